From an optimization exercise on the open Yosys and OpenROAD flow, aimed at small area; shortcuts taken in it are not production practice. At most, simulation tests tie the RTL to the original design; equivalence was not proved. The runs stand in the order in which they began. Some may have run side by side, so a run need not build on the results above it, and the first need not be the original design. The series may have gaps, and a smaller design here may also do less where the tests do not look. Only the layout flow was run in runs 1 to 6; the RTL was not checked for function there. The clock input has no modelled driver; a real chip could not lean on it and would need a root buffer or a full tree.

===== run.sh =====
#!/bin/bash
# synth_recipe.tcl (not shown) runs the flow's synth.tcl, then flattens the netlist and writes it again
# the make line also repeats each setting of config.mk as NAME=value (left out here)
make -C /OpenROAD-flow-scripts/flow DESIGN_CONFIG=/design/flow/config.mk WORK_HOME=/design/flow/orfs CLKGATE_MAP_FILE= SYNTH_SCRIPT=/design/flow/synth_recipe.tcl finish

===== config.mk =====
export PLATFORM = sky130hd
export DESIGN_NAME = hockey
export DESIGN_NICKNAME = hockey
export VERILOG_FILES = /design/flow/design.v
export SDC_FILE = /design/flow/constraint.sdc
export NUM_CORES = 4
export LEC_CHECK = 0
export CAP_MARGIN = 20
export CORE_MARGIN = 2
export CORE_UTILIZATION = 40
export PLACE_DENSITY = 0.6
export SLEW_MARGIN = 20

===== constraint.sdc =====
create_clock -name core_clock -period 5.0 [get_ports {clk}]
set_input_delay 1.0000 -clock core_clock [delete_from_list [all_inputs] [get_ports {clk}]]
set_output_delay 1.0000 -clock core_clock [all_outputs]
set_load 0.01 [all_outputs]

===== design.v =====
module hockey(
    input clk,
    input rst,
    input BTN_A,
    input BTN_B,
    input [1:0] DIR_A,
    input [1:0] DIR_B,
    input [2:0] Y_in_A,
    input [2:0] Y_in_B,
    output reg [6:0] SSD5,
    output reg [6:0] SSD4, 
    output reg [6:0] SSD2,
    output reg [6:0] SSD1,
    output reg [6:0] SSD0, 
	output reg [2:0] X_COORD,
	output reg [2:0] Y_COORD,
    output reg LD0,
    output reg LD5,
    output reg LD6,
    output reg LD7,
    output reg LD8,
    output reg LD9,
    output reg LD15
    );
    parameter [3:0] IDLE = 0;
    parameter [3:0] DISP = 1;
    parameter [3:0] HIT_A = 2;
    parameter [3:0] HIT_B = 3;
    parameter [3:0] SEND_A = 4;
    parameter [3:0] SEND_B = 5; 
    parameter [3:0] RESP_A = 6;
    parameter [3:0] RESP_B = 7;
    parameter [3:0] GOAL_A = 8;
    parameter [3:0] GOAL_B = 9;
    parameter [3:0] END_state = 10;
    reg Turn;
    reg [1:0] Timer;
    reg [1:0] direction_Y;
    reg [1:0] Score_A;
    reg [1:0] Score_B;
    reg [3:0] State; 
    always @(posedge clk or posedge rst)  
    begin
        if(rst) begin
            State <= IDLE;
            Timer <= 0;
            Score_A <= 0;
            Score_B <= 0;
            X_COORD <= 0;
            Y_COORD <= 0;
            SSD2 <= 7'b0000000;  
            SSD0 <= 7'b0000000;
            SSD5 <= 7'b0000000;
            SSD4 <= 7'b0000000;
            SSD1 <= 7'b0000000;
            Turn <= 0;
            direction_Y <= 0;
            LD0 <=0;
            LD5 <=0;
            LD6 <=0;
            LD7 <=0;
            LD8 <=0;
            LD9 <=0;
            LD15 <=0;
        end
        else begin
        case(State)
        IDLE:
        begin
        if(BTN_A  == 1)
        begin
            Turn<= 0;
            State <= DISP; 
        end
        else if(BTN_B == 1)begin
            Turn<= 1;  
            State <= DISP; 
        end
        else begin
            State <=IDLE ;
        end
        end
        DISP: 
        begin
            SSD2<=Score_A; 
            SSD1 <= 7'b1111110;
            SSD0<=Score_B;
            if(Timer < 2) begin
                Timer <= Timer + 1;
                State <= DISP;
            end
            else begin
                Timer <= 0 ;
                if(Turn == 1)begin
                    State <= HIT_B; 
                end
                else begin
                    State <= HIT_A; 
                end
            end
        end
        HIT_B: begin
            LD9<=0;
            LD8<=0;
            LD7<=0;
            LD6<=0;
            LD5<=0;
            LD0<=1; 
            SSD2 <= 7'b0000000;  
            SSD0 <= 7'b0000000;
            SSD1 <= 7'b0000000;
        if(BTN_B == 1 && (Y_in_B <5)) begin
            X_COORD <= 4;
            Y_COORD <= Y_in_B;
            direction_Y <= DIR_B;
            State <= SEND_A; 
        end
        else begin
            State <= HIT_B; 
        end
        end
        HIT_A: begin
            LD9 <= 0;
            LD8 <= 0;
            LD7 <= 0;
            LD6 <= 0;
            LD5 <= 0;
            LD15 <=1;  
            SSD2 <= 7'b0000000;  
            SSD0 <= 7'b0000000;
            SSD1 <= 7'b0000000;
        if(BTN_A == 1 && (Y_in_A < 5)) begin
            X_COORD <= 0;
            Y_COORD <= Y_in_A;
            direction_Y <= DIR_A;
            State <= SEND_B; 
        end
        else begin
            State <= HIT_A; 
        end
        end
        SEND_A:  begin
            LD0<=0;
            if(X_COORD==4)begin LD9<=1;SSD4<=4; end
            else if(X_COORD==3)begin LD9<=0; LD8<=1;SSD4<=3; end
            else if(X_COORD==2)begin LD8<=0; LD7<=1;SSD4<=2; end
            else if(X_COORD==1)begin LD7<=0; LD6<=1;SSD4<=1; end
            else if(X_COORD==0)begin LD6<=0; LD5<=1;SSD4<=0; end
            SSD5<=Y_COORD;
            if(Timer < 2)begin
                Timer <= Timer + 1;
                State<=SEND_A;
            end
            else begin
               Timer <= 0;
               if(direction_Y == 0) begin  
                if(X_COORD > 1)begin
                    X_COORD <= X_COORD -1;
                    SSD4<=SSD4-1;
                    State <= SEND_A;
                end
                else begin
                    X_COORD <= 0;
                    SSD4<=SSD4-1;
                    State <= RESP_A; 
                end
               end
               if(direction_Y == 2'b01)begin  
                 if(Y_COORD == 4)begin
                    direction_Y <= 2'b10;
                    Y_COORD <= Y_COORD - 1;  
                    SSD5<=SSD5-1;  
                    if(X_COORD > 1)begin
                        X_COORD <= X_COORD -1;
                        SSD4<=SSD4-1;
                        State <= SEND_A;  
                    end
                    else begin
                        X_COORD <= 0;
                        SSD4<=SSD4-1;
                        State <= RESP_A; 
                    end
                end
                else begin
                    Y_COORD <= Y_COORD + 1;
                    SSD5<=SSD5+1;
                    if(X_COORD > 1)begin
                        X_COORD <= X_COORD -1;
                        SSD4<=SSD4-1;
                        State <= SEND_A  ;    
                    end
                    else begin
                        X_COORD <= 0;
                        SSD4<=SSD4-1;
                        State <= RESP_A; 
                    end
                end
               end
               if(direction_Y == 2'b10)begin  
                   if(Y_COORD == 0)begin
                    direction_Y <= 2'b01;
                    Y_COORD <= Y_COORD + 1;
                    SSD5<=SSD5+1; 
                    if(X_COORD > 1)begin
                        X_COORD <= X_COORD -1;
                        SSD4<=SSD4-1;
                        State <= SEND_A   ;   
                    end
                    else begin
                        X_COORD <= 0;
                        SSD4<=SSD4-1;
                        State <= RESP_A; 
                    end
                   end
                   else begin
                    Y_COORD <= Y_COORD - 1;
                    SSD5<=SSD5-1; 
                    if(X_COORD > 1)begin
                        X_COORD <= X_COORD -1;
                        SSD4<=SSD4-1;
                        State <= SEND_A  ;    
                    end
                    else begin
                        X_COORD <= 0;
                        SSD4<=SSD4-1;
                        State <= RESP_A; 
                    end
                   end
                end
            end
        end
        SEND_B: begin
            LD15<=0;
            if(X_COORD==0)begin LD5<=1;SSD4<=0; end
            else if(X_COORD==1)begin LD5<=0; LD6<=1;SSD4<=1; end
            else if(X_COORD==2)begin LD6<=0; LD7<=1;SSD4<=2; end
            else if(X_COORD==3)begin LD7<=0; LD8<=1;SSD4<=3; end
            else if(X_COORD==4)begin LD8<=0; LD9<=1;SSD4<=4; end
            if(Y_COORD==5)begin SSD5<=5; end
            else if(Y_COORD==4)begin  SSD5<=4; end
            else if(Y_COORD==3)begin  SSD5<=3; end
            else if(Y_COORD==2)begin  SSD5<=2; end
            else if(Y_COORD==1)begin  SSD5<=1; end
            if(Timer < 2) begin
                Timer <= Timer + 1;
                State <= SEND_B;
            end
            else begin
                Timer <= 0;
                if(direction_Y == 2'b00) begin  
                    if(X_COORD < 3)begin
                        X_COORD <= X_COORD + 1;
                        SSD4 <= SSD4 +1;
                        State <= SEND_B;
                    end
                    else begin
                        X_COORD <= 4;
                        SSD4<=SSD4+1;
                        State <= RESP_B;
                    end
                end
                else if(direction_Y == 2'b01)begin 
                    if(Y_COORD == 4)begin
                        direction_Y <= 2'b10;
                        Y_COORD <= Y_COORD - 1;
                        SSD5<=SSD5-1;
                        if(X_COORD < 3)begin
                            X_COORD <= X_COORD + 1;
                            SSD4<= SSD4+1;
                            State <= SEND_B;
                        end
                        else begin
                            X_COORD <= 4;
                            SSD4<=SSD4+1;
                            State <= RESP_B;
                        end
                    end
                    else begin
                        Y_COORD <= Y_COORD + 1;
                        SSD5<=SSD5+1;
                        if(X_COORD < 3)begin
                            X_COORD <= X_COORD + 1;
                            SSD4<=SSD4+1;
                            State <= SEND_B;
                        end
                        else begin
                            X_COORD <= 4;
                            SSD4<=SSD4+1;
                            State <= RESP_B;
                        end
                    end
                end
                else if(direction_Y == 2'b10) begin 
                        if(Y_COORD == 0)begin
                            direction_Y <= 2'b01;
                            Y_COORD <= Y_COORD + 1;
                            SSD5<=SSD5+1;
                            if(X_COORD < 3)begin
                                X_COORD <= X_COORD + 1;
                                SSD4<=SSD4+1;
                                State <= SEND_B;
                            end
                            else begin
                                X_COORD <= 4;
                                SSD4<=SSD4+1;
                                State <= RESP_B;
                            end
                        end
                        else begin
                            Y_COORD <= Y_COORD - 1;
                            SSD5<=SSD5-1;
                            if(X_COORD < 3)begin
                                X_COORD <= X_COORD + 1;
                                SSD4<=SSD4+1;
                                State <= SEND_B;
                            end
                            else begin
                                X_COORD <= 4;
                                SSD4<=SSD4+1;
                                State <= RESP_B;
                            end
                         end
                end
            end
        end
    RESP_A: begin
     LD5<=0;
     if(Timer < 2)begin
        if(BTN_A == 1 && (Y_COORD == Y_in_A))begin
          X_COORD <= 1;
          Timer <= 0;
          if(DIR_A == 2'b00) begin
            direction_Y <= DIR_A;
            State <= SEND_B;
            end
          else if(DIR_A == 2'b01) begin
            if(Y_COORD == 4)begin
                direction_Y <= 2'b10;
                Y_COORD <= Y_COORD -1;
                State <= SEND_B;
            end
            else begin
                direction_Y <= DIR_A;
                Y_COORD <= Y_COORD +1;
                State <= SEND_B;
            end
          end
          else if(DIR_A == 2'b10)begin
            if(Y_COORD == 0)begin
                direction_Y <= 2'b01;
                Y_COORD <= Y_COORD + 1;
                State <= SEND_B;
            end
            else begin
                direction_Y <= DIR_A;
                Y_COORD <= Y_COORD - 1;
                State <= SEND_B;
            end
          end
        end
        else begin
            Timer <=Timer + 1;
            State <= RESP_A;
         end
     end
     else begin
        Timer <= 0;
        Score_B <= Score_B + 1;
        State <= GOAL_B;
     end
    end
    RESP_B: begin
    LD9<=0;
    if(Timer < 2)begin
       if(BTN_B== 1 && (Y_COORD == Y_in_B))begin
        X_COORD <= 3;
        Timer <= 0;
        if(DIR_B == 2'b00)begin
            direction_Y <= DIR_B;
            State <= SEND_A;
        end
        else if(DIR_B == 2'b01) begin
            if(Y_COORD == 4)begin
                direction_Y <= 2'b10;
                Y_COORD <= Y_COORD -1;
                State <= SEND_A;
            end
            else begin
                direction_Y <= DIR_B   ;
                Y_COORD <= Y_COORD + 1;
                State <= SEND_A;
            end
        end
        else if(DIR_B == 2'b10) begin
            if(Y_COORD == 0)begin
                direction_Y <= 2'b01;
                Y_COORD <= Y_COORD +1;
                State <= SEND_A;
            end
            else begin
                direction_Y <= DIR_B;
                Y_COORD <= Y_COORD -1;
                State <= SEND_A;
            end
        end
       end
       else begin
        Timer <= Timer + 1;
        State <= RESP_B;
       end
    end
    else begin
        Timer <= 0;
        Score_A <= Score_A + 1;
        State <= GOAL_A; 
    end
    end
    GOAL_B: begin
        LD9<=1;
        LD8<=1;
        LD7<=1;
        LD6<=1;
        LD5<=1;
        SSD0<=Score_B;
        SSD2<=Score_A;
        if(Timer < 2) begin
            Timer <= Timer + 1;
            State <= GOAL_B; 
        end
        else begin
            Timer <= 0;
            if(Score_B == 3) begin
                Turn <= 1; 
                State <= END_state; 
            end
            else begin
                State <= HIT_A; 
            end
        end
    end
    GOAL_A: begin
        LD9<=1;
        LD8<=1;
        LD7<=1;
        LD6<=1;
        LD5<=1;
        SSD2<=Score_A;
        SSD0<=Score_B;
        if(Timer < 2)begin
            Timer <= Timer + 1;
            State <= GOAL_A; 
        end
        else begin
            Timer <= 0;
            if(Score_A == 3)begin
                Turn <= 0;
                State <= END_state; 
            end
            else begin
                State <= HIT_B; 
            end
        end
    end
    END_state: begin
        SSD0<=Score_B;
        SSD2<=Score_A;
        if(Score_A==2'b10)begin SSD5<= 7'b1100000; end
        else if(Score_B==2'b10)begin SSD5<= 7'b0001000; end
        if (Timer % 4 == 0) begin
            LD9 <= ~LD9;  
            LD8 <= ~LD8;  
            LD7 <= ~LD7;  
            LD6 <= ~LD6;  
            LD5 <= ~LD5;  
        end
        Timer <= Timer + 1;    
        State <= END_state; 
    end
endcase
end
end
endmodule

==> results of run 1 <==
## critical path, stage by stage
cell and delay (ps):
clkdlybuf4s50_1 470, o21ai_0 370, a32oi_1 210, a2111oi_4 480, nand2_1 110, nor3_2 340
mux2_2 380
## per-layer routing
metal	wire length (µm)	global-route usage
met1	6820	0.305
met2	7330	0.381
met3	904	0.0379
met4	233	0.0786
met5	0	0
## path summary, 6_finish.rpt
path / startpoint / endpoint / slack (ps) / depth (start not counted)
setup / recovery: Y_in_A[1] / Y_COORD[0]$_DFFE_PP0P_ / 1830 / 7
hold / removal: SSD4[6]$_DFFE_PP0N_ / SSD4[6]$_DFFE_PP0N_ / 480 / 1
setup reg to reg: Y_COORD[0]$_DFFE_PP0P_ / SSD5[6]$_DFFE_PP0P_ / 1880 / 8
hold reg to reg: SSD4[6]$_DFFE_PP0N_ / SSD4[6]$_DFFE_PP0N_ / 480 / 1
max in group asynchronous: rst / Score_A[0]$_DFFE_PP0P_ / 3310 / 2
min in group asynchronous: rst / SSD5[1]$_DFFE_PP0P_ / 1170 / 2
## final cells by class
cell class	count	area, µm²
multi-input cells	530	3490
fillers	1216	6530
repair buffers	55	538
well taps	168	210
clock buffers	8	136
inverters	35	133
flip-flops and latches	45	1130
## synth_stat cells (all sizes together), types with 12 or more instances
cell    count  area, µm²
nor2       52        195
a32oi      14        123
nand2      51        191
a21oi      58        290
o21ai      77        389
dfrtp      45       1130
o22ai      15       93.8
ha         31        388
clkbuf     31        118
inv        33        124
nand3      17       85.1
nand2b     12       75.1
buf        36        216
## through the flow
| step | cell area, µm² | utilization |
|---|---|---|
| final | 5630 | 0.463 |
| after global routing | 5630 | 0.463 |
| after CTS | 5630 | 0.463 |
| after detailed placement | 5500 | 0.452 |
| after global placement | 5500 | 0.452 |
| after floorplan | 5070 | - |
## registers in the layout, indices dropped and copies added (netlist names), 2 cells and up
register,flops
Timer,2
SSD0,2
Y_COORD,3
SSD5,7
SSD2,2
Score_A,2
Score_B,2
State,4
X_COORD,3
direction_Y,2
SSD4,7
## logic make-up (layout without fill, tap and decap cells)
logic type      count (synthesis)  count (layout)  share of synthesized area
compound gates                254             254                      0.331
xor+xnor                       16              16                     0.0278
fa+ha+maj                      31              31                     0.0770
buf+inv                       102              98                     0.0924
flops                          45              45                      0.224
mux                            20              20                     0.0442
other cells                     1              11                   0.000744
simple gates                  198             198                      0.204
==> qor.yml, run 1 <==
global_route:
  grt_use_total: 0.230
  first_global_vias: 4917
  antenna_found_initial: 0
  grt_max_degree: 51
  grt_pass1_wl_um: 24900
  grt-ovfl-total: 0
yosys:
  syn_inst: 667
  syn_area_per_cell_um2: 7.55
  synth-async-reset-ratio: 1.00
  synth_seq_cells: 45
  synth_cell_type_count: 83
  ys_warn_count: 1
  synth_edf_count: 0
  ys.flop_type: "dfrtp_1"
  netlist_area_mm2: 0.00504
  seq_area_frac_synth: 0.224
clock_tree:
  cts_hold_buf: 0
  cts_buffers: 5
  cts_root_buffer: "clkbuf_16"
  cts.htree.levels: 2
  clk_latency_ps: 300
  cts_resized: 0
  numClockSinks: 45
  cts_tree: "yes"
  cts_setup_buffers: 0
  path_clk_slew_ps: 70
  cts_max_path_buffers: 2
sta:
  rsz0062_at_grt: "false"
  tns_ps: 0
  hold_viol: 0
  fin_skew_ps: 8.18
  setup_viol: 0
  min_period_ps: 3170
  fmax_ghz: 0.315
  hold_slack_ps: 485
  drv_slew: 0
  finalCritPeriodShare: 0.635
  worst_slack_ps: 1830
  tightestPinTransition_ps: 1050
  relSlewSlack: 0.291
routing:
  route.vias.total: 5210
  drt_pass1_iterations: 6
  wl_per_cell_um: 18.2
  routed_wl_um: 15300
  route.antenna.remaining_nets: 0
  drc: 0
  avgViaCountPerCell: 6.20
  drtIter0Drc: 567
floorplan:
  ios: 62
  start_util: 0.414
  fp.dieW_um: 116
  core.rowCount: 40
  dieArea_mm2: 0.0135
  core-area_mm2: 0.0122
  die_h_um: 116
worst_setup_path:
  worstSetupPathType: "input pin to flip-flop"
  cp-end-kind: "flip-flop"
  crit_path_start_kind: "input pin"
  cp_max_fo: 4
  cp_data_arrival_time_ps: 3360
  required_ps: 5190
placed_design:
  dp.cells: 833
  place_ws_ps: 1560
  hpwlAfterDp_um: 10900
  io_buffers: 50
  gp_congestion: 0.910
finish:
  num_antenna_cells: 0
  final_nets: 717
  mostFrequentLayoutCell: "o21ai_0"
  drive_above_1_share: 0.0639
  fin_cells: 841
  final_cell_mix: "o21ai_0 (74), a21oi_1 (58), nor2_1 (52)"
  area_growth_pct: 11.8
run:
  max_cap_viol_count: 0
min_path:
  hold_class: "flip-flop to flip-flop"
outcome:
  status: "finished clean"
Power of run 1 is not shown: the default activity estimate is doubtful for this run.
==> run 2, diff against run 1 <==
==> design.v (replaced) <==
module hockey(
    input clk,
    input rst,
    input BTN_A,
    input BTN_B,
    input [1:0] DIR_A,
    input [1:0] DIR_B,
    input [2:0] Y_in_A,
    input [2:0] Y_in_B,
    output [6:0] SSD5,
    output [6:0] SSD4,
    output [6:0] SSD2,
    output [6:0] SSD1,
    output [6:0] SSD0,
    output reg [2:0] X_COORD,
    output reg [2:0] Y_COORD,
    output LD0,
    output LD5,
    output LD6,
    output LD7,
    output LD8,
    output LD9,
    output LD15
    );
    localparam [2:0] IDLE = 3'd0,
                     DISP = 3'd1,
                     HIT  = 3'd2,
                     SEND = 3'd3,
                     RESP = 3'd4,
                     GOAL = 3'd5,
                     END0 = 3'd6,
                     ENDS = 3'd7;
    reg [2:0] p;
    reg s;
    reg [1:0] T;
    reg [1:0] d;
    reg [1:0] SA, SB;
    reg f;           
    reg s1;          
    reg m;           
    reg [2:0] v;     
    reg [4:0] led;   
    reg l0, l15;
    wire btn = s ? BTN_B : BTN_A;
    wire [1:0] dir = s ? DIR_B : DIR_A;
    wire [2:0] yin = s ? Y_in_B : Y_in_A;
    wire tend = (T == 2'd2);
    wire [1:0] dd = (p == SEND) ? d : dir;
    wire up = (dd == 2'd1);
    wire [2:0] yst = up ? ((Y_COORD == 3'd4) ? 3'd3 : Y_COORD + 3'd1)
                        : ((Y_COORD == 3'd0) ? 3'd1 : Y_COORD - 3'd1);
    wire [1:0] dst = up ? ((Y_COORD == 3'd4) ? 2'd2 : 2'd1)
                        : ((Y_COORD == 3'd0) ? 2'd1 : 2'd2);
    wire ymove = (d == 2'd1) || (d == 2'd2);
    wire [2:0] ynext = (tend && ymove) ? yst : Y_COORD;
    wire [4:0] xoh = 5'b1 << X_COORD;
    wire [1:0] conc = s ? SA : SB;    
    wire hit = btn && (Y_COORD == yin);
    always @(posedge clk or posedge rst) begin
        if (rst) begin
            p <= IDLE; s <= 0; T <= 0; d <= 0; SA <= 0; SB <= 0;
            f <= 0; s1 <= 0; m <= 0; v <= 0; led <= 0; l0 <= 0; l15 <= 0;
            X_COORD <= 0; Y_COORD <= 0;
        end else begin
            case (p)
            IDLE: begin
                if (BTN_A) p <= DISP;
                else if (BTN_B) begin p <= DISP; s <= 1; end
            end
            DISP: begin
                f <= 1; s1 <= 1;
                if (tend) begin T <= 0; p <= HIT; end
                else T <= T + 1;
            end
            HIT: begin
                led <= 0; f <= 0; s1 <= 0;
                if (s) l0 <= 1; else l15 <= 1;
                if (btn && yin < 5) begin
                    X_COORD <= {s, 2'b00}; Y_COORD <= yin; d <= dir; p <= SEND; s <= ~s;
                    m <= s & (X_COORD[2:1] == 2'b00);
                end
            end
            SEND: begin
                if (s) l15 <= 0; else l0 <= 0;
                led <= xoh; m <= 0;
                v <= (~s || Y_COORD != 0) ? ynext : v + {2'b0, tend && ymove};
                if (tend) begin
                    T <= 0;
                    if (d != 2'd3) begin
                        X_COORD <= s ? X_COORD + 1 : X_COORD - 1;
                        if (X_COORD == {1'b0, s, 1'b1}) p <= RESP;
                        if (ymove) begin d <= dst; Y_COORD <= yst; end
                    end
                end else T <= T + 1;
            end
            RESP: begin
                if (tend) begin
                    T <= 0; p <= GOAL;
                    if (s) SA <= SA + 1; else SB <= SB + 1;
                end else if (hit) begin
                    X_COORD <= {1'b0, s, 1'b1}; T <= 0; m <= 1;
                    if (dir != 2'd3) begin p <= SEND; s <= ~s; end
                    if (dir == 2'd0) d <= 0;
                    else if (dir != 2'd3) begin d <= dst; Y_COORD <= yst; end
                end else T <= T + 1;
            end
            GOAL: begin
                led <= 5'b11111; f <= 1;
                if (tend) begin
                    T <= 0;
                    p <= ((s ? SA : SB) == 2'd3) ? END0 : HIT;
                end else T <= T + 1;
            end
            default: begin  
                p <= ENDS;
                T <= T + 1;
                if (T == 2'd0) led <= ~led;
                if (SA == 2'd2 || SB == 2'd2) v <= 0;
            end
            endcase
        end
    end
    wire pa = (p == ENDS) && (SA == 2'd2);
    wire pb = (p == ENDS) && (SB == 2'd2);
    assign SSD5 = {pa, pa, 1'b0, pb, v};
    assign SSD4 = {4'b0, m ? X_COORD[1] : X_COORD[2], X_COORD[1] & ~m, X_COORD[0] & ~m};
    assign SSD2 = {5'b0, SA & {2{f}}};
    assign SSD0 = {5'b0, SB & {2{f}}};
    assign SSD1 = {{6{s1}}, 1'b0};
    assign {LD9, LD8, LD7, LD6, LD5} = led;
    assign LD0 = l0;
    assign LD15 = l15;
endmodule
--- a/config.mk
+++ b/config.mk
@@ -6,4 +6,5 @@
 export NUM_CORES = 4
 export LEC_CHECK = 0
+export ABC_AREA = 1
 export CAP_MARGIN = 20
 export CORE_MARGIN = 2
==> run 2 against run 1 <==
Compared with the run above: critical endpoint is now SSD5[6]; first-iteration DRC count fell by 74%; sequential share of layout area rose by 4.1 points; still clean on timing, DRC and antenna; worst setup slack better by 340 ps; global-route usage fell by 4.9 points; utilization rose by 1.9 points.
==> qor.yml, run 2 <==
outcome:
  status: "finished clean"
finish:
  final_nets: 450
  fin_cells: 503
  regArea_um2: 776
  mostFrequentLayoutCell: "nand2_1"
  area_growth_pct: 18.1
  largest_register: "led"
  largest_reg_flops: 5
  drive_above_1_share: 0.109
  multi_input_area_mm2: 0.00156
  final_cell_mix: "nand2_1 (102), inv_1 (48), clkdlybuf4s50_1 (45)"
  num_antenna_cells: 0
  fillers: 723
worst_setup_path:
  cp_data_arrival_time_ps: 1830
  crit_cells: 5
  crit_slowest_cell: "dfrtp_1"
  r2r-start: "s$_DFFE_PP0P_"
  required_ps: 4000
  cp-end-kind: "output pin"
  slowest_delay_ps: 560
  critPathLaunch: "p[2]$_DFFE_PP0P_"
  reg2reg_depth: 9
  cp_max_fo: 7
  cp_top_family: "buffers and inverters"
  worstSetupPathType: "flip-flop to output pin"
  crit_top_cell: "nand2_1"
  path_cells: "nand2_1 > inv_1 > nand2_1 > nor2_1 > clkdlybuf4s50_1"
  crit_path_start_kind: "flip-flop"
  worstPathBufferInverterCount: 2
routing:
  avgViaCountPerCell: 4.79
  drc: 0
  wl_per_cell_um: 12.7
  route.antenna.remaining_nets: 0
  drtIter0Drc: 145
  routed_wl_um: 6370
  drt_pass1_iterations: 5
  route.vias.total: 2408
clock_tree:
  cts.htree.levels: 2
  clk_latency_ps: 280
  cts_resized: 0
  path_clk_slew_ps: 70
  cts_tree: "yes"
  numClockSinks: 31
  cts_buffers: 5
  cts_root_buffer: "clkbuf_8"
  cts_setup_buffers: 0
  cts_hold_buf: 0
  cts_max_path_buffers: 2
yosys:
  syn_inst: 385
  synth.top_cell.area_share: 0.285
  syn_area_per_cell_um2: 7.08
  netlist_area_mm2: 0.00273
  synthMuxAreaShare: 0
  seq_area_frac_synth: 0.285
  ys_warn_count: 1
  synth_edf_count: 0
  synth_top_area_cell: "dfrtp_1"
  synthTopCellsByArea: "dfrtp_1 (28%), nand2_1 (14%), buf_4 (7.7%)"
  ys.flop_type: "dfrtp_1"
  synth_top_family_by_area: "simple AND/OR/NAND/NOR gates"
  yosysMostFrequentCell: "nand2_1"
  yosys-top-cells-count: "nand2_1 (102), inv_1 (48), nand3_1 (37)"
  synth_fa_ha_area_frac: 0.0670
  synth-async-reset-ratio: 1.00
  synth_xor_area_frac: 0.0225
  synth-compound-area-share: 0.0973
  synth-simple-area-share: 0.363
  synth_cell_type_count: 32
  synth_seq_cells: 31
min_path:
  min_path_cells: 2
  min_from: "l15$_DFFE_PP0P_"
  hold_class: "flip-flop to flip-flop"
global_route:
  antenna_found_initial: 0
  grt-ovfl-total: 0
  grt_use_total: 0.182
  first_global_vias: 2254
  grt_max_degree: 32
  grt_pass1_wl_um: 10700
floorplan:
  ios: 62
  core-area_mm2: 0.00668
  fp.dieW_um: 86.6
  dieArea_mm2: 0.00749
  core.rowCount: 30
  start_util: 0.408
  die_h_um: 86.6
sta:
  tns_ps: 0
  min_period_ps: 2830
  fmax_ghz: 0.353
  relSlewSlack: 0.399
  rsz0062_at_grt: "false"
  fin_skew_ps: 3.61
  setup_viol: 0
  tightestPinTransition_ps: 890
  finalCritPeriodShare: 0.567
  hold_viol: 0
  drv_slew: 0
placed_design:
  io_buffers: 45
  dp.cells: 495
  gp_congestion: 0.899
  hpwlAfterDp_um: 4870
run:
  max_cap_viol_count: 0
==> run 2: worst paths after layout <==
path                       slack (ps)                  to
min                               510     l15$_DFFE_PP0P_
min in group asynchronous        1090    v[1]$_DFFE_PP0P_
max reg2reg                      2790    p[1]$_DFFE_PP0P_
min reg2reg                       510     l15$_DFFE_PP0P_
max                              2170             SSD5[6]
max in group asynchronous        3600  led[3]$_DFFE_PP0P_
==> run 2: layout make-up <==
class,instances,share of cell area
sequential,31,0.241
multi-input combinational,283,0.484
clock buffer,6,0.0256
clock inverter,2,0.0109
inverter,55,0.0657
tap,80,0.0311
timing repair buffer,46,0.142
==> run 2: stage by stage <==
stage          hold slack, ps  utilization  setup slack, ps  instance area (µm²)
3_3_place_gp              497        0.464             2460                 3100
2_1_floorplan             467            -             3070                 2780
3_5_place_dp              498        0.464             2390                 3100
6_report                  513        0.482             2170                 3220
4_1_cts                   519        0.482             2160                 3220
5_1_grt                   557        0.482             2040                 3220
==> run 2: per-layer routing <==
layer	wire length [µm]	track usage	share of wire
met1	3150	0.251	0.49
met3	269	0.0324	0.042
met5	0	0	0
met4	87	0.0540	0.014
met2	2870	0.291	0.45
==> run 2: cell families after synthesis <==
| kind of cell | count (synthesis) |
|---|---|
| DFF | 31 |
| buffers and inverters | 86 |
| other | 1 |
| AOI/OAI and AO/OA | 48 |
| and+or+nand+nor | 198 |
| adders and majority gates | 14 |
| xor gates and xnor gates | 7 |
==> run 2: tightest hold or removal path, cell delays in order (launching register included) <==
cell	delay, ps
dfrtp_1	370
nand2_1	60
nand2_1	50
Power of run 2 is not shown: the default activity estimate is doubtful for this run.
==> run 3, diff against run 2 <==
==> flow/run.sh (new file) <==
#!/bin/bash
# The standard layout (standard.sh), with two changes to how the layout is made:
#  - synthesis maps the logic with an area-oriented ABC script (flow/abc_area2.script) and
#    leaves adders as plain gates for ABC (ADDER_MAP_FILE empty); registers are unchanged;
#  - port buffers are the smallest buffer, buf_1.
set -euo pipefail
HERE=$(pwd)
rm -rf "$HERE/scripts_mod"
cp -r "$FLOW_HOME/scripts" "$HERE/scripts_mod"
sed -i "s|set abc_script \$::env(SCRIPTS_DIR)/abc_area.script|set abc_script $HERE/flow/abc_area2.script|" "$HERE/scripts_mod/synth_preamble.tcl"
grep -q "abc_area2.script" "$HERE/scripts_mod/synth_preamble.tcl"
export BUFFER_PORTS_ARGS="-buffer_cell sky130_fd_sc_hd__buf_1"
bash standard.sh SCRIPTS_DIR="$HERE/scripts_mod" ADDER_MAP_FILE= finish > standard.log 2>&1
==> flow/abc_area2.script (new file) <==
strash
&get -n
&deepsyn -T 30
&put
dch
map -a
topo
==> standard.sh (new file) <==
#!/bin/bash
# synth_recipe.tcl (not shown) runs the flow's synth.tcl, then flattens the netlist and writes it again
# the make line also repeats each setting of config.mk as NAME=value (left out here)
make -C /OpenROAD-flow-scripts/flow DESIGN_CONFIG=/design/flow/config.mk WORK_HOME=/design/flow/orfs CLKGATE_MAP_FILE= SYNTH_SCRIPT=/design/flow/synth_recipe.tcl "${@:-finish}"
removed: run.sh
==> run 3 against run 2 <==
Compared with the run above: maximum frequency decreased by 10%; global-route usage increased by 0.71 points; synthesized area is 25% lower; routed wire length shrank 22%; first-iteration DRC count grew 17%; still clean on timing, DRC and antenna; count of clock-buffer cells in the layout unchanged; synthesized cell count shrank 25%; flip-flop and latch count stayed put; die area fell by 24%.
==> qor.yml, run 3 <==
outcome:
  status: "finished clean"
finish:
  area_growth_pct: 12.5
  regArea_um2: 776
  largest_register: "led"
  final_cell_mix: "nand2_1 (55), clkinv_1 (45), buf_1 (45)"
  mostFrequentLayoutCell: "nand2_1"
  final_nets: 345
  num_antenna_cells: 0
  largest_reg_flops: 5
  post-route-util: 0.475
  drive_above_1_share: 0.0361
  multi_input_area_um2: 960
  fillers: 493
placed_design:
  gp_congestion: 0.883
  place_ws_ps: 1880
  io_buffers: 45
  hpwlAfterDp_um: 3800
yosys:
  syn_area_per_cell_um2: 7.09
  synth-compound-area-share: 0.210
  synth_top_family_by_area: "compound AO/OA/AOI/OAI gates"
  synthMuxAreaShare: 0
  ys.flop_type: "dfrtp_1"
  synth_cell_type_count: 25
  synth_edf_count: 0
  yosys-top-cells-count: "nand2_1 (55), clkinv_1 (45), nor2_1 (41)"
  seq_area_frac_synth: 0.381
  synth.top_cell.area_share: 0.381
  ys_warn_count: 1
  netlist_area_mm2: 0.00204
  yosysMostFrequentCell: "nand2_1"
  synth_xor_area_frac: 0.0215
  syn_inst: 287
  synth_seq_cells: 31
  synth_fa_ha_area_frac: 0
  synthTopCellsByArea: "dfrtp_1 (38%), nand2_1 (10%), buf_4 (9.2%)"
  synth-async-reset-ratio: 1.00
  synth_top_area_cell: "dfrtp_1"
  synth-simple-area-share: 0.210
worst_setup_path:
  worstPathBufferInverterCount: 4
  required_ps: 5200
  crit_path_start_kind: "flip-flop"
  crit_slowest_cell: "dfrtp_1"
  cp-end-kind: "flip-flop"
  cp_max_fo: 15
  cp_data_arrival_time_ps: 3360
  worstSetupPathType: "flip-flop to flip-flop"
  cp_top_family: "compound AO/OA/AOI/OAI gates"
  path_cells: "clkinv_1 > nand2_1 > nand2_1 > clkinv_1 > o22ai_1 > a21oi_1 > o2111ai_1 > o21ai_0 > nand2_1 > o21ai_0 > nand2_1 > clkinv_1 > o21ai_0 > clkinv_1 > o21ai_0 > a22oi_1"
  slowest_delay_ps: 630
run:
  max_cap_viol_count: 0
routing:
  drc: 0
  routed_wl_um: 4950
  route.vias.total: 1970
  wl_per_cell_um: 12.4
  route.antenna.remaining_nets: 0
  drt_pass1_iterations: 4
  drtIter0Drc: 170
  avgViaCountPerCell: 4.94
clock_tree:
  cts.htree.levels: 2
  cts_root_buffer: "clkbuf_8"
  numClockSinks: 31
  cts_setup_buffers: 0
  cts_max_path_buffers: 2
  cts_hold_buf: 0
  clk_latency_ps: 280
  path_clk_slew_ps: 70
  cts_tree: "yes"
  cts_resized: 0
  cts_buffers: 5
floorplan:
  core.rowCount: 25
  start_util: 0.423
  ios: 62
  core-area_mm2: 0.00482
  dieArea_mm2: 0.00568
  fp.dieW_um: 75.3
  die_h_um: 75.3
sta:
  fin_skew_ps: 4.37
  tns_ps: 0
  worst_slack_ps: 1840
  relSlewSlack: 0.618
  drv_slew: 0
  tightestPinTransition_ps: 567
  setup_viol: 0
  rsz0062_at_grt: "false"
  fmax_ghz: 0.317
  hold_slack_ps: 479
  finalCritPeriodShare: 0.631
  min_period_ps: 3160
  hold_viol: 0
global_route:
  grt_max_degree: 32
  grt_use_total: 0.189
  antenna_found_initial: 0
  grt-ovfl-total: 0
  grt_pass1_wl_um: 7980
  first_global_vias: 1689
min_path:
  hold_class: "flip-flop to flip-flop"
==> run 3: final cells by class <==
| class | count | share of cell area |
|---|---|---|
| clock inverter | 2 | 0.0153 |
| timing repair buffer | 47 | 0.0803 |
| tap | 67 | 0.0366 |
| multi-input combinational | 201 | 0.419 |
| clock buffer | 6 | 0.0361 |
| inverter | 45 | 0.0738 |
| sequential | 31 | 0.339 |
==> run 3: cells by family (layout without fill, tap and decap cells) <==
| group | count (synthesis) | in the layout |
|---|---|---|
| AOI/OAI and AO/OA | 71 | 71 |
| and+or+nand+nor | 109 | 109 |
| buffers and inverters | 70 | 100 |
| xor gates and xnor gates | 5 | 5 |
| other | 1 | 16 |
| DFF | 31 | 31 |
==> run 3: path summary, 6_finish.rpt <==
| kind | startpoint | slack (ps) | cells past startpoint | endpoint |
|---|---|---|---|---|
| setup / recovery | s$_DFFE_PP0P_ | 1840 | 16 | Y_COORD[2]$_DFFE_PP0P_ |
| hold / removal | SB[1]$_DFFE_PP0P_ | 480 | 1 | SB[1]$_DFFE_PP0P_ |
| setup reg to reg | s$_DFFE_PP0P_ | 1840 | 16 | Y_COORD[2]$_DFFE_PP0P_ |
| hold reg to reg | SB[1]$_DFFE_PP0P_ | 480 | 1 | SB[1]$_DFFE_PP0P_ |
| max in group asynchronous | rst | 3940 | 3 | l0$_DFFE_PP0P_ |
| min in group asynchronous | rst | 760 | 3 | v[0]$_DFFE_PP0P_ |
==> run 3: per-layer routing <==
metal	vias up	track usage	wire length, µm
met2	78	0.270	2100
met5	-	0	0
met4	0	0.0663	70
li1	1004	-	-
met3	6	0.0476	334
met1	882	0.277	2440
==> run 3: per-stage QoR <==
stage               cells  cell area, µm²
floorplan             302            2090
global placement      391            2170
global route          399            2290
finish                399            2290
detailed placement    391            2170
CTS                   399            2290
Power of run 3 is not shown: the default activity estimate is doubtful for this run.
==> run 4, diff against run 3 <==
--- a/config.mk
+++ b/config.mk
@@ -10,4 +10,5 @@
 export CORE_MARGIN = 2
 export CORE_UTILIZATION = 40
+export CTS_BUF_LIST = sky130_fd_sc_hd__clkbuf_2 sky130_fd_sc_hd__clkbuf_4
 export PLACE_DENSITY = 0.6
 export SLEW_MARGIN = 20
==> run 4 against run 3 <==
Compared with the run above: via count grew 0.71%; flip-flop and latch count unchanged; largest cell class unchanged; clock skew up 8.6 ps; critical endpoint unchanged.
==> qor.yml, run 4 <==
finish:
  final_cell_mix: "nand2_1 (55), clkinv_1 (46), buf_1 (45)"
  area_growth_pct: 10.4
  mostFrequentLayoutCell: "nand2_1"
  num_antenna_cells: 0
  final_nets: 345
  post-route-util: 0.467
  largest_register: "led"
  largest_reg_flops: 5
  drive_above_1_share: 0.0331
  fillers: 504
worst_setup_path:
  cp-end-kind: "flip-flop"
  crit_path_start_kind: "flip-flop"
  cp_data_arrival_time_ps: 3430
  critPathLaunch: "s$_DFFE_PP0P_"
  r2r-start: "s$_DFFE_PP0P_"
  cp_max_fo: 15
  worstSetupPathType: "flip-flop to flip-flop"
  required_ps: 5260
placed_design:
  gp_congestion: 0.883
  io_buffers: 45
  hpwlAfterDp_um: 3800
sta:
  rsz0062_at_grt: "false"
  min_period_ps: 3170
  setup_viol: 0
  relSlewSlack: 0.618
  fmax_ghz: 0.316
  tns_ps: 0
  tightestPinTransition_ps: 567
  fin_skew_ps: 13.0
  drv_slew: 0
  hold_viol: 0
  finalCritPeriodShare: 0.634
routing:
  avgViaCountPerCell: 4.97
  drc: 0
  routed_wl_um: 4970
  route.antenna.remaining_nets: 0
  drtIter0Drc: 172
  wl_per_cell_um: 12.4
  drt_pass1_iterations: 4
  route.vias.total: 1984
yosys:
  synth_fa_ha_area_frac: 0
  netlist_area_mm2: 0.00204
  syn_area_per_cell_um2: 7.09
  synth_xor_area_frac: 0.0215
  synth_edf_count: 0
  syn_inst: 287
  yosys-top-cells-count: "nand2_1 (55), clkinv_1 (45), nor2_1 (41)"
  synthTopCellsByArea: "dfrtp_1 (38%), nand2_1 (10%), buf_4 (9.2%)"
  seq_area_frac_synth: 0.381
  synth-async-reset-ratio: 1.00
  synth_seq_cells: 31
  synth-compound-area-share: 0.210
  synth_top_family_by_area: "compound AO/OA/AOI/OAI gates"
  synth_cell_type_count: 25
  synth_top_area_cell: "dfrtp_1"
  yosysMostFrequentCell: "nand2_1"
  ys.flop_type: "dfrtp_1"
  synth.top_cell.area_share: 0.381
  synthMuxAreaShare: 0
  synth-simple-area-share: 0.210
  ys_warn_count: 1
min_path:
  min_from: "SB[1]$_DFFE_PP0P_"
  hold_class: "flip-flop to flip-flop"
floorplan:
  die_h_um: 75.3
  start_util: 0.423
  fp.dieW_um: 75.3
  dieArea_mm2: 0.00568
  core.rowCount: 25
  ios: 62
  core-area_mm2: 0.00482
global_route:
  grt_use_total: 0.188
  grt-ovfl-total: 0
  first_global_vias: 1691
  grt_pass1_wl_um: 7980
  antenna_found_initial: 0
  grt_max_degree: 32
clock_tree:
  cts_tree: "yes"
  cts_buffers: 5
  cts_resized: 0
  path_clk_slew_ps: 100
  clk_latency_ps: 350
  cts_setup_buffers: 0
  cts_max_path_buffers: 2
  cts.htree.levels: 2
  cts_root_buffer: "clkbuf_4"
  numClockSinks: 31
  cts_hold_buf: 0
run:
  max_cap_viol_count: 0
outcome:
  status: "finished clean"
==> run 4: kinds of logic after synthesis <==
kind of cell,after synthesis
buf+inv,70
flops,31
other cells,1
xor+xnor,5
simple gates,109
compound gates,71
==> run 4: layout make-up <==
| type | instances | area [µm²] | area share |
|---|---|---|---|
| clock inverter | 3 | 38.8 | 0.0173 |
| inverter | 45 | 169 | 0.0751 |
| multi-input combinational | 201 | 960 | 0.427 |
| clock buffer | 5 | 37.5 | 0.0167 |
| sequential | 31 | 776 | 0.345 |
| tap | 67 | 83.8 | 0.0373 |
| timing repair buffer | 47 | 184 | 0.0818 |
==> run 4: path summary, 6_finish.rpt <==
check	slack [ps]	cells after the start	end
min in group asynchronous	690	3	s1$_DFFE_PP0P_
worst min register to register	480	1	SB[1]$_DFFE_PP0P_
worst min-delay path	480	1	SB[1]$_DFFE_PP0P_
max in group asynchronous	4000	3	m$_DFFE_PP0P_
worst max-delay path	1830	16	Y_COORD[2]$_DFFE_PP0P_
worst max register to register	1830	16	Y_COORD[2]$_DFFE_PP0P_
==> run 4: worst max-delay path: stages (launching register included) <==
cell and delay, ps:
dfrtp_1 640, clkinv_1 450, nand2_1 160, nand2_1 110, clkinv_1 60, o22ai_1 50, a21oi_1 120, o2111ai_1 110
o21ai_0 310, nand2_1 130, o21ai_0 210, nand2_1 140, clkinv_1 110, o21ai_0 140, clkinv_1 120, o21ai_0 90
a22oi_1 140
==> run 4: layer usage <==
metal  wire, µm  global-route usage  up-vias
met5          0                   0        -
met4         86              0.0643        0
met3        282              0.0503        9
met1       2490               0.274      894
li1           -                   -     1005
met2       2110               0.270       76
==> run 4: through the flow <==
step                      hold slack [ps]  cells  setup slack (ps)  cell area [µm²]
after floorplan                       449    302              2340             2090
after global placement                465    391              1960             2170
after detailed placement              472    391              1880             2170
after CTS                             489    399              1850             2250
after global routing                  503    399              1370             2250
final                                 485    399              1830             2250
Power of run 4 is not shown: the default activity estimate is doubtful for this run.
==> run 5, diff against run 4 <==
--- a/design.v
+++ b/design.v
@@ -37,8 +37,7 @@
     reg [1:0] SA, SB;
     reg f;           
-    reg s1;          
     reg m;           
     reg [2:0] v;     
-    reg [4:0] led;   
+    reg [2:0] L;     
     reg l0, l15;
     wire btn = s ? BTN_B : BTN_A;
@@ -54,5 +53,4 @@
     wire ymove = (d == 2'd1) || (d == 2'd2);
     wire [2:0] ynext = (tend && ymove) ? yst : Y_COORD;
-    wire [4:0] xoh = 5'b1 << X_COORD;
     wire [1:0] conc = s ? SA : SB;    
     wire hit = btn && (Y_COORD == yin);
@@ -60,5 +58,5 @@
         if (rst) begin
             p <= IDLE; s <= 0; T <= 0; d <= 0; SA <= 0; SB <= 0;
-            f <= 0; s1 <= 0; m <= 0; v <= 0; led <= 0; l0 <= 0; l15 <= 0;
+            f <= 0; m <= 0; v <= 0; L <= 0; l0 <= 0; l15 <= 0;
             X_COORD <= 0; Y_COORD <= 0;
         end else begin
@@ -69,10 +67,10 @@
             end
             DISP: begin
-                f <= 1; s1 <= 1;
+                f <= 1;
                 if (tend) begin T <= 0; p <= HIT; end
                 else T <= T + 1;
             end
             HIT: begin
-                led <= 0; f <= 0; s1 <= 0;
+                L <= 0; f <= 0;
                 if (s) l0 <= 1; else l15 <= 1;
                 if (btn && yin < 5) begin
@@ -83,5 +81,5 @@
             SEND: begin
                 if (s) l15 <= 0; else l0 <= 0;
-                led <= xoh; m <= 0;
+                L <= X_COORD ^ 3'b101; m <= 0;
                 v <= (~s || Y_COORD != 0) ? ynext : v + {2'b0, tend && ymove};
                 if (tend) begin
@@ -106,5 +104,5 @@
             end
             GOAL: begin
-                led <= 5'b11111; f <= 1;
+                L <= 3'b010; f <= 1;
                 if (tend) begin
                     T <= 0;
@@ -115,5 +113,5 @@
                 p <= ENDS;
                 T <= T + 1;
-                if (T == 2'd0) led <= ~led;
+                if (T == 2'd0) L[1] <= ~L[1];
                 if (SA == 2'd2 || SB == 2'd2) v <= 0;
             end
@@ -127,6 +125,11 @@
     assign SSD2 = {5'b0, SA & {2{f}}};
     assign SSD0 = {5'b0, SB & {2{f}}};
-    assign SSD1 = {{6{s1}}, 1'b0};
-    assign {LD9, LD8, LD7, LD6, LD5} = led;
+    assign SSD1 = {{6{f & ~|{SA, SB}}}, 1'b0};
+    wire lon = (L == 3'b010);
+    assign LD5 = lon | (L == 3'd5);
+    assign LD6 = lon | (L == 3'd4);
+    assign LD7 = lon | (L == 3'd7);
+    assign LD8 = lon | (L == 3'd6);
+    assign LD9 = lon | (L == 3'd1);
     assign LD0 = l0;
     assign LD15 = l15;
--- a/flow/run.sh
+++ b/flow/run.sh
@@ -3,5 +3,6 @@
 #  - synthesis maps the logic with an area-oriented ABC script (flow/abc_area2.script) and
 #    leaves adders as plain gates for ABC (ADDER_MAP_FILE empty); registers are unchanged;
-#  - port buffers are the smallest buffer, buf_1.
+#  - port buffers are the smallest buffer, buf_1;
+#  - clock tree: one level of clkbuf_8, no dummy loads.
 set -euo pipefail
 HERE=$(pwd)
@@ -11,3 +12,4 @@
 grep -q "abc_area2.script" "$HERE/scripts_mod/synth_preamble.tcl"
 export BUFFER_PORTS_ARGS="-buffer_cell sky130_fd_sc_hd__buf_1"
+export CTS_ARGS="${MY_CTS_ARGS:--sink_clustering_enable -repair_clock_nets -dont_use_dummy_load -buf_list sky130_fd_sc_hd__clkbuf_8 -sink_clustering_size 40 -sink_clustering_max_diameter 400}"
 bash standard.sh SCRIPTS_DIR="$HERE/scripts_mod" ADDER_MAP_FILE= finish > standard.log 2>&1
--- a/config.mk
+++ b/config.mk
@@ -10,5 +10,4 @@
 export CORE_MARGIN = 2
 export CORE_UTILIZATION = 40
-export CTS_BUF_LIST = sky130_fd_sc_hd__clkbuf_2 sky130_fd_sc_hd__clkbuf_4
 export PLACE_DENSITY = 0.6
 export SLEW_MARGIN = 20
==> run 5 against run 4 <==
Compared with the run above: cell area fell by 9.3%; clock skew fell by 5.6 ps; worst setup slack got worse by 810 ps; maximum frequency fell by 20%; utilization fell by 0.79 points.
==> qor.yml, run 5 <==
sta:
  tns_ps: 0
  rsz0062_at_grt: "false"
  fmax_ghz: 0.252
  relSlewSlack: 0.601
  min_period_ps: 3970
  finalCritPeriodShare: 0.795
  setup_viol: 0
  tightestPinTransition_ps: 598
  hold_viol: 0
  fin_skew_ps: 7.43
  drv_slew: 0
routing:
  drtIter0Drc: 110
  routed_wl_um: 4730
  wl_per_cell_um: 13.2
  drt_pass1_iterations: 4
  route.antenna.remaining_nets: 0
  avgViaCountPerCell: 5.17
  route.vias.total: 1845
  drc: 0
global_route:
  first_global_vias: 1662
  grt_max_degree: 29
  grt_use_total: 0.190
  grt_pass1_wl_um: 7900
  antenna_found_initial: 0
  grt-ovfl-total: 0
floorplan:
  fp.dieW_um: 72.7
  core-area_mm2: 0.00444
  dieArea_mm2: 0.00529
  start_util: 0.425
  ios: 62
  core.rowCount: 24
  die_h_um: 72.7
clock_tree:
  clk_latency_ps: 270
  path_clk_slew_ps: 100
  cts_tree: "yes"
  numClockSinks: 28
  cts_hold_buf: 0
  cts_root_buffer: "clkbuf_8"
  cts_setup_buffers: 0
  cts_buffers: 3
  cts_resized: 0
  cts_max_path_buffers: 2
  cts.htree.levels: 1
worst_setup_path:
  cp_data_arrival_time_ps: 4130
  crit_slowest_cell: "dfrtp_1"
  cp-end-kind: "flip-flop"
  path_cells: "clkinv_1 > nand2_1 > nand2_1 > a22oi_1 > o21ai_0 > o41ai_1 > nand3_1 > nor2_1 > clkinv_1 > nand2_1 > nand2_1 > nor2_1 > nand2_1 > a32oi_1 > a21oi_1"
  slowest_delay_ps: 720
  required_ps: 5150
  worstSetupPathType: "flip-flop to flip-flop"
  cp_top_family: "simple AND/OR/NAND/NOR gates"
  cp_max_fo: 18
  crit_top_cell: "nand2_1"
  crit_path_start_kind: "flip-flop"
  worstPathBufferInverterCount: 2
yosys:
  synth.top_cell.area_share: 0.371
  synth-async-reset-ratio: 1.00
  netlist_area_mm2: 0.00189
  yosys-top-cells-count: "nand2_1 (51), nor2_1 (38), clkinv_1 (34)"
  ys_warn_count: 1
  ys.flop_type: "dfrtp_1"
  synthTopCellsByArea: "dfrtp_1 (37%), nand2_1 (10%), buf_4 (9.5%)"
  syn_area_per_cell_um2: 7.10
  synth_seq_cells: 28
  synth_cell_type_count: 24
  synth_edf_count: 0
  seq_area_frac_synth: 0.371
  syn_inst: 266
  synth_top_area_cell: "dfrtp_1"
  yosysMostFrequentCell: "nand2_1"
run:
  max_cap_viol_count: 0
placed_design:
  gp_congestion: 0.874
  hpwlAfterDp_um: 3750
  io_buffers: 45
finish:
  final_cell_mix: "nand2_1 (51), buf_1 (45), nor2_1 (38)"
  area_growth_pct: 8.02
  drive_above_1_share: 0.0164
  mostFrequentLayoutCell: "nand2_1"
  final_nets: 321
  num_antenna_cells: 0
min_path:
  hold_class: "flip-flop to flip-flop"
outcome:
  status: "finished clean"
run 5: cell count changes after synthesis, moves of 3 or more:
| cell | change |
|---|---|
| nor3_1 | +6 |
| a21oi_1 | +6 |
| dfrtp_1 | -3 |
| o22ai_1 | +3 |
| nand2_1 | -4 |
| o21ai_0 | -10 |
| nor2_1 | -3 |
| clkinv_1 | -11 |
| xnor2_1 | +3 |
run 5: path summary, 6_finish.rpt:
path                                   start                end  slack (ps)  depth (start not counted)
hold / removal             SA[0]$_DFFE_PP0P_  SA[0]$_DFFE_PP0P_         510                          1
hold reg to reg            SA[0]$_DFFE_PP0P_  SA[0]$_DFFE_PP0P_         510                          1
setup reg to reg               s$_DFFE_PP0P_   d[0]$_DFFE_PP0P_        1030                         15
setup / recovery               s$_DFFE_PP0P_   d[0]$_DFFE_PP0P_        1030                         15
min in group asynchronous                rst   L[1]$_DFFE_PP0P_         760                          2
max in group asynchronous                rst   v[1]$_DFFE_PP0P_        3840                          2
run 5: area by class of cell:
| class | count | area, µm² |
|---|---|---|
| Clock buffer | 3 | 41.3 |
| Fill cell | 473 | 2400 |
| Inverter | 34 | 128 |
| Multi-Input combinational cell | 195 | 936 |
| Sequential cell | 28 | 701 |
| Tap cell | 52 | 65.1 |
| Timing Repair Buffer | 45 | 169 |
run 5: logic make-up after synthesis:
family                    after synthesis  synth area share
AOI/OAI and AO/OA                      63             0.197
and+or+nand+nor                       107             0.225
xor gates and xnor gates                9            0.0418
DFF                                    28             0.371
other                                   1           0.00199
buffers and inverters                  58             0.163
run 5: metal layers:
layer	wire length, µm	track usage
met5	0	0
met1	2190	0.281
met2	2210	0.303
met3	293	0.0207
met4	31	0.0370
run 5: through the flow:
| step | worst slack (ps) | util | hold WS [ps] | instance area (µm²) | cells |
|---|---|---|---|---|---|
| floorplan | 1820 | - | 470 | 1940 | 281 |
| global placement | 1320 | 0.450 | 495 | 2000 | 354 |
| detailed placement | 1100 | 0.450 | 493 | 2000 | 354 |
| CTS | 1070 | 0.459 | 509 | 2040 | 357 |
| global route | 562 | 0.459 | 527 | 2040 | 357 |
| finish | 1030 | 0.459 | 508 | 2040 | 357 |
Power of run 5 is not shown: the default activity estimate is doubtful for this run.
==> run 6, diff against run 5 <==
--- a/flow/run.sh
+++ b/flow/run.sh
@@ -13,3 +13,3 @@
 export BUFFER_PORTS_ARGS="-buffer_cell sky130_fd_sc_hd__buf_1"
 export CTS_ARGS="${MY_CTS_ARGS:--sink_clustering_enable -repair_clock_nets -dont_use_dummy_load -buf_list sky130_fd_sc_hd__clkbuf_8 -sink_clustering_size 40 -sink_clustering_max_diameter 400}"
-bash standard.sh SCRIPTS_DIR="$HERE/scripts_mod" ADDER_MAP_FILE= finish > standard.log 2>&1
+bash standard.sh SCRIPTS_DIR="$HERE/scripts_mod" ADDER_MAP_FILE= SKIP_REPAIR_TIE_FANOUT=1 finish > standard.log 2>&1
==> run 6 against run 5 <==
Compared with the run above: still clean on timing, DRC and antenna; routed wire length rose by 2.3%; cell area fell by 2.8%; clock skew rose by 4.0 ps; maximum frequency fell by 1.8%; register-to-register slack got worse by 70 ps; global-route usage rose by 0.40 points; count of clock-buffer cells in the layout did not move; critical path depth did not move; final cell count fell by 4.2%; sequential share of layout area rose by 0.98 points.
==> qor.yml, run 6 <==
clock_tree:
  cts_tree: "yes"
  cts_resized: 0
  cts_buffers: 3
  cts.htree.levels: 1
  clk_latency_ps: 280
  cts_hold_buf: 0
  numClockSinks: 28
  cts_setup_buffers: 0
  cts_root_buffer: "clkbuf_8"
  cts_max_path_buffers: 2
  path_clk_slew_ps: 90
sta:
  drv_slew: 0
  fmax_ghz: 0.247
  relSlewSlack: 0.594
  hold_viol: 0
  rsz0062_at_grt: "false"
  tns_ps: 0
  fin_skew_ps: 11.5
  finalCritPeriodShare: 0.809
  setup_viol: 0
  min_period_ps: 4050
  tightestPinTransition_ps: 607
floorplan:
  ios: 62
  die_h_um: 72.7
  dieArea_mm2: 0.00529
  core-area_mm2: 0.00444
  start_util: 0.425
  fp.dieW_um: 72.7
  core.rowCount: 24
routing:
  drt_pass1_iterations: 4
  route.vias.total: 1823
  wl_per_cell_um: 14.1
  route.antenna.remaining_nets: 0
  avgViaCountPerCell: 5.33
  routed_wl_um: 4840
  drtIter0Drc: 73
  drc: 0
min_path:
  hold_class: "flip-flop to flip-flop"
  min_path_cells: 1
yosys:
  synth-async-reset-ratio: 1.00
  synth_cell_type_count: 24
  ys_warn_count: 1
  syn_inst: 266
  syn_area_per_cell_um2: 7.10
  yosys-top-cells-count: "nand2_1 (51), nor2_1 (38), clkinv_1 (34)"
  yosysMostFrequentCell: "nand2_1"
  seq_area_frac_synth: 0.371
  synth_seq_cells: 28
  ys.flop_type: "dfrtp_1"
  synth.top_cell.area_share: 0.371
  synthTopCellsByArea: "dfrtp_1 (37%), nand2_1 (10%), buf_4 (9.5%)"
  synth_edf_count: 0
  synth_top_area_cell: "dfrtp_1"
  netlist_area_mm2: 0.00189
finish:
  design_area_mm2: 0.00198
  final_cell_mix: "nand2_1 (51), buf_1 (45), nor2_1 (38)"
  final_nets: 306
  fillers: 470
  num_antenna_cells: 0
  mostFrequentLayoutCell: "nand2_1"
  drive_above_1_share: 0.0172
  area_growth_pct: 5.04
  post-route-util: 0.446
global_route:
  antenna_found_initial: 0
  first_global_vias: 1740
  grt_max_degree: 29
  grt-ovfl-total: 0
  grt_pass1_wl_um: 8070
  grt_use_total: 0.194
outcome:
  status: "finished clean"
worst_setup_path:
  crit_slowest_cell: "dfrtp_1"
  reg2reg_depth: 15
  cp_max_fo: 18
  r2r-start: "s$_DFFE_PP0P_"
  cp_data_arrival_time_ps: 4190
  required_ps: 5140
  path_cells: "clkinv_1 > nand2_1 > nand2_1 > a22oi_1 > o21ai_0 > o41ai_1 > nand3_1 > nor2_1 > clkinv_1 > nand2_1 > nand2_1 > nor2_1 > nand2_1 > a32oi_1 > a21oi_1"
  critPathLaunch: "s$_DFFE_PP0P_"
  worstSetupPathType: "flip-flop to flip-flop"
  slowest_delay_ps: 740
  cp-end-kind: "flip-flop"
  ff2ff_setup_slack_ps: 950
  crit_path_start_kind: "flip-flop"
  crit_top_cell: "nand2_1"
  endpoint: "d[0]$_DFFE_PP0P_"
  r2r-end: "d[0]$_DFFE_PP0P_"
placed_design:
  gp_congestion: 0.883
  placed_cell_area_mm2: 0.00194
  io_buffers: 45
  hpwlAfterDp_um: 3750
run:
  max_cap_viol_count: 0
-- run 6: logic make-up (layout without fill, tap and decap cells) --
| family | Yosys count | count (layout) | synth area share |
|---|---|---|---|
| flip-flops | 28 | 28 | 0.371 |
| AO/OA/AOI/OAI | 63 | 63 | 0.197 |
| AND/OR/NAND/NOR | 107 | 107 | 0.225 |
| buffers and inverters | 58 | 82 | 0.163 |
| other | 1 | 1 | 0.00199 |
| XOR/XNOR | 9 | 9 | 0.0418 |
-- run 6: metrics by stage --
stage / std cells / setup slack (ps) / hold WS [ps]
floorplan: 266 / 1820 / 470
global placement: 339 / 1320 / 501
detailed placement: 339 / 1050 / 495
CTS: 342 / 1030 / 510
global route: 342 / 397 / 535
finish: 342 / 954 / 509
-- run 6: layer usage --
metal	GRT usage	routed length [µm]	share of wire	vias up
met3	0.0262	266	0.055	6
met4	0.0535	45	0.0093	0
met2	0.309	2170	0.45	62
met1	0.277	2360	0.49	830
met5	0	0	0	-
li1	-	-	-	925
-- run 6: critical path: cells and delay by family, from the launching register on --
kind	cells	cell delay, ps
simple gates	8	1490
flops	1	740
buf+inv	2	750
compound gates	5	930
-- run 6: layout make-up --
class                   instances  area (µm²)  area share
clock buffers                   3        41.3      0.0208
well taps                      52        65.1      0.0328
multi-input cells             180         880       0.444
repair buffers                 45         169      0.0852
inverters                      34         128      0.0644
flip-flops and latches         28         701       0.353
-- run 6: worst min-delay path by stage --
stage | startpoint | end | slack, ps
detailed placement | SA[0]$_DFFE_PP0P_ | SA[0]$_DFFE_PP0P_ | 490
floorplan | SA[0]$_DFFE_PP0P_ | SA[0]$_DFFE_PP0P_ | 470
CTS | SA[0]$_DFFE_PP0P_ | SA[0]$_DFFE_PP0P_ | 510
global placement | SA[0]$_DFFE_PP0P_ | SA[0]$_DFFE_PP0P_ | 500
finish | SA[0]$_DFFE_PP0P_ | SA[0]$_DFFE_PP0P_ | 510
global route | SA[0]$_DFFE_PP0P_ | SA[0]$_DFFE_PP0P_ | 530
Power of run 6 is not shown: the default activity estimate is doubtful for this run.
==> run 7, diff against run 6 <==
==> design.v (replaced) <==
module hockey(
    input clk,
    input rst,
    input BTN_A,
    input BTN_B,
    input [1:0] DIR_A,
    input [1:0] DIR_B,
    input [2:0] Y_in_A,
    input [2:0] Y_in_B,
    output [6:0] SSD5,
    output [6:0] SSD4,
    output [6:0] SSD2,
    output [6:0] SSD1,
    output [6:0] SSD0,
    output reg [2:0] X_COORD,
    output reg [2:0] Y_COORD,
    output LD0,
    output LD5,
    output LD6,
    output LD7,
    output LD8,
    output LD9,
    output LD15
    );
    localparam [2:0] IDLE = 3'b000,
                     DISP = 3'b100,
                     HIT  = 3'b001,
                     SEND = 3'b011,
                     RESP = 3'b010,
                     GOAL = 3'b101,
                     END0 = 3'b110,
                     ENDS = 3'b111;
    reg [2:0] p;
    reg s;
    reg [1:0] T;       
    reg [1:0] d;       
    reg [1:0] SA, SB;
    reg f;             
    reg m;             
    reg [2:0] v;       
    reg [2:0] L;       
    reg l0, l15;
    wire [2:0] X = X_COORD;
    wire [2:0] Y = Y_COORD;
    wire pIDLE = (p == IDLE);
    wire pDISP = (p == DISP);
    wire pHIT  = (p == HIT);
    wire pSEND = (p == SEND);
    wire pRESP = (p == RESP);
    wire pGOAL = (p == GOAL);
    wire pEND  = (p[2:1] == 2'b11);
    wire pENDS = (p == ENDS);
    wire btn = s ? BTN_B : BTN_A;
    wire [1:0] dir = s ? DIR_B : DIR_A;
    wire [2:0] yin = s ? Y_in_B : Y_in_A;
    wire tend = T[1];                        
    wire serve = pHIT & btn & (~yin[2] | ~(yin[1] | yin[0]));
    wire hit = pRESP & ~tend & btn & (Y == yin);    
    wire ret = hit & ~(dir[1] & dir[0]);             
    wire step = pSEND & tend & ~(d[1] & d[0]);       
    wire ystep = pSEND ? (tend & (d[1] ^ d[0])) : (hit & (dir[1] ^ dir[0]));
    wire up = pSEND ? d[0] : dir[0];         
    wire y0 = ~(Y[2] | Y[1] | Y[0]);
    wire [2:0] ys = {up & Y[1] & Y[0], Y[2] | (up ? (Y[1] ^ Y[0]) : (Y[1] & Y[0])), ~Y[0]};
    wire upn = up ? ~Y[2] : y0;              
    wire [2:0] yn = serve ? yin : (ystep ? ys : Y);
    wire edge_ = X[0] & ~(X[1] ^ s);         
    wire [2:0] xs = {s & X[1] & X[0], s ? (X[1] ^ X[0]) : (X[2] | (X[1] & X[0])), ~X[0]};
    wire cnt = ~(pIDLE | pHIT | hit);
    wire [1:0] Tn = (cnt & ~(tend & ~pEND)) ? {T[0], ~T[1]} : 2'b00;
    wire [1:0] scorer = s ? SA : SB;
    wire loser2 = SA[1] & SB[1];             
    always @(posedge clk or posedge rst) begin
        if (rst) begin
            p <= IDLE; s <= 0; T <= 0; d <= 0; SA <= 0; SB <= 0;
            f <= 0; m <= 0; v <= 0; L <= 0; l0 <= 0; l15 <= 0;
            X_COORD <= 0; Y_COORD <= 0;
        end else begin
            T <= Tn;
            Y_COORD <= yn;
            if (pIDLE) begin
                s <= BTN_B & ~BTN_A;
                if (BTN_A | BTN_B) p <= DISP;
            end
            if (pDISP & tend) p <= HIT;
            if (pDISP | pGOAL | pEND) f <= 1;
            if (pHIT) begin
                L <= 0; f <= 0;
                if (s) l0 <= 1; else l15 <= 1;
            end
            if (serve) begin
                X_COORD <= {s, 2'b00}; d <= dir; p <= SEND; s <= ~s;
                m <= ~(X[2] | X[1]);
            end
            if (pSEND) begin
                if (s) l15 <= 0; else l0 <= 0;
                L <= X ^ 3'b101; m <= 0;
                if (~(s & y0)) v <= yn;
                else if (ystep) v <= {v[2] | (v[1] & v[0]), v[1] ^ v[0], ~v[0]};
                if (step) begin
                    X_COORD <= xs;
                    if (edge_) p <= RESP;
                end
            end
            if (ystep) d <= {~upn, upn};
            if (pRESP & tend) begin
                p <= GOAL;
                if (s) SA <= {SA[1] ^ SA[0], ~SA[0]}; else SB <= {SB[1] ^ SB[0], ~SB[0]};
            end
            if (hit) begin
                X_COORD <= {1'b0, s, 1'b1}; m <= 1;
                if (ret) begin p <= SEND; s <= ~s; end
                if (dir == 2'b00) d <= 2'b00;
            end
            if (pGOAL) begin
                L <= 3'b010;
                if (tend) p <= (scorer == 2'd3) ? END0 : HIT;
            end
            if (pEND) begin
                p <= ENDS;
                if (T == 2'b00) L[1] <= ~L[1];
                if (loser2) v <= 0;
            end
        end
    end
    wire pa = pENDS & loser2 & ~SA[0];
    wire pb = pENDS & loser2 & ~SB[0];
    assign SSD5 = {pa, pa, 1'b0, pb, v};
    assign SSD4 = {4'b0, m ? X[1] : X[2], X[1] & ~m, X[0] & ~m};
    assign SSD2 = {5'b0, SA & {2{f}}};
    assign SSD0 = {5'b0, SB & {2{f}}};
    assign SSD1 = {{6{f & ~(SA[1] | SA[0] | SB[1] | SB[0])}}, 1'b0};
    wire lon = (L == 3'b010);
    assign LD5 = lon | (L == 3'b101);
    assign LD6 = lon | (L == 3'b100);
    assign LD7 = lon | (L == 3'b111);
    assign LD8 = lon | (L == 3'b110);
    assign LD9 = lon | (L == 3'b001);
    assign LD0 = l0;
    assign LD15 = l15;
endmodule
--- a/flow/run.sh
+++ b/flow/run.sh
@@ -1,8 +1,9 @@
 #!/bin/bash
-# The standard layout (standard.sh), with two changes to how the layout is made:
+# The standard layout (standard.sh), with these changes to how the layout is made:
 #  - synthesis maps the logic with an area-oriented ABC script (flow/abc_area2.script) and
 #    leaves adders as plain gates for ABC (ADDER_MAP_FILE empty); registers are unchanged;
 #  - port buffers are the smallest buffer, buf_1;
-#  - clock tree: one level of clkbuf_8, no dummy loads.
+#  - clock tree: one level of clkbuf_8, no dummy loads;
+#  - constant outputs share the one tie cell that synthesis makes (no repair_tie_fanout).
 set -euo pipefail
 HERE=$(pwd)
==> flow/abc_area2.script (replaced) <==
strash
&get -n
&deepsyn -T 30
&put
dch -f
amap
topo
==> run 7 against run 6 <==
Compared with the run above: sequential share of layout area increased by 2.2 points; largest cell class unchanged; still clean; utilization decreased by 1.1 points; critical path type is now input pin to flip-flop; via count decreased by 9.4%; synthesized cell count decreased by 13%.
==> qor.yml, run 7 <==
outcome:
  status: "finished clean"
worst_setup_path:
  crit_path_start_kind: "input pin"
  path_cells: "buf_1 > o22ai_1 > or4_1 > nor4_1 > buf_4 > o21ai_0 > o21ai_0 > nor2_1 > a222oi_1 > nor2b_1 > nor2_1 > a21oi_1 > nor2_1"
  cp-end-kind: "flip-flop"
  worstSetupPathType: "input pin to flip-flop"
  crit_slowest_cell: "o21ai_0"
  slowest_delay_ps: 450
  cp_max_fo: 7
  crit_top_cell: "nor2_1"
  cp_data_arrival_time_ps: 3660
  required_ps: 5140
routing:
  route.antenna.remaining_nets: 0
  avgViaCountPerCell: 5.33
  drt_pass1_iterations: 4
  drtIter0Drc: 81
  wl_per_cell_um: 13.5
  routed_wl_um: 4180
  drc: 0
  route.vias.total: 1652
placed_design:
  dp.cells: 307
  io_buffers: 45
  hpwlAfterDp_um: 3220
  gp_congestion: 0.848
  place_ws_ps: 1220
floorplan:
  core.rowCount: 24
  ios: 62
  start_util: 0.409
  dieArea_mm2: 0.00494
  die_h_um: 70.3
  fp.dieW_um: 70.3
  core-area_mm2: 0.00429
yosys:
  netlist_area_mm2: 0.00176
  ys.flop_type: "dfrtp_1"
  synth_top_area_cell: "dfrtp_1"
  yosys-top-cells-count: "nor2_1 (46), clkinv_1 (36), dfrtp_1 (28)"
  synth.top_cell.area_share: 0.399
  synth_cell_type_count: 28
  synth_edf_count: 0
  ys_warn_count: 1
  syn_area_per_cell_um2: 7.57
  synthTopCellsByArea: "dfrtp_1 (40%), buf_4 (10%), nor2_1 (9.8%)"
  synth-async-reset-ratio: 1.00
  seq_area_frac_synth: 0.399
  yosysMostFrequentCell: "nor2_1"
  syn_inst: 232
  synth_seq_cells: 28
sta:
  min_period_ps: 3520
  fmax_ghz: 0.284
  fin_skew_ps: 14.0
  worst_slack_ps: 1480
  setup_viol: 0
  hold_viol: 0
  tns_ps: 0
  finalCritPeriodShare: 0.704
  rsz0062_at_grt: "false"
  tightestPinTransition_ps: 731
  drv_slew: 0
  relSlewSlack: 0.508
clock_tree:
  cts.htree.levels: 1
  cts_resized: 0
  cts_hold_buf: 0
  cts_root_buffer: "clkbuf_8"
  path_clk_slew_ps: 100
  clk_latency_ps: 280
  cts_buffers: 3
  cts_setup_buffers: 0
  cts_max_path_buffers: 2
  numClockSinks: 28
  cts_tree: "yes"
global_route:
  grt_use_total: 0.180
  grt_max_degree: 29
  grt_pass1_wl_um: 7070
  first_global_vias: 1512
  grt-ovfl-total: 0
  antenna_found_initial: 0
run:
  max_cap_viol_count: 0
finish:
  fin_cells: 310
  num_antenna_cells: 0
  drive_above_1_share: 0.0233
  mostFrequentLayoutCell: "nor2_1"
  area_growth_pct: 6.27
  final_cell_mix: "nor2_1 (46), buf_1 (45), clkinv_1 (35)"
  final_nets: 274
min_path:
  hold_class: "flip-flop to flip-flop"
## run 7: critical path: cells and delay by family
kind	cells	cell delay [ps]
AOI/OAI and AO/OA	5	1120
buffers and inverters	2	310
and+or+nand+nor	6	1210
## run 7: final timing paths
kind	slack, ps	depth (start not counted)	end	from
max in group asynchronous	3850	2	d[0]$_DFF_PP0_	rst
min in group asynchronous	750	2	p[2]$_DFF_PP0_	rst
hold reg to reg	500	1	SA[1]$_DFFE_PP0P_	SA[1]$_DFFE_PP0P_
setup / recovery	1480	13	v[0]$_DFF_PP0_	BTN_A
hold / removal	500	1	SA[1]$_DFFE_PP0P_	SA[1]$_DFFE_PP0P_
setup reg to reg	1570	13	v[0]$_DFF_PP0_	s$_DFF_PP0_
## run 7: cell type report
| cell class | count | area [µm²] |
|---|---|---|
| sequential | 28 | 701 |
| inverter | 36 | 135 |
| multi-input combinational | 144 | 741 |
| clock buffer | 3 | 41.3 |
| tap | 52 | 65.1 |
| fill | 463 | 2430 |
| timing repair buffer | 47 | 184 |
## run 7: metal layers
metal	part of all wire	GRT usage	up-vias
met4	0.011	0.0449	0
li1	-	-	826
met2	0.48	0.301	55
met3	0.067	0.0346	6
met1	0.44	0.239	765
met5	0	0	-
## run 7: stage by stage
step	area, µm²	hold slack [ps]	util
final	1870	499	0.435
after global routing	1870	534	0.435
after CTS	1870	503	0.435
after detailed placement	1830	489	0.425
after global placement	1830	486	0.425
after floorplan	1760	454	-
## run 7: cell families after synthesis
family	share of synthesized area
AND/OR/NAND/NOR	0.197
AO/OA/AOI/OAI	0.223
buffers and inverters	0.179
flip-flops	0.399
other	0.00213
Power of run 7 is not shown: the default activity estimate is doubtful for this run.
==> run 8, diff against run 7 <==
--- a/design.v
+++ b/design.v
@@ -36,9 +36,7 @@
     reg [1:0] d;       
     reg [1:0] SA, SB;
-    reg f;             
-    reg m;             
+    reg e;             
     reg [2:0] v;       
     reg [2:0] L;       
-    reg l0, l15;
     wire [2:0] X = X_COORD;
     wire [2:0] Y = Y_COORD;
@@ -58,6 +56,6 @@
     wire hit = pRESP & ~tend & btn & (Y == yin);    
     wire ret = hit & ~(dir[1] & dir[0]);             
-    wire step = pSEND & tend & ~(d[1] & d[0]);       
-    wire ystep = pSEND ? (tend & (d[1] ^ d[0])) : (hit & (dir[1] ^ dir[0]));
+    wire step = pSEND & tend & ~(~d[1] & d[0]);       
+    wire ystep = pSEND ? (tend & d[1]) : (hit & (dir[1] ^ dir[0]));
     wire up = pSEND ? d[0] : dir[0];         
     wire y0 = ~(Y[2] | Y[1] | Y[0]);
@@ -74,8 +72,9 @@
         if (rst) begin
             p <= IDLE; s <= 0; T <= 0; d <= 0; SA <= 0; SB <= 0;
-            f <= 0; m <= 0; v <= 0; L <= 0; l0 <= 0; l15 <= 0;
+            e <= 0; v <= 0; L <= 0;
             X_COORD <= 0; Y_COORD <= 0;
         end else begin
             T <= Tn;
+            e <= serve | ret | ((pDISP | pGOAL) & tend);
             Y_COORD <= yn;
             if (pIDLE) begin
@@ -84,16 +83,12 @@
             end
             if (pDISP & tend) p <= HIT;
-            if (pDISP | pGOAL | pEND) f <= 1;
             if (pHIT) begin
-                L <= 0; f <= 0;
-                if (s) l0 <= 1; else l15 <= 1;
+                L <= 0;
             end
             if (serve) begin
-                X_COORD <= {s, 2'b00}; d <= dir; p <= SEND; s <= ~s;
-                m <= ~(X[2] | X[1]);
+                X_COORD <= {s, 2'b00}; p <= SEND; s <= ~s;
             end
             if (pSEND) begin
-                if (s) l15 <= 0; else l0 <= 0;
-                L <= X ^ 3'b101; m <= 0;
+                L <= X ^ 3'b101;
                 if (~(s & y0)) v <= yn;
                 else if (ystep) v <= {v[2] | (v[1] & v[0]), v[1] ^ v[0], ~v[0]};
@@ -103,5 +98,8 @@
                 end
             end
-            if (ystep) d <= {~upn, upn};
+            if (pSEND) begin
+                if (ystep) d[0] <= upn;
+            end else if (pRESP) d <= {dir[1] ^ dir[0], (dir[1] | dir[0]) & upn};
+            else d <= {dir[1] ^ dir[0], dir[0]};
             if (pRESP & tend) begin
                 p <= GOAL;
@@ -109,7 +107,6 @@
             end
             if (hit) begin
-                X_COORD <= {1'b0, s, 1'b1}; m <= 1;
+                X_COORD <= {1'b0, s, 1'b1};
                 if (ret) begin p <= SEND; s <= ~s; end
-                if (dir == 2'b00) d <= 2'b00;
             end
             if (pGOAL) begin
@@ -124,4 +121,7 @@
         end
     end
+    wire noscore = ~(SA[1] | SA[0] | SB[1] | SB[0]);
+    wire f = ((pDISP | pGOAL) & T[0]) | pEND | (pHIT & e);     
+    wire m = pSEND ? (e & (X[0] | noscore)) : X[0];
     wire pa = pENDS & loser2 & ~SA[0];
     wire pb = pENDS & loser2 & ~SB[0];
@@ -130,5 +130,5 @@
     assign SSD2 = {5'b0, SA & {2{f}}};
     assign SSD0 = {5'b0, SB & {2{f}}};
-    assign SSD1 = {{6{f & ~(SA[1] | SA[0] | SB[1] | SB[0])}}, 1'b0};
+    assign SSD1 = {{6{f & noscore}}, 1'b0};
     wire lon = (L == 3'b010);
     assign LD5 = lon | (L == 3'b101);
@@ -137,5 +137,5 @@
     assign LD8 = lon | (L == 3'b110);
     assign LD9 = lon | (L == 3'b001);
-    assign LD0 = l0;
-    assign LD15 = l15;
+    assign LD0  = s ? (pHIT & ~e) : (pSEND & e & ~X[0]);
+    assign LD15 = s ? (pSEND & e & ~X[0]) : (pHIT & ~e);
 endmodule
==> run 8 against run 7 <==
Compared with the run above: still clean; count of clock-buffer cells in the layout unchanged; utilization grew 0.35 points; non-clock buffer count down 2; first-iteration DRC count grew 26%; worst setup slack got worse by 510 ps; via count is 2.3% lower; die area shrank 5.8%; critical path type is now flip-flop to output pin; critical endpoint is now SSD4[2]; largest cell class unchanged.
==> qor.yml, run 8 <==
sta:
  drv_slew: 0
  finalCritPeriodShare: 0.805
  tightestPinTransition_ps: 976
  hold_viol: 0
  fmax_ghz: 0.249
  min_period_ps: 4020
  fin_skew_ps: 14.5
  setup_viol: 0
  relSlewSlack: 0.344
  rsz0062_at_grt: "false"
  tns_ps: 0
worst_setup_path:
  required_ps: 4000
  worstSetupPathType: "flip-flop to output pin"
  cp_data_arrival_time_ps: 3020
  cp_top_family: "simple AND/OR/NAND/NOR gates"
  crit_slowest_cell: "nor3_1"
  crit_top_cell: "nor2_1"
  crit_path_start_kind: "flip-flop"
  worstPathBufferInverterCount: 3
  cp-end-kind: "output pin"
  cp_max_fo: 10
  slowest_delay_ps: 810
  path_cells: "clkinv_1 > nor3_1 > clkinv_1 > nor2_1 > nor2_1 > a21oi_1 > nor2_1 > a21oi_1 > buf_1"
floorplan:
  core.rowCount: 23
  fp.dieW_um: 68.2
  dieArea_mm2: 0.00465
  die_h_um: 68.2
  core-area_mm2: 0.00397
  start_util: 0.415
  ios: 62
min_path:
  hold_class: "flip-flop to flip-flop"
clock_tree:
  cts_setup_buffers: 0
  cts_hold_buf: 0
  cts_max_path_buffers: 2
  numClockSinks: 25
  cts.htree.levels: 1
  clk_latency_ps: 280
  cts_resized: 0
  cts_buffers: 3
  cts_root_buffer: "clkbuf_8"
  cts_tree: "yes"
  path_clk_slew_ps: 90
yosys:
  ys_warn_count: 1
  ys.flop_type: "dfrtp_1"
  synth-async-reset-ratio: 1.00
  synthTopCellsByArea: "dfrtp_1 (38%), buf_4 (11%), nor2_1 (11%)"
  seq_area_frac_synth: 0.380
  synth_edf_count: 0
  syn_inst: 221
  netlist_area_mm2: 0.00165
  synth_top_area_cell: "dfrtp_1"
  yosys-top-cells-count: "nor2_1 (47), clkinv_1 (31), dfrtp_1 (25)"
  synth.top_cell.area_share: 0.380
  syn_area_per_cell_um2: 7.46
  synth_seq_cells: 25
  yosysMostFrequentCell: "nor2_1"
  synth_cell_type_count: 25
routing:
  route.vias.total: 1614
  drc: 0
  drtIter0Drc: 102
  routed_wl_um: 4080
  wl_per_cell_um: 13.8
  avgViaCountPerCell: 5.47
  drt_pass1_iterations: 4
  route.antenna.remaining_nets: 0
global_route:
  grt-ovfl-total: 0
  grt_use_total: 0.189
  grt_max_degree: 26
  first_global_vias: 1408
  grt_pass1_wl_um: 6510
  antenna_found_initial: 0
placed_design:
  gp_congestion: 0.881
  hpwlAfterDp_um: 3140
  io_buffers: 45
finish:
  mostFrequentLayoutCell: "nor2_1"
  final_nets: 261
  area_growth_pct: 5.62
  drive_above_1_share: 0.0122
  num_antenna_cells: 0
  final_cell_mix: "nor2_1 (47), buf_1 (45), clkinv_1 (31)"
run:
  max_cap_viol_count: 0
outcome:
  status: "finished clean"
-- run 8: final timing paths --
kind | startpoint | end | slack [ps] | cells after the start
worst max-delay path | p[0]$_DFF_PP0_ | SSD4[2] | 980 | 9
worst min-delay path | SA[1]$_DFFE_PP0P_ | SA[1]$_DFFE_PP0P_ | 520 | 1
worst max register to register | s$_DFF_PP0_ | v[0]$_DFF_PP0_ | 1440 | 11
worst min register to register | SA[1]$_DFFE_PP0P_ | SA[1]$_DFFE_PP0P_ | 520 | 1
max in group asynchronous | rst | T[1]$_DFF_PP0_ | 3800 | 2
min in group asynchronous | rst | v[2]$_DFF_PP0_ | 770 | 2
-- run 8: cell families after synthesis --
| family | synth area share |
|---|---|
| and+or+nand+nor | 0.204 |
| AOI/OAI and AO/OA | 0.235 |
| buffers and inverters | 0.180 |
| DFF | 0.380 |
| other | 0.00228 |
-- run 8: through the flow --
step / setup slack [ps] / hold slack (ps) / utilization / cell area (µm²) / instances
after floorplan: 2040 / 465 / - / 1650 / 221
after global placement: 1330 / 496 / 0.428 / 1700 / 292
final: 977 / 516 / 0.438 / 1740 / 295
after global routing: 713 / 563 / 0.438 / 1740 / 295
after detailed placement: 1310 / 503 / 0.428 / 1700 / 292
after CTS: 980 / 516 / 0.438 / 1740 / 295
-- run 8: area by class of cell --
class / count / area [µm²]
tap: 50 / 62.6
sequential: 25 / 626
multi-input combinational: 141 / 726
timing repair buffer: 45 / 169
clock buffer: 3 / 41.3
fill: 412 / 2230
inverter: 31 / 116
-- run 8: metal layers --
| layer | track usage | share of wire | vias to the layer above |
|---|---|---|---|
| met3 | 0.0148 | 0.056 | 5 |
| met4 | 0.0675 | 0.013 | 0 |
| li1 | - | - | 792 |
| met2 | 0.314 | 0.46 | 75 |
| met5 | 0 | 0 | - |
| met1 | 0.258 | 0.47 | 742 |
Power of run 8 is not shown: the default activity estimate is doubtful for this run.
==> run 9, diff against run 8 <==
--- a/flow/run.sh
+++ b/flow/run.sh
@@ -4,5 +4,5 @@
 #    leaves adders as plain gates for ABC (ADDER_MAP_FILE empty); registers are unchanged;
 #  - port buffers are the smallest buffer, buf_1;
-#  - clock tree: one level of clkbuf_8, no dummy loads;
+#  - clock tree: a single clkbuf_16 drives every register (flow/cts_collapse.tcl), no dummy loads;
 #  - constant outputs share the one tie cell that synthesis makes (no repair_tie_fanout).
 set -euo pipefail
@@ -13,4 +13,5 @@
 grep -q "abc_area2.script" "$HERE/scripts_mod/synth_preamble.tcl"
 export BUFFER_PORTS_ARGS="-buffer_cell sky130_fd_sc_hd__buf_1"
+export POST_CTS_TCL="$HERE/flow/cts_collapse.tcl"
 export CTS_ARGS="${MY_CTS_ARGS:--sink_clustering_enable -repair_clock_nets -dont_use_dummy_load -buf_list sky130_fd_sc_hd__clkbuf_8 -sink_clustering_size 40 -sink_clustering_max_diameter 400}"
 bash standard.sh SCRIPTS_DIR="$HERE/scripts_mod" ADDER_MAP_FILE= SKIP_REPAIR_TIE_FANOUT=1 finish > standard.log 2>&1
==> flow/cts_collapse.tcl (new file) <==
# POST_CTS hook: the design is small enough for one clock buffer. Move every sink of the
# leaf clock buffers onto the root buffer's net and remove the leaf buffers, so all
# registers are clocked through the same single buffer, a clkbuf_16.
set block [ord::get_db_block]
set root [$block findInst clkbuf_0_clk]
if { $root ne "NULL" } {
  set rnet [[$root findITerm X] getNet]
  set rname [$rnet getName]
  set leaves {}
  foreach inst [$block getInsts] {
    set name [$inst getName]
    if { $name eq "clkbuf_0_clk" } { continue }
    if { ![string match "sky130_fd_sc_hd__clkbuf_*" [[$inst getMaster] getName]] } { continue }
    set anet [[$inst findITerm A] getNet]
    if { $anet eq "NULL" || [$anet getName] ne $rname } { continue }
    lappend leaves $inst
  }
  foreach inst $leaves {
    set name [$inst getName]
    set xit [$inst findITerm X]
    set onet [$xit getNet]
    foreach it [$onet getITerms] {
      if { [[$it getInst] getName] ne $name } {
        $it disconnect
        $it connect $rnet
      }
    }
    [$inst findITerm A] disconnect
    $xit disconnect
    odb::dbInst_destroy $inst
    odb::dbNet_destroy $onet
    puts "cts_collapse: removed $name"
  }
  # one buffer for all registers: the strongest clock buffer keeps the clock-pin slew low
  set big [[ord::get_db] findMaster sky130_fd_sc_hd__clkbuf_16]
  $root swapMaster $big
  puts "cts_collapse: [llength [$rnet getITerms]] pins on $rname, root is [[$root getMaster] getName]"
}
==> run 9 against run 8 <==
Compared with the run above: still clean on timing, DRC and antenna; first-iteration DRC count grew 34%; synthesized area is the same; synthesized cell count did not move; maximum frequency up 1.6%; cell area down 0.93%; final cell count shrank 0.68%; critical endpoint unchanged; highest routed layer is now met3.
==> qor.yml, run 9 <==
outcome:
  status: "finished clean"
worst_setup_path:
  cp_data_arrival_time_ps: 2960
  slowest_delay_ps: 810
  cp_max_fo: 10
  required_ps: 4000
  crit_slowest_cell: "nor3_1"
  crit_top_cell: "nor2_1"
  cp_top_family: "simple AND/OR/NAND/NOR gates"
  path_cells: "clkinv_1 > nor3_1 > clkinv_1 > nor2_1 > nor2_1 > a21oi_1 > nor2_1 > a21oi_1 > buf_1"
  worstPathBufferInverterCount: 3
  crit_path_start_kind: "flip-flop"
  cp-end-kind: "output pin"
  worstSetupPathType: "flip-flop to output pin"
finish:
  regArea_um2: 626
  num_antenna_cells: 0
  final_nets: 259
  post-route-util: 0.434
  final_cell_mix: "nor2_1 (47), buf_1 (45), clkinv_1 (31)"
  multi_input_area_um2: 726
  fin_cells: 293
  mostFrequentLayoutCell: "nor2_1"
  drive_above_1_share: 0.00412
  area_growth_pct: 4.63
  fillers: 415
yosys:
  ys_warn_count: 1
  netlist_area_mm2: 0.00165
  synth-async-reset-ratio: 1.00
  yosysMostFrequentCell: "nor2_1"
  synth_seq_cells: 25
  synth.top_cell.area_share: 0.380
  synthTopCellsByArea: "dfrtp_1 (38%), buf_4 (11%), nor2_1 (11%)"
  seq_area_frac_synth: 0.380
  yosys-top-cells-count: "nor2_1 (47), clkinv_1 (31), dfrtp_1 (25)"
  synth_cell_type_count: 25
  ys.flop_type: "dfrtp_1"
  syn_area_per_cell_um2: 7.46
  syn_inst: 221
  synth_top_area_cell: "dfrtp_1"
  synth_edf_count: 0
floorplan:
  fp.dieW_um: 68.2
  start_util: 0.415
  core.rowCount: 23
  die_h_um: 68.2
  ios: 62
  dieArea_mm2: 0.00465
  core-area_mm2: 0.00397
routing:
  drc: 0
  drtIter0Drc: 137
  avgViaCountPerCell: 5.55
  routed_wl_um: 4110
  route.vias.total: 1626
  drt_pass1_iterations: 7
  route.antenna.remaining_nets: 0
  wl_per_cell_um: 14.0
sta:
  tns_ps: 0
  tightestPinTransition_ps: 981
  worst_slack_ps: 1040
  setup_viol: 0
  fin_skew_ps: 2.42
  fmax_ghz: 0.253
  relSlewSlack: 0.341
  rsz0062_at_grt: "false"
  finalCritPeriodShare: 0.792
  drv_slew: 0
  min_period_ps: 3960
  hold_viol: 0
placed_design:
  hpwlAfterDp_um: 3140
  gp_congestion: 0.881
  dp.cells: 292
  place_ws_ps: 1310
  io_buffers: 45
global_route:
  grt_pass1_wl_um: 6480
  grt-ovfl-total: 0
  grt_max_degree: 26
  grt_use_total: 0.208
  first_global_vias: 1386
  antenna_found_initial: 0
clock_tree:
  numClockSinks: 25
  clk_latency_ps: 160
  path_clk_slew_ps: 100
min_path:
  hold_class: "flip-flop to flip-flop"
run:
  max_cap_viol_count: 0
## run 9: cell counts after synthesis
No cell type changed its count.
## run 9: cells by family (layout without fill, tap and decap cells)
group | count (synthesis) | after routing | share of synthesized area
compound gates | 59 | 59 | 0.235
buf+inv | 55 | 77 | 0.180
flops | 25 | 25 | 0.380
other cells | 1 | 1 | 0.00228
simple gates | 81 | 81 | 0.204
## run 9: per-layer routing
layer | global-route usage | wire [µm] | vias to the layer above
met1 | 0.299 | 1820 | 739
li1 | - | - | 792
met4 | 0.0350 | 0 | 0
met2 | 0.350 | 1900 | 95
met3 | 0.0148 | 392 | 0
met5 | 0 | 0 | -
## run 9: path summary, 6_finish.rpt
check | start | endpoint | slack, ps | cells after the start
max in group asynchronous | rst | p[1]$_DFF_PP0_ | 3700 | 2
min in group asynchronous | rst | v[2]$_DFF_PP0_ | 880 | 2
hold / removal | SA[1]$_DFFE_PP0P_ | SA[1]$_DFFE_PP0P_ | 520 | 1
setup / recovery | p[0]$_DFF_PP0_ | SSD4[2] | 1040 | 9
hold reg to reg | SA[1]$_DFFE_PP0P_ | SA[1]$_DFFE_PP0P_ | 520 | 1
setup reg to reg | s$_DFF_PP0_ | v[0]$_DFF_PP0_ | 1450 | 11
## run 9: stage by stage
| stage | cell area, µm² | hold slack [ps] |
|---|---|---|
| 2_1_floorplan | 1650 | 465 |
| 3_3_place_gp | 1700 | 496 |
| 3_5_place_dp | 1700 | 503 |
| 5_1_grt | 1720 | 565 |
| 6_report | 1720 | 515 |
## run 9: final cells by class
| class | instances | area share |
|---|---|---|
| timing repair buffer | 45 | 0.0980 |
| clock buffer | 1 | 0.0145 |
| tap | 50 | 0.0363 |
| sequential | 25 | 0.363 |
| multi-input combinational | 141 | 0.421 |
| inverter | 31 | 0.0675 |
Power of run 9 is not shown: the default activity estimate is doubtful for this run.
==> run 10, diff against run 9 <==
--- a/flow/run.sh
+++ b/flow/run.sh
@@ -5,5 +5,4 @@
 #  - port buffers are the smallest buffer, buf_1;
 #  - clock tree: a single clkbuf_16 drives every register (flow/cts_collapse.tcl), no dummy loads;
-#  - constant outputs share the one tie cell that synthesis makes (no repair_tie_fanout).
 set -euo pipefail
 HERE=$(pwd)
@@ -15,3 +14,3 @@
 export POST_CTS_TCL="$HERE/flow/cts_collapse.tcl"
 export CTS_ARGS="${MY_CTS_ARGS:--sink_clustering_enable -repair_clock_nets -dont_use_dummy_load -buf_list sky130_fd_sc_hd__clkbuf_8 -sink_clustering_size 40 -sink_clustering_max_diameter 400}"
-bash standard.sh SCRIPTS_DIR="$HERE/scripts_mod" ADDER_MAP_FILE= SKIP_REPAIR_TIE_FANOUT=1 finish > standard.log 2>&1
+bash standard.sh SCRIPTS_DIR="$HERE/scripts_mod" ADDER_MAP_FILE= finish > standard.log 2>&1
==> run 10 against run 9 <==
Compared with the run above: still clean; non-clock buffer count stayed put; die area stayed put; count of clock-buffer cells in the layout stayed put; first-iteration DRC count is 31% lower; via count is 1.6% lower; cell area is 3.3% higher; global-route usage is 0.25 points higher.
==> qor.yml, run 10 <==
yosys:
  ys_warn_count: 1
  synth-compound-area-share: 0.235
  netlist_area_mm2: 0.00165
  synth_fa_ha_area_frac: 0
  synth_edf_count: 0
  seq_area_frac_synth: 0.380
  syn_area_per_cell_um2: 7.46
  synth_cell_type_count: 25
  synthMuxAreaShare: 0
  synth_top_family_by_area: "compound AO/OA/AOI/OAI gates"
  synth-async-reset-ratio: 1.00
  yosysMostFrequentCell: "nor2_1"
  synth_top_area_cell: "dfrtp_1"
  yosys-top-cells-count: "nor2_1 (47), clkinv_1 (31), dfrtp_1 (25)"
  synth_seq_cells: 25
  ys.flop_type: "dfrtp_1"
  synth-simple-area-share: 0.203
  syn_inst: 221
  synth_xor_area_frac: 0
  synth.top_cell.area_share: 0.380
  synthTopCellsByArea: "dfrtp_1 (38%), buf_4 (11%), nor2_1 (11%)"
worst_setup_path:
  r2r-end: "v[0]$_DFF_PP0_"
  cp_data_arrival_time_ps: 3870
  endpoint: "v[0]$_DFF_PP0_"
  required_ps: 5040
  worstSetupPathType: "flip-flop to flip-flop"
  crit_path_start_kind: "flip-flop"
  cp_max_fo: 15
  ff2ff_setup_slack_ps: 1180
  reg2reg_depth: 11
  critPathLaunch: "s$_DFF_PP0_"
  cp-end-kind: "flip-flop"
  r2r-start: "s$_DFF_PP0_"
global_route:
  grt_max_degree: 26
  grt_pass1_wl_um: 6570
  antenna_found_initial: 0
  first_global_vias: 1454
  grt-ovfl-total: 0
  grt_use_total: 0.211
placed_design:
  io_buffers: 45
  gp_congestion: 0.867
  place_ws_ps: 1240
  placed_cell_area_mm2: 0.00176
  hpwlAfterDp_um: 3220
finish:
  design_area_mm2: 0.00178
  final_nets: 274
  post-route-util: 0.448
  fillers: 453
  final_cell_mix: "nor2_1 (47), buf_1 (45), clkinv_1 (31)"
  mostFrequentLayoutCell: "nor2_1"
  multi_input_area_um2: 782
  area_growth_pct: 8.05
  num_antenna_cells: 0
  regArea_um2: 626
  drive_above_1_share: 0.00388
clock_tree:
  path_clk_slew_ps: 100
  clk_latency_ps: 160
  numClockSinks: 25
sta:
  relSlewSlack: 0.382
  rsz0062_at_grt: "false"
  tns_ps: 0
  fmax_ghz: 0.261
  setup_viol: 0
  tightestPinTransition_ps: 922
  min_period_ps: 3820
  worst_slack_ps: 1180
  fin_skew_ps: 3.45
  drv_slew: 0
  finalCritPeriodShare: 0.765
  hold_viol: 0
floorplan:
  dieArea_mm2: 0.00465
  die_h_um: 68.2
  ios: 62
  core-area_mm2: 0.00397
  core.rowCount: 23
  fp.dieW_um: 68.2
  start_util: 0.415
routing:
  drc: 0
  drtIter0Drc: 95
  wl_per_cell_um: 13.4
  avgViaCountPerCell: 5.19
  drt_pass1_iterations: 6
  routed_wl_um: 4120
  route.vias.total: 1600
  route.antenna.remaining_nets: 0
run:
  max_cap_viol_count: 0
min_path:
  hold_class: "flip-flop to flip-flop"
  min_from: "SA[1]$_DFFE_PP0P_"
outcome:
  status: "finished clean"
-- run 10: cell counts after synthesis --
No cell type changed its count.
-- run 10: per-layer routing --
layer | up-vias | part of all wire | GRT usage | wire length (µm)
li1 | 806 | - | - | -
met1 | 715 | 0.44 | 0.299 | 1820
met2 | 73 | 0.47 | 0.346 | 1930
met3 | 6 | 0.079 | 0.0263 | 326
met4 | 0 | 0.010 | 0.0425 | 42
met5 | - | 0 | 0 | 0
-- run 10: layout make-up --
class | instances | area share
Clock buffer | 1 | 0.0141
Timing Repair Buffer | 45 | 0.0949
Sequential cell | 25 | 0.351
Inverter | 31 | 0.0654
Tap cell | 50 | 0.0351
Multi-Input combinational cell | 156 | 0.439
-- run 10: critical path: stages (launching register included) --
cell	delay (ps)
dfrtp_1	710
clkinv_1	500
o22ai_1	420
a221oi_1	150
o2111ai_1	230
clkinv_1	250
o21ai_0	540
clkinv_1	190
a221oi_1	370
nand2_1	130
a21oi_1	160
nor2_1	50
-- run 10: logic make-up (layout without fill, tap and decap cells) --
group	count (synthesis)	after routing
AO/OA/AOI/OAI	59	59
flip-flops	25	25
buffers and inverters	55	77
AND/OR/NAND/NOR	81	81
other	1	16
-- run 10: worst min path at each step --
stage                                   end  slack, ps  cells past startpoint
after detailed placement  SA[1]$_DFFE_PP0P_        490                      1
after global routing      SA[1]$_DFFE_PP0P_        540                      1
after floorplan           SA[1]$_DFFE_PP0P_        470                      1
final                     SA[1]$_DFFE_PP0P_        500                      1
after global placement    SA[1]$_DFFE_PP0P_        490                      1
-- run 10: per-stage QoR --
step           cells  hold WS (ps)
6_report         308           502
2_1_floorplan    236           465
3_5_place_dp     307           491
5_1_grt          308           537
3_3_place_gp     307           487
Power of run 10 is not shown: the default activity estimate is doubtful for this run.

[re-timing with driven ports]
No port has a modelled driver above. Below, the same layouts with a new extraction and two added sets of constraints. Step 1: set_driving_cell puts a clkbuf_16 on clk and a buf_2 on each other input, an assumption about the parent block. Step 2 adds t to the input delays and takes it off the output delays; t is the mean of the earliest and latest rising clock arrival at the registers after step 1. Input paths then give back, and output paths get back, about the clock's delay inside the block. Slacks: ideal / step 1 / step 2; pairs: ideal / step 1.
run | t (ns) | setup slack, ns | slew at the worst register clock pin (ns) | worst data-port slew with drivers (ns)
run 1 | 0.334 | 1.826 / 1.843 / 1.509 | 0.07 / 0.07 | 0.03
run 2 | 0.310 | 2.167 / 2.139 / 2.372 | 0.07 / 0.07 | 0.03
run 3 | 0.310 | 1.845 / 1.845 / 1.845 | 0.07 / 0.07 | 0.03
run 4 | 0.365 | 1.832 / 1.832 / 1.832 | 0.11 / 0.11 | 0.03
run 5 | 0.293 | 1.025 / 1.025 / 1.025 | 0.10 / 0.10 | 0.03
run 6 | 0.296 | 0.954 / 0.954 / 0.954 | 0.10 / 0.10 | 0.03
run 7 | 0.300 | 1.482 / 1.484 / 1.184 | 0.10 / 0.10 | 0.03
run 8 | 0.295 | 0.977 / 0.951 / 1.246 | 0.09 / 0.09 | 0.03
run 9 | 0.191 | 1.040 / 1.013 / 1.203 | 0.10 / 0.10 | 0.03
run 10 | 0.191 | 1.176 / 1.176 / 1.176 | 0.10 / 0.10 | 0.04
After both steps every run listed still meets setup and hold. The setup slack of run 1, which loses most, moves by +0.017 ns with the drivers and by -0.317 ns with both steps.
